Background: an optimization exercise with open tools, aiming at small area. Do not read the settings as production practice. The RTL was checked by simulation tests, not by an equivalence proof against the original design. Runs are listed by start time; runs that overlapped did not see each other's results, and the first one shown may already differ from the original design. Not every run is shown, and edits may drop behaviour that the tests do not exercise. The flow treats the clock pin as an ideal source, which a real chip does not have. Power figures rest on the tool's default switching activity, not on a simulated workload.

### flow/design.v
`timescale 1ns / 1ps
module APB_master #(parameter
    size = 32,
    addr = 8
) (
    input                 clk_APB,
    input                 rst,
    input                 MIW,
    input                 MISEL,
    input  [size-1 : 0]   MIDATA,
    input  [addr-1 : 0] MIADDR,                
    input                 PREADY,
    input  [size-1 : 0]   PRDATA,
    output                PSEL,
    output                PEN,
    output                PW,
    output [size-1 : 0]   PWDATA,
    output [addr-1 : 0] PADDR,
    output [size-1 : 0]   MODATA,
    output  reg [1:0] state, nxt_state);
wire setup;
wire access;
reg pw_r;
reg [size-1:0] pwdat;
reg [addr-1:0] padd;
reg flg, flg_r;
assign setup = (state == 2'd1) ? 1'b1 : 1'b0;
assign access = (state == 2'd2) ? 1'b1 : 1'b0;
assign PSEL = setup | access;
assign PEN = access;
assign MODATA = ((!MIW) & PREADY & access) ? PRDATA : 'd0;
assign PWDATA = pwdat;
assign PADDR = padd;
assign PW = pw_r;
always @(posedge clk_APB,negedge rst) begin
    if(!rst) begin
        pwdat <= 'd0;
        padd <= 'd0;
        pw_r <= 'd0;
    end
    else if((access) && (!flg)) begin
        pwdat <= MIDATA;  
        padd <= MIADDR;
        pw_r <= MIW;
    end
    else begin
        pwdat <= pwdat;
        padd <= padd;
        pw_r <= pw_r;
    end
end
always @(posedge clk_APB, negedge rst) begin
    if(!rst) begin
        flg <= 'd0;
    end
    else begin
        flg <= access;
    end
end
always @(posedge clk_APB, negedge rst) begin
    if(!rst) begin
        state <= 2'd0;
    end
    else begin
        state <= nxt_state;
    end
end
always @(*) begin
    case (state)
        2'd0: begin
            nxt_state = MISEL ? 2'd1 : 2'd0;
        end
        2'd1: begin
            nxt_state = 2'd2;
        end
        2'd2: begin
            if (PREADY) begin
                nxt_state = MISEL ? 2'd1 : 2'd0;
            end
            else begin
                nxt_state = 2'd2;
            end
        end
        2'd3: nxt_state = 2'd0;
    endcase
end
endmodule 
`timescale 1ns / 1ps
module APB_slave #(parameter 
    size = 32,
    addr = 8 
)(
    input                clk_APB,
    input                rst, 
    output               PREADY, 
    output [size-1 : 0]  PRDATA,  
    input                PSEL, 
    input                PEN, 
    input                PW, 
    input  [size-1 : 0]  PWDATA, 
    input  [addr-1:0]    PADDR,
    output [size-1:0]    PRESCALAR);
    reg [size-1:0] device_regs [addr-1:0];
    assign PRESCALAR = device_regs[0];
    always @ (posedge clk_APB,negedge rst) begin
        if(!rst) begin
            device_regs[0][size-1:0] <= 'd0;
            device_regs[1][size-1:0] <= 'd0;
            device_regs[2][size-1:0] <= 'd0;
            device_regs[3][size-1:0] <= 'd0;
            device_regs[4][size-1:0] <= 'hbababab4;
            device_regs[5][size-1:0] <= 'hcacacac5;
            device_regs[6][size-1:0] <= 'd0;
            device_regs[7][size-1:0] <= 'd0;
        end
        else if (PADDR == 'd0 || PADDR == 'd1 || PADDR == 'd2 || PADDR == 'd3) begin
            device_regs[PADDR] <= (PW && PREADY) ? PWDATA : device_regs[PADDR];
        end
        else begin
            device_regs[PADDR] <= device_regs[PADDR];
        end
    end
    assign PRDATA = (!PW && PREADY && (PADDR < 8)) ? device_regs[PADDR[2:0]] : 'd0;
    assign PREADY = PSEL & PEN;  
endmodule
`timescale 1ns / 1ps
module APB_top #(parameter
    size = 32,
    addr = 8
) (
    input                 clk_APB,
    input                 rst,
    input                 MIW,
    input                 MISEL,
    input  [size-1 : 0]   MIDATA,
    input  [addr-1 : 0]   MIADDR,
    output [size-1 : 0]   MODATA,
    output [size-1 : 0]   PRESCALAR
);
    wire              PSEL, PEN, PW, PREADY;
    wire [size-1 : 0] PWDATA, PRDATA;
    wire [addr-1 : 0] PADDR;
    wire [1:0]        state, nxt_state;
    APB_master #(.size(size), .addr(addr)) u_master (
        .clk_APB(clk_APB), .rst(rst), .MIW(MIW), .MISEL(MISEL),
        .MIDATA(MIDATA), .MIADDR(MIADDR), .PREADY(PREADY), .PRDATA(PRDATA),
        .PSEL(PSEL), .PEN(PEN), .PW(PW), .PWDATA(PWDATA), .PADDR(PADDR),
        .MODATA(MODATA), .state(state), .nxt_state(nxt_state));
    APB_slave #(.size(size), .addr(addr)) u_slave (
        .clk_APB(clk_APB), .rst(rst), .PREADY(PREADY), .PRDATA(PRDATA),
        .PSEL(PSEL), .PEN(PEN), .PW(PW), .PWDATA(PWDATA), .PADDR(PADDR),
        .PRESCALAR(PRESCALAR));
endmodule
### flow/run.sh
#!/bin/bash
# synth_recipe.tcl (not shown) runs the flow's synth.tcl, then flattens the netlist and writes it again
# the make line also repeats each setting of config.mk as NAME=value (left out here)
make -C /OpenROAD-flow-scripts/flow DESIGN_CONFIG=/design/flow/config.mk WORK_HOME=/design/flow/orfs CLKGATE_MAP_FILE= SYNTH_SCRIPT=/design/flow/synth_recipe.tcl finish
### flow/config.mk
export PLATFORM = sky130hd
export DESIGN_NAME = APB_top
export DESIGN_NICKNAME = APB_top
export VERILOG_FILES = /design/flow/design.v
export SDC_FILE = /design/flow/constraint.sdc
export NUM_CORES = 4
export LEC_CHECK = 0
export CAP_MARGIN = 20
export CORE_MARGIN = 2
export CORE_UTILIZATION = 40
export PLACE_DENSITY = 0.6
export SLEW_MARGIN = 20
### flow/constraint.sdc
create_clock -name core_clock -period 6.0 [get_ports {clk_APB}]
set_input_delay 1.2000 -clock core_clock [delete_from_list [all_inputs] [get_ports {clk_APB}]]
set_output_delay 1.2000 -clock core_clock [all_outputs]
set_load 0.01 [all_outputs]
==> flow_summary.json, run 1 <==
{
  "dpl_cell_area_mm2": 0.0142,
  "drive_gt1_share_pct": 15.7,
  "synthToLayoutAreaGrowth_pct": 13.0,
  "synthFlopType": "dfrtp_1",
  "fin_skew_ps": 11.5,
  "start_util_pct": 40.4,
  "synth_compound_area_share_pct": 12.1,
  "synth.distinct_cells": 36,
  "status": "finished clean",
  "synthAdderAreaFrac_pct": 0,
  "via_per_inst": 5.26,
  "cts.sinks": 300,
  "async_reset_ff_share_pct": 100,
  "postSynthCellCount": 1191,
  "worstMarginPinSlew_ps": 1080,
  "die_y_um": 187,
  "dpl.hpwl_um": 17100,
  "final_area_mm2": 0.0152,
  "crit_fanout": 52,
  "vias": 8438,
  "synth_top_family_by_area": "multiplexers",
  "die_width_um": 187,
  "overflow": 0,
  "report.final.slew_viol_count": 0,
  "rsz0062_at_grt": "false",
  "start_kind": "flop",
  "synth-seq-area-share_pct": 56.2,
  "antenna_cells": 0,
  "num_rows": 67,
  "portBuffers": 107,
  "holdCritPathClass": "flop to flop",
  "tns_ps": 0,
  "ctsHoldBuffers": 0,
  "grt_start_max_net_pins": 122,
  "die_area_mm2": 0.0351,
  "io_pins": 108,
  "max_freq_mhz": 208,
  "htreeDepth": 1,
  "wl_per_cell_um": 19.1,
  "antenna_found_initial": 0,
  "synth_area_mm2": 0.0134,
  "fin_util_pct": 45.6,
  "maxCapViolCount": 0,
  "gp_congestion": 0.724,
  "synth.net_count": 1235,
  "synth_xor_area_share_pct": 0,
  "final_antenna_net_count": 0,
  "fin_crit_sh_pct": 80.0,
  "cts_made_buffers": 31,
  "slew_headroom_pct": 27.7,
  "fin_crit_ps": 4800,
  "leakage_nw": 6.56,
  "grt_first_pass_wirelength_um": 49000,
  "cts_setup_buffers": 0,
  "cts_buffer_depth": 3,
  "fin_total_pwr_w": 0.00624,
  "ys_seq_elements": 300,
  "peakVddDrop_mv": 0.289,
  "layout_commonest_cell": "dfrtp_1",
  "clkTransAtPathRegs_ps": 60,
  "synth-simple-area-share_pct": 9.99,
  "track_usage_pct": 17.4,
  "syn_avg_cell_area_um2": 11.3,
  "yosysWarningCount": 3,
  "cp-end-kind": "primary output",
  "final_hold_viol_count": 0,
  "insertion_delay_ps": 550,
  "arrival_ps": 3600,
  "final_cell_mix": "dfrtp_1, clkdlybuf4s50_1, a31oi_1, mux2i_1, o21ai_0",
  "final_nets": 1177,
  "hold_slack_ps": 365,
  "core_mm2": 0.0333,
  "cp.required_ps": 4800,
  "drt-initial-drc-count": 610,
  "synth_edf_count": 0,
  "path_class": "flop to primary output",
  "drtPass1Iterations": 5,
  "setup_viol_count_final": 0,
  "muxShareOfSynthArea_pct": 13.9,
  "powerDensity_mw_per_mm2": 411,
  "routed_wl_um": 30700,
  "cts_root_buf": "clkbuf_16",
  "fillCellCount": 3045,
  "drc_errors": 0,
  "cts-resized-gates": 0,
  "grt_pass1_vias": 8640,
  "cts_tree": "yes"
}
==> layout make-up <==
type	instances	area (um2)	area share, %
multi-input combinational	675	4870	32.1
tap	448	561	3.69
timing repair buffer	123	1210	7.96
inverter	2	7.51	0.0495
clock buffer	52	905	5.96
clock inverter	4	72.6	0.478
sequential	300	7560	49.8
==> power by group <==
group | total (W) | switching, W | internal [W]
Combinational | 0.00163 | 0.000893 | 0.000736
Sequential | 0.00274 | 0.000321 | 0.00242
Clock | 0.00187 | 0.000767 | 0.00110
Total | 0.00624 | 0.00198 | 0.00426
==> cell usage after synthesis, types with 2 or more instances <==
library cell	number	area share [%]
nor3_1	32	1.2
and2_1	32	1.5
buf_6	15	1.3
inv_1	2	0.056
a21oi_1	57	2.1
dfrtp_1	265	49
a31oi_1	96	4.5
mux2_2	42	3.5
o22ai_1	32	1.5
buf_4	10	0.56
nor2b_1	69	3.2
nand2_1	6	0.17
buf_2	34	1.3
mux2_4	30	3.4
nor2_1	38	1.1
nor3b_2	2	0.19
o21ai_1	25	0.93
mux2i_1	94	7.0
dfstp_2	35	6.8
o21ai_0	72	2.7
buf_12	3	0.45
clkbuf_1	152	4.2
nand2b_1	2	0.093
a211oi_1	4	0.22
nor3b_1	31	1.7
==> routing by layer <==
metal / share of wire (%) / routed length, um / vias to the layer above / global-route usage [%]
met1: 47 / 14400 / 4179 / 24.9
met3: 5.9 / 1800 / 33 / 3.38
li1: - / - / 3993 / -
met5: 0 / 0 / - / 0
met4: 1.5 / 467 / 0 / 3.27
met2: 46 / 14000 / 233 / 28.0
==> worst paths after layout <==
kind	from	end	slack (ps)	cells after the start
max	u_master.padd[1]	MODATA[0]	1200	6
min	u_slave.device_regs[4][21]	u_slave.device_regs[4][21]	370	0
max reg2reg	u_master.padd[1]	u_slave.device_regs[0][31]	2690	5
min reg2reg	u_slave.device_regs[4][21]	u_slave.device_regs[4][21]	370	0
max in group asynchronous	rst	u_master.padd[2]	4020	2
min in group asynchronous	rst	u_master.pwdat[1]	720	1
==> per-stage QoR <==
step | instances | setup WS (ps)
floorplan | 1191 | 2850
global placement | 1548 | 1380
detailed placement | 1548 | 1360
CTS | 1604 | 1070
global route | 1604 | 920
finish | 1604 | 1200
==> worst max-delay path, cell delays in order, from the launching register on <==
cell and delay (ps):
dfrtp_2 610, buf_4 590, nor2_1 150, nand2_2 780
nor2_1 70, nor3_1 230, clkdlybuf4s50_1 590
==> state kept, by name, summed over array words and instances (netlist names) <==
register / flops
u_master.pwdat: 32
u_master.padd: 8
u_master.pw_r: 1
u_master.flg: 1
u_master.state: 2
u_slave.device_regs: 256
==> cell families (layout without fill, tap and decap cells) <==
logic type | Yosys count | in the layout
compound gates | 288 | 288
buf+inv | 216 | 181
simple gates | 221 | 221
flops | 300 | 300
mux | 166 | 166
==> run 2, diff against run 1 <==
==> flow/design.v (replaced) <==
`timescale 1ns / 1ps
module APB_top #(parameter
    size = 32,
    addr = 8
) (
    input                 clk_APB,
    input                 rst,
    input                 MIW,
    input                 MISEL,
    input  [size-1 : 0]   MIDATA,
    input  [addr-1 : 0]   MIADDR,
    output [size-1 : 0]   MODATA,
    output [size-1 : 0]   PRESCALAR
);
    reg ph_s, ph_a;
    reg [2:0] op;
    reg v1, v2, v3;
    reg [size-1:0] r0, r1, r2, r3, pwdat;
    wire hi = (MIADDR[addr-1:3] == 0);
    wire a0 = hi & (MIADDR[2:0] == 3'd0);
    wire we1 = ph_a & MIW & hi & (MIADDR[2:0] == 3'd1);
    wire we2 = ph_a & MIW & hi & (MIADDR[2:0] == 3'd2);
    wire we3 = ph_a & MIW & hi & (MIADDR[2:0] == 3'd3);
    wire rd_ok = !MIW & hi & (MIADDR[2:1] != 2'b11);
    wire [2:0] op_nxt = (rd_ok ? MIADDR[2:0] : {2'b11, MIW & a0}) ^ 3'b110;
    wire we0 = ph_a & (op == (3'd7 ^ 3'b110));
    always @(posedge clk_APB, negedge rst) begin
        if (!rst) begin
            ph_s <= 1'b0;
            ph_a <= 1'b0;
        end else begin
            ph_s <= MISEL & !ph_s;
            ph_a <= ph_s;
        end
    end
    always @(posedge clk_APB, negedge rst) begin
        if (!rst)
            op <= 3'd0;
        else if (ph_a)
            op <= op_nxt;
    end
    always @(posedge clk_APB, negedge rst) begin
        if (!rst) begin
            v1 <= 1'b0;
            v2 <= 1'b0;
            v3 <= 1'b0;
        end else begin
            v1 <= v1 | we1;
            v2 <= v2 | we2;
            v3 <= v3 | we3;
        end
    end
    always @(posedge clk_APB, negedge rst) begin
        if (!rst)
            r0 <= 'd0;
        else if (we0)
            r0 <= pwdat;
    end
    always @(posedge clk_APB) begin
        if (ph_a)
            pwdat <= MIDATA;
        if (we1)
            r1 <= MIDATA;
        if (we2)
            r2 <= MIDATA;
        if (we3)
            r3 <= MIDATA;
    end
    wire rd = ph_a & !MIW;
    wire s0 = rd & (op == (3'd0 ^ 3'b110));
    wire s1 = rd & (op == (3'd1 ^ 3'b110)) & v1;
    wire s2 = rd & (op == (3'd2 ^ 3'b110)) & v2;
    wire s3 = rd & (op == (3'd3 ^ 3'b110)) & v3;
    wire s4 = rd & (op == (3'd4 ^ 3'b110));
    wire s5 = rd & (op == (3'd5 ^ 3'b110));
    assign MODATA = ({size{s0}} & r0) | ({size{s1}} & r1) |
                    ({size{s2}} & r2) | ({size{s3}} & r3) |
                    ({size{s4}} & 32'hbababab4) | ({size{s5}} & 32'hcacacac5);
    assign PRESCALAR = r0;
endmodule
==> run 2 against run 1 <==
Against the previous run:
- still clean
- maximum frequency down 0.56%
- clock skew shrank 4.9 ps
- utilization grew 6.1 points
- combinational power decreased by 89%
- cell area fell by 44%
- critical path depth unchanged
- register-to-register slack improved by 580 ps
- sequential power is 51% lower
- synthesized cell count is 64% lower
- clock power fell by about 40%
- hold slack gained 20 ps
- critical endpoint is now MODATA[10]
==> flow_summary.json, run 2 <==
{
  "portBuffers": 107,
  "path_class": "primary input to primary output",
  "final_cell_mix": "edfxtp_1, clkdlybuf4s50_1, nand3_1, dfrtp_1, mux2_1",
  "die_area_mm2": 0.0176,
  "cts-resized-gates": 0,
  "antenna_cells": 0,
  "final-instance-count-excl-fill": 761,
  "slew_headroom_pct": 36.0,
  "drtPass1Iterations": 4,
  "synth_area_mm2": 0.00662,
  "hold_end": "ph_a",
  "postSynthCellCount": 428,
  "die_y_um": 133,
  "use_met2_pct": 30.3,
  "holdCritPathClass": "flop to flop",
  "hold_start": "ph_s",
  "leakage_nw": 3.07,
  "worstMarginPinSlew_ps": 960,
  "cts.sinks": 168,
  "yosysWarningCount": 1,
  "synth.net_count": 472,
  "top_usage_layer": "met2",
  "max_freq_mhz": 207,
  "cpPeakStageDelay_ps": 810,
  "peakVddDrop_mv": 0.218,
  "num_rows": 47,
  "ys_seq_elements": 168,
  "cpLargestDelayFamily": "buffers and inverters",
  "synth-seq-area-share_pct": 73.2,
  "track_usage_pct": 18.5,
  "reg2reg_slack_ps": 3270,
  "crit_chain": "clkdlybuf4s50_1, and4bb_1, buf_4, nand3_1, nand4_1, clkdlybuf4s50_1",
  "final_hold_viol_count": 0,
  "ff2ff_path_depth": 3,
  "synth_top_cell_area_share_pct": 58.1,
  "cts_buffer_depth": 2,
  "layout_commonest_cell": "edfxtp_1",
  "status": "finished clean",
  "grt_start_max_net_pins": 41,
  "use_met1_pct": 23.8,
  "clkTransAtPathRegs_ps": 60,
  "async_reset_ff_share_pct": 23.8,
  "htreeDepth": 4,
  "dpl.hpwl_um": 9640,
  "via_per_inst": 5.27,
  "cp.required_ps": 4800,
  "grt_pass1_vias": 4273,
  "overflow": 0,
  "holdPathStages": 0,
  "critical_path_buf_inv_count": 3,
  "fillCellCount": 1409,
  "cpMaxStageDelayCell": "and4bb_1",
  "fin_crit_sh_pct": 80.4,
  "netlist.top_cell.by_area": "edfxtp_1",
  "cp-end-kind": "primary output",
  "drc_errors": 0,
  "crit_fanout": 15,
  "syn_avg_cell_area_um2": 15.5,
  "cts_made_buffers": 17,
  "fin_skew_ps": 6.68,
  "vias": 4009,
  "setup_viol_count_final": 0,
  "insertion_delay_ps": 430,
  "report.final.slew_viol_count": 0,
  "cts_root_buf": "clkbuf_16",
  "drive_gt1_share_pct": 9.24,
  "tns_ps": 0,
  "final_nets": 572,
  "path_common_cell": "clkdlybuf4s50_1",
  "arrival_ps": 3630,
  "grtUsageMet3_pct": 5.10,
  "synth.distinct_cells": 37,
  "powerDensity_mw_per_mm2": 314,
  "dp.cells": 729,
  "synth.most_common_cell": "edfxtp_1",
  "die_width_um": 133,
  "synth_edf_count": 128,
  "drt-initial-drc-count": 341,
  "wl_per_cell_um": 20.4,
  "start_kind": "primary input",
  "ctsHoldBuffers": 0,
  "core_mm2": 0.0163,
  "cts_tree": "yes",
  "final_antenna_net_count": 0,
  "r2r-end": "r3[27]",
  "cts_setup_buffers": 0,
  "rsz0062_at_grt": "false",
  "fin_crit_ps": 4830,
  "synth_common_cells": "edfxtp_1, nand3_1, dfrtp_1",
  "antenna_found_initial": 0,
  "io_pins": 108,
  "gp_congestion": 0.749,
  "maxCapViolCount": 0,
  "crit-reg2reg-launch": "ph_a",
  "synthTopCellsByArea": "edfxtp_1, dfrtp_1, nand3_1, mux2_1, nand4_1",
  "routed_wl_um": 15500,
  "grt_first_pass_wirelength_um": 24300,
  "synthFlopType": "edfxtp_1",
  "start_util_pct": 40.5,
  "synthToLayoutAreaGrowth_pct": 27.7
}
run 2: power breakdown:
group          total (W)  switching [W]  internal [W]  leakage (nW)
clock network    0.00113       0.000433      0.000694         0.298
logic           0.000183      0.0000728      0.000110          1.07
registers        0.00134      0.0000382       0.00130          1.70
run 2: worst max path at each step:
stage,slack (ps),to,depth (start not counted),from
2_1_floorplan,2560,MODATA[12],6,MIW
5_1_grt,1020,MODATA[5],6,MIW
3_5_place_dp,1170,MODATA[10],6,MIW
4_1_cts,1170,MODATA[10],6,MIW
3_3_place_gp,1200,MODATA[10],6,MIW
6_report,1170,MODATA[10],6,MIW
run 2: worst register-to-register path: stages (launching register included):
cell and delay (ps):
dfrtp_2 710, buf_4 430, and4b_1 370, and3_2 820
run 2: stage by stage:
step | util [%] | hold WS (ps) | setup slack, ps | instance area, um2 | total power, W
after global routing | 51.7 | 411 | 1020 | 8450 | 0.00274
after detailed placement | 47.9 | 373 | 1170 | 7840 | 0.00155
after floorplan | - | 354 | 2560 | 6620 | 0.00141
after CTS | 51.7 | 387 | 1170 | 8450 | 0.00267
final | 51.7 | 385 | 1170 | 8450 | 0.00265
after global placement | 47.8 | 370 | 1200 | 7820 | 0.00155
run 2: area by class of cell:
cell class | instances | area [um2] | share of cell area, %
Sequential cell | 168 | 4850 | 57.4
Multi-Input combinational cell | 221 | 1560 | 18.5
Timing Repair Buffer | 115 | 1140 | 13.4
Clock buffer | 19 | 433 | 5.12
Tap cell | 220 | 275 | 3.26
Clock inverter | 13 | 176 | 2.09
Inverter | 5 | 18.8 | 0.222
run 2: logic make-up (layout without fill, tap and decap cells):
family / after synthesis / count (layout) / synth area share (%)
muxes: 32 / 32 / 5.45
DFF: 168 / 168 / 73.2
AOI/OAI and AO/OA: 40 / 40 / 4.77
and+or+nand+nor: 149 / 149 / 13.2
buffers and inverters: 39 / 152 / 3.39
run 2: metal layers:
layer | wire length, um | up-vias
li1 | - | 1866
met1 | 6590 | 2007
met2 | 7960 | 126
met3 | 791 | 10
met4 | 158 | 0
met5 | 0 | -
==> run 3, diff against run 2 <==
==> flow/flow/run.sh (new file) <==
#!/bin/bash
# Standard layout (bash standard.sh), with two changes that only affect cell choice:
#  * port buffers are buf_1 instead of the buffer buffer_ports picks by default;
#  * CTS uses small clock buffers and inserts no dummy loads.
set -euo pipefail
export BUFFER_PORTS_ARGS="-buffer_cell sky130_fd_sc_hd__buf_1"
export CTS_ARGS="-sink_clustering_enable -repair_clock_nets -dont_use_dummy_load -buf_list {sky130_fd_sc_hd__clkbuf_4 sky130_fd_sc_hd__clkbuf_8}"
bash standard.sh > standard.log 2>&1
==> flow/standard.sh (new file) <==
#!/bin/bash
# synth_recipe.tcl (not shown) runs the flow's synth.tcl, then flattens the netlist and writes it again
# the make line also repeats each setting of config.mk as NAME=value (left out here)
make -C /OpenROAD-flow-scripts/flow DESIGN_CONFIG=/design/flow/config.mk WORK_HOME=/design/flow/orfs CLKGATE_MAP_FILE= SYNTH_SCRIPT=/design/flow/synth_recipe.tcl "${@:-finish}"
removed: flow/run.sh
==> run 3 against run 2 <==
Against the previous run:
- still clean on timing, DRC and antenna
- die area did not move
- combinational power fell by about 30%
- utilization decreased by 6.5 points
- sequential power about the same
==> flow_summary.json, run 3 <==
{
  "routed_wl_um": 16000,
  "wl_per_cell_um": 21.5,
  "netSwitchingFraction_pct": 22.0,
  "powerDensity_mw_per_mm2": 278,
  "clkTransAtPathRegs_ps": 70,
  "synth_compound_area_share_pct": 4.77,
  "synth_top_cell_area_share_pct": 58.1,
  "vias": 4120,
  "drt-initial-drc-count": 352,
  "fin_total_pwr_w": 0.00205,
  "arrival_ps": 2960,
  "synth_common_cells": "edfxtp_1, nand3_1, dfrtp_1",
  "cts_made_buffers": 17,
  "peakVddDrop_mv": 0.109,
  "ff2ff_path_depth": 2,
  "num_rows": 47,
  "layout_commonest_cell": "edfxtp_1",
  "drc_errors": 0,
  "grt_start_max_net_pins": 45,
  "cp-end-kind": "primary output",
  "synthToLayoutAreaGrowth_pct": 11.8,
  "postSynthCellCount": 428,
  "synth_area_mm2": 0.00662,
  "grt_pass1_vias": 4420,
  "rsz0062_at_grt": "false",
  "final_nets": 571,
  "cts_tree": "yes",
  "pre_cts_slack_ps": 1840,
  "die_width_um": 133,
  "leakage_nw": 2.62,
  "path_class": "primary input to primary output",
  "ys_seq_elements": 168,
  "cts.sinks": 168,
  "synth.distinct_cells": 37,
  "drive_gt1_share_pct": 7.62,
  "synth-simple-area-share_pct": 13.2,
  "dpl_cell_area_mm2": 0.00716,
  "async_reset_ff_share_pct": 23.8,
  "power_frac_clock_pct": 28.9,
  "final_antenna_net_count": 0,
  "crit_fanout": 21,
  "crit-reg2reg-launch": "op[0]",
  "start_kind": "primary input",
  "fin_crit_sh_pct": 69.4,
  "maxCapViolCount": 0,
  "gp_congestion": 0.731,
  "final_area_mm2": 0.00739,
  "synth.net_count": 472,
  "final_cell_mix": "edfxtp_1, buf_1, nand3_1, dfrtp_1, mux2_1",
  "fillCellCount": 1527,
  "fin_crit_ps": 4160,
  "drtPass1Iterations": 4,
  "cts_buffer_depth": 2,
  "fin_skew_ps": 20.1,
  "hold_start": "ph_s",
  "overflow": 0,
  "portBuffers": 107,
  "htreeDepth": 4,
  "worstMarginPinSlew_ps": 1030,
  "synthAdderAreaFrac_pct": 0,
  "synth.most_common_cell": "edfxtp_1",
  "synth_xor_area_share_pct": 0,
  "max_freq_mhz": 240,
  "io_pins": 108,
  "via_per_inst": 5.53,
  "synth_top_family_by_area": "simple AND/OR/NAND/NOR gates",
  "pwr-share-comb_pct": 6.2,
  "cp.required_ps": 4800,
  "ctsHoldBuffers": 0,
  "track_usage_pct": 18.7,
  "syn_avg_cell_area_um2": 15.5,
  "grt_first_pass_wirelength_um": 25100,
  "p_seq_share_pct": 64.9,
  "synth_edf_count": 128,
  "tns_ps": 0,
  "yosysWarningCount": 1,
  "critPathLaunch": "MIW",
  "worst_slack_ps": 1840,
  "r2r-end": "r0[0]",
  "insertion_delay_ps": 450,
  "die_area_mm2": 0.0176,
  "status": "finished clean",
  "die_y_um": 133,
  "cp-endpoint": "MODATA[10]",
  "synthFlopType": "edfxtp_1",
  "cts_root_buf": "clkbuf_8",
  "cts-resized-gates": 0,
  "cts_setup_buffers": 0,
  "power.internal_w": 0.00160,
  "netlist.top_cell.by_area": "edfxtp_1",
  "muxShareOfSynthArea_pct": 5.45,
  "synthTopCellsByArea": "edfxtp_1, dfrtp_1, nand3_1, mux2_1, nand4_1",
  "slew_headroom_pct": 31.3,
  "core_mm2": 0.0163,
  "report.final.slew_viol_count": 0,
  "final_hold_viol_count": 0,
  "p_sw_w": 0.000453,
  "antenna_found_initial": 0,
  "antenna_cells": 0,
  "reg2reg_slack_ps": 3390,
  "synth-seq-area-share_pct": 73.2,
  "dpl.hpwl_um": 9320,
  "holdCritPathClass": "flop to flop",
  "setup_viol_count_final": 0,
  "start_util_pct": 40.5
}
## run 3: power groups by stage
stage | logic (W) | clock network, W | registers (W)
2_1_floorplan | 0.0000430 | 0 | 0.00137
3_3_place_gp | 0.000126 | 0 | 0.00136
3_5_place_dp | 0.000132 | 0 | 0.00136
4_1_cts | 0.000132 | 0.000608 | 0.00133
5_1_grt | 0.000143 | 0.000648 | 0.00134
6_report | 0.000128 | 0.000593 | 0.00133
## run 3: how the worst min path moves through the flow
stage,slack [ps],to,cells after the start
floorplan,350,ph_a,0
global route,390,ph_a,0
global placement,370,ph_a,0
finish,370,ph_a,0
CTS,380,ph_a,0
detailed placement,360,ph_a,0
## run 3: through the flow
stage	hold slack [ps]	util, %	std cells
after CTS	376	45.2	745
final	374	45.2	745
after floorplan	354	-	428
after global routing	395	45.2	745
after detailed placement	365	43.8	728
after global placement	366	43.8	728
## run 3: cells by family after synthesis
| logic type | Yosys count |
|---|---|
| flops | 168 |
| simple gates | 149 |
| compound gates | 40 |
| buf+inv | 39 |
| mux | 32 |
## run 3: worst max-delay path, cell delays in order
cell and delay (ps):
buf_1 210, and4bb_1 1030, nand3_1 160, nand4_1 190, buf_1 170
## run 3: layer usage
metal	share of wire, %	track usage (%)	vias up
li1	-	-	1844
met1	42	23.5	2112
met2	50	31.0	140
met3	5.8	5.02	24
met4	2.2	7.53	0
met5	0	0	-
## run 3: final cells by class
cell class | instances | area (um2) | area share [%]
clock buffer | 17 | 234 | 3.16
tap | 220 | 275 | 3.72
multi-input combinational | 221 | 1570 | 21.2
inverter | 5 | 18.8 | 0.254
timing repair buffer | 114 | 455 | 6.16
sequential | 168 | 4850 | 65.5
==> run 4, diff against run 3 <==
==> flow/flow/run.sh (replaced) <==
#!/bin/bash
# The standard layout (standard.sh) with three changes that only affect cell choice:
#  * synthesis is the standard synthesis script, but ABC maps the combinational
#    logic with an area-oriented script (flow/area.abc) instead of abc_speed;
#    flip-flop mapping, flattening and renaming are unchanged;
#  * port buffers are buf_1 instead of the buffer buffer_ports picks by default;
#  * CTS uses small clock buffers and inserts no dummy loads.
set -euo pipefail
W=$PWD
sed "s#source \$::env(SCRIPTS_DIR)/synth.tcl#source $W/my_synth.tcl#" synth_recipe.tcl > my_synth_recipe.tcl
grep -q "source $W/my_synth.tcl" my_synth_recipe.tcl
sed "s#log_cmd abc {\*}\$abc_args#log_cmd abc -script $W/flow/area.abc {*}[lrange \$abc_args 2 end]#" \
    "$FLOW_HOME/scripts/synth.tcl" > my_synth.tcl
grep -q "flow/area.abc" my_synth.tcl
sed "s#SYNTH_SCRIPT=[^ ]*synth_recipe.tcl#SYNTH_SCRIPT=$W/my_synth_recipe.tcl#" standard.sh > my_standard.sh
grep -q "my_synth_recipe.tcl" my_standard.sh
export BUFFER_PORTS_ARGS="-buffer_cell sky130_fd_sc_hd__buf_1"
export CTS_ARGS="-sink_clustering_enable -repair_clock_nets -dont_use_dummy_load -buf_list {sky130_fd_sc_hd__clkbuf_4 sky130_fd_sc_hd__clkbuf_8}"
bash my_standard.sh > standard.log 2>&1
==> flow/flow/area.abc (new file) <==
&get -n
&st
&dch -f
&nf -R 1000
&st
&syn2
&dch -f
&nf -R 1000
&put
==> run 4 against run 3 <==
Against the previous run:
- first-iteration DRC count grew 41%
- clock-buffer cell count is the same
- critical path depth rose by 1
- area after synthesis shrank 9.4%
- register-to-register slack hardly changed
- sequential cell count is the same
- sequential power barely moved
- critical endpoint is now MODATA[0]
- highest routed layer unchanged
==> flow_summary.json, run 4 <==
{
  "slew_headroom_pct": 34.7,
  "ys_seq_elements": 168,
  "p_sw_w": 0.000427,
  "clkTransAtPathRegs_ps": 70,
  "synth_edf_count": 128,
  "final_nets": 506,
  "final_antenna_net_count": 0,
  "antenna_found_initial": 0,
  "vias": 3622,
  "fin_crit_ps": 4380,
  "max_freq_mhz": 228,
  "drc_errors": 0,
  "arrival_ps": 3180,
  "synth.distinct_cells": 21,
  "path_class": "flop to primary output",
  "synth.most_common_cell": "edfxtp_1",
  "hold_start": "ph_s",
  "cp.required_ps": 4800,
  "die_y_um": 126,
  "wl_per_cell_um": 20.7,
  "final_cell_mix": "edfxtp_1, buf_1, nand2_1, dfrtp_1",
  "crit_fanout": 40,
  "status": "finished clean",
  "htreeDepth": 4,
  "top_usage_layer": "met2",
  "yosysWarningCount": 1,
  "synthToLayoutAreaGrowth_pct": 16.2,
  "regArea_mm2": 0.00485,
  "grt_pass1_vias": 3607,
  "rsz0062_at_grt": "false",
  "report.final.slew_viol_count": 0,
  "fin_crit_sh_pct": 73.0,
  "syn_avg_cell_area_um2": 18.2,
  "cts_root_buf": "clkbuf_8",
  "cts-resized-gates": 0,
  "use_met1_pct": 23.1,
  "p_seq_share_pct": 66.5,
  "portBuffers": 107,
  "holdPathStages": 0,
  "leakage_nw": 2.54,
  "hold_end": "ph_a",
  "final-instance-count-excl-fill": 644,
  "worstMarginPinSlew_ps": 979,
  "core_mm2": 0.0146,
  "gp_congestion": 0.720,
  "fin_skew_ps": 17.1,
  "track_usage_pct": 17.2,
  "synth_area_mm2": 0.00599,
  "peakVddDrop_mv": 0.121,
  "grt_start_max_net_pins": 41,
  "setup_viol_count_final": 0,
  "postSynthCellCount": 329,
  "overflow": 0,
  "netSwitchingFraction_pct": 21.1,
  "power_frac_clock_pct": 28.6,
  "cts.sinks": 168,
  "synthTopCellsByArea": "edfxtp_1, dfrtp_1, mux2_1, a222oi_1, nand2_1",
  "antenna_cells": 0,
  "final_hold_viol_count": 0,
  "netlist.top_cell.by_area": "edfxtp_1",
  "cts_buffer_depth": 2,
  "io_pins": 108,
  "start_util_pct": 41.1,
  "layout_commonest_cell": "edfxtp_1",
  "synth-seq-area-share_pct": 80.8,
  "dp.cells": 626,
  "cp-end-kind": "primary output",
  "powerDensity_mw_per_mm2": 290,
  "via_per_inst": 5.62,
  "tns_ps": 0,
  "fillCellCount": 1261,
  "r2r-end": "r3[29]",
  "reg2reg_slack_ps": 3400,
  "ctsHoldBuffers": 0,
  "multi_input_area_mm2": 0.00117,
  "drt-initial-drc-count": 497,
  "insertion_delay_ps": 440,
  "async_reset_ff_share_pct": 23.8,
  "num_rows": 44,
  "maxCapViolCount": 0,
  "ff2ff_path_depth": 2,
  "synthFlopType": "edfxtp_1",
  "drive_gt1_share_pct": 7.61,
  "pwr-share-comb_pct": 4.8,
  "drtPass1Iterations": 6,
  "holdCritPathClass": "flop to flop",
  "power.internal_w": 0.00159,
  "cts_setup_buffers": 0,
  "routed_wl_um": 13300,
  "synth_top_cell_area_share_pct": 64.1,
  "cts_made_buffers": 17,
  "grtUsageMet3_pct": 4.93,
  "start_kind": "flop",
  "grt_first_pass_wirelength_um": 20500,
  "use_met2_pct": 27.1,
  "die_width_um": 126,
  "synth.net_count": 373,
  "cts_tree": "yes",
  "synth_common_cells": "edfxtp_1, nand2_1, dfrtp_1",
  "dpl.hpwl_um": 7790,
  "die_area_mm2": 0.0160,
  "crit-reg2reg-launch": "ph_a"
}
[run 4: layout make-up]
| class | instances | share of cell area (%) |
|---|---|---|
| Tap cell | 184 | 3.30 |
| Sequential cell | 168 | 69.6 |
| Timing Repair Buffer | 114 | 6.82 |
| Multi-Input combinational cell | 158 | 16.8 |
| Clock buffer | 17 | 3.36 |
| Inverter | 3 | 0.162 |
[run 4: critical path, stage by stage, from the launching register on]
cell and delay (ps):
dfrtp_2 1010, nand2_1 270, nor2_1 180, and4b_2 770, a222oi_1 200, nand2_1 160
buf_1 160
[run 4: worst max path at each step]
stage	startpoint	endpoint	slack, ps	cells after the start
4_1_cts	ph_a	MODATA[13]	1510	6
5_1_grt	ph_a	MODATA[21]	1270	6
6_report	ph_a	MODATA[0]	1620	6
3_3_place_gp	MIW	MODATA[26]	1970	6
2_1_floorplan	ph_a	MODATA[11]	830	4
3_5_place_dp	MIW	MODATA[26]	1930	6
[run 4: cells by family after synthesis]
group / after synthesis / share of synthesized area [%]
compound gates: 61 / 7.91
buf+inv: 3 / 0.188
flops: 168 / 80.8
mux: 32 / 6.01
simple gates: 65 / 5.07
[run 4: metal layers]
| layer | wire (um) | up-vias | share of wire [%] |
|---|---|---|---|
| met4 | 162 | 0 | 1.2 |
| li1 | - | 1601 | - |
| met3 | 925 | 16 | 6.9 |
| met2 | 6470 | 154 | 49 |
| met5 | 0 | - | 0 |
| met1 | 5780 | 1851 | 43 |
[run 4: metrics by stage]
| stage | setup slack (ps) | hold slack, ps | area (um2) | util (%) | power (W) |
|---|---|---|---|---|---|
| finish | 1620 | 372 | 6970 | 47.8 | 0.00202 |
| CTS | 1510 | 376 | 6940 | 47.6 | 0.00204 |
| detailed placement | 1930 | 372 | 6710 | 46.0 | 0.00147 |
| global route | 1270 | 375 | 6970 | 47.8 | 0.00211 |
| global placement | 1970 | 366 | 6710 | 46.0 | 0.00146 |
| floorplan | 828 | 354 | 5990 | - | 0.00140 |
[run 4: power groups by stage]
stage,Combinational [W],Sequential [W],Clock (W)
4_1_cts,0.000101,0.00134,0.000597
3_3_place_gp,0.0000969,0.00137,0
5_1_grt,0.000110,0.00135,0.000646
3_5_place_dp,0.000100,0.00137,0
6_report,0.0000978,0.00134,0.000578
2_1_floorplan,0.0000254,0.00137,0
==> run 5, diff against run 4 <==
--- a/flow/flow/run.sh
+++ b/flow/flow/run.sh
@@ -16,4 +16,4 @@
 grep -q "my_synth_recipe.tcl" my_standard.sh
 export BUFFER_PORTS_ARGS="-buffer_cell sky130_fd_sc_hd__buf_1"
-export CTS_ARGS="-sink_clustering_enable -repair_clock_nets -dont_use_dummy_load -buf_list {sky130_fd_sc_hd__clkbuf_4 sky130_fd_sc_hd__clkbuf_8}"
+export CTS_ARGS="-sink_clustering_enable -repair_clock_nets -dont_use_dummy_load -sink_clustering_size 10 -sink_clustering_max_diameter 60 -buf_list {sky130_fd_sc_hd__clkbuf_4 sky130_fd_sc_hd__clkbuf_8}"
 bash my_standard.sh > standard.log 2>&1
--- a/flow/config.mk
+++ b/flow/config.mk
@@ -6,7 +6,7 @@
 export NUM_CORES = 4
 export LEC_CHECK = 0
-export CAP_MARGIN = 20
+export CAP_MARGIN = 0
 export CORE_MARGIN = 2
-export CORE_UTILIZATION = 40
-export PLACE_DENSITY = 0.6
-export SLEW_MARGIN = 20
+export CORE_UTILIZATION = 60
+export PLACE_DENSITY = 0.75
+export SLEW_MARGIN = 0
==> run 5 against run 4 <==
Against the previous run:
- still clean
- sequential cell count stayed put
- worst setup slack lost 84 ps
- wire length decreased by 7.5%
- cell area is 1.1% lower
- via count is 1.5% lower
- critical path depth rose by 1
- clock-buffer cell count is the same
- area after synthesis unchanged
- critical path type unchanged
- highest routed layer unchanged
==> flow_summary.json, run 5 <==
{
  "synth.net_count": 373,
  "synthAdderAreaFrac_pct": 0,
  "crit-reg2reg-launch": "ph_a",
  "crit_fanout": 40,
  "hold_slack_ps": 390,
  "hold_end": "ph_a",
  "drtPass1Iterations": 5,
  "async_reset_ff_share_pct": 23.8,
  "report.final.slew_viol_count": 0,
  "synth_xor_area_share_pct": 0,
  "powerDensity_mw_per_mm2": 293,
  "reg2reg_slack_ps": 3290,
  "arrival_ps": 3270,
  "grt_pass1_vias": 3698,
  "drt-initial-drc-count": 374,
  "synth_edf_count": 128,
  "via_per_inst": 6.01,
  "antenna_found_initial": 0,
  "cts_setup_buffers": 0,
  "synth-simple-area-share_pct": 5.07,
  "muxShareOfSynthArea_pct": 6.01,
  "drive_gt1_share_pct": 7.38,
  "start_kind": "flop",
  "yosysWarningCount": 1,
  "wl_per_cell_um": 20.8,
  "grt_first_pass_wirelength_um": 19500,
  "cts_made_buffers": 17,
  "final_cell_mix": "edfxtp_1, buf_1, nand2_1, dfrtp_1",
  "final_antenna_net_count": 0,
  "htreeDepth": 4,
  "fin_crit_ps": 4470,
  "setup_viol_count_final": 0,
  "ys_seq_elements": 168,
  "final_area_mm2": 0.00689,
  "synthFlopType": "edfxtp_1",
  "synth.distinct_cells": 21,
  "ff2ff_path_depth": 3,
  "core_mm2": 0.00973,
  "portBuffers": 107,
  "die_width_um": 104,
  "num_rows": 36,
  "postSynthCellCount": 329,
  "dpl.hpwl_um": 7200,
  "maxCapViolCount": 0,
  "drc_errors": 0,
  "vias": 3568,
  "rsz0062_at_grt": "false",
  "netlist.top_cell.by_area": "edfxtp_1",
  "die_y_um": 104,
  "fin_crit_sh_pct": 74.4,
  "slew_headroom_pct": 28.5,
  "cts_root_buf": "clkbuf_8",
  "gp_congestion": 0.756,
  "cts_tree": "yes",
  "synth.most_common_cell": "edfxtp_1",
  "synthTopCellsByArea": "edfxtp_1, dfrtp_1, mux2_1, a222oi_1, nand2_1",
  "clkTransAtPathRegs_ps": 80,
  "antenna_cells": 0,
  "layout_commonest_cell": "edfxtp_1",
  "cts.sinks": 168,
  "synth_common_cells": "edfxtp_1, nand2_1, dfrtp_1",
  "holdCritPathClass": "flop to flop",
  "insertion_delay_ps": 440,
  "path_class": "flop to primary output",
  "overflow": 0,
  "synth_area_mm2": 0.00599,
  "cts-resized-gates": 0,
  "fin_util_pct": 70.8,
  "start_util_pct": 61.6,
  "final_nets": 507,
  "syn_avg_cell_area_um2": 18.2,
  "leakage_nw": 2.54,
  "hold_start": "ph_s",
  "synth_top_family_by_area": "compound AO/OA/AOI/OAI gates",
  "cp-end-kind": "primary output",
  "io_pins": 108,
  "dpl_cell_area_mm2": 0.00665,
  "synthToLayoutAreaGrowth_pct": 14.9,
  "synth_top_cell_area_share_pct": 64.1,
  "synth-seq-area-share_pct": 80.8,
  "cts_buffer_depth": 2,
  "cp.required_ps": 4800,
  "track_usage_pct": 24.0,
  "fin_skew_ps": 20.6,
  "status": "finished clean",
  "max_freq_mhz": 224,
  "die_area_mm2": 0.0108,
  "tns_ps": 0,
  "ctsHoldBuffers": 0,
  "routed_wl_um": 12300,
  "r2r-end": "r1[24]",
  "worstMarginPinSlew_ps": 1070,
  "holdPathStages": 0,
  "final_hold_viol_count": 0,
  "grt_start_max_net_pins": 41,
  "synth_compound_area_share_pct": 7.91,
  "peakVddDrop_mv": 0.151
}
[run 5: area by class of cell]
type | count | area [um2]
multi-input cells | 158 | 1170
clock buffers | 17 | 234
repair buffers | 115 | 463
fillers | 680 | 2840
well taps | 133 | 166
inverters | 3 | 11.3
flip-flops and latches | 168 | 4850
[run 5: worst max-delay path by stage]
stage,startpoint,endpoint,slack [ps],cells after the start
3_5_place_dp,MIW,MODATA[3],1900,7
3_3_place_gp,MIW,MODATA[3],1960,7
2_1_floorplan,ph_a,MODATA[11],830,4
4_1_cts,ph_a,MODATA[11],1500,7
5_1_grt,ph_a,MODATA[11],1260,7
6_report,ph_a,MODATA[26],1530,7
[run 5: per-layer routing]
layer | global-route usage, % | up-vias | routed length (um)
met3 | 5.95 | 16 | 930
met2 | 39.1 | 168 | 6150
met5 | 0 | - | 0
met1 | 32.3 | 1780 | 5120
met4 | 8.01 | 0 | 145
li1 | - | 1604 | -
[run 5: kinds of logic (layout without fill, tap and decap cells)]
kind of cell	Yosys count	in the layout
compound gates	61	61
buf+inv	3	135
flops	168	168
mux	32	32
simple gates	65	65
[run 5: power by group]
part | internal [W] | switching [W]
Sequential | 0.00130 | 0.0000393
Combinational | 0.0000388 | 0.0000605
Clock | 0.000250 | 0.000325
[run 5: worst max-delay path: stages (launching register included)]
cell      delay, ps
dfrtp_2        1020
nand2_1         260
nor2_1          200
and3_1          570
buf_4           370
a222oi_1        150
nand2_1         100
buf_1           150
[run 5: metrics by stage]
step	std cells	setup slack, ps	power (W)
final	594	1530	0.00202
after global routing	594	1260	0.00208
after CTS	594	1500	0.00203
after detailed placement	577	1900	0.00147
after global placement	577	1960	0.00146
after floorplan	329	828	0.00140
==> run 6, diff against run 5 <==
--- a/flow/flow/run.sh
+++ b/flow/flow/run.sh
@@ -5,5 +5,6 @@
 #    flip-flop mapping, flattening and renaming are unchanged;
 #  * port buffers are buf_1 instead of the buffer buffer_ports picks by default;
-#  * CTS uses small clock buffers and inserts no dummy loads.
+#  * CTS uses clkbuf_4 and inserts no dummy loads; flow/post_cts.tcl then
+#    upsizes the leaf buffers with the most flip-flops to clkbuf_8.
 set -euo pipefail
 W=$PWD
@@ -16,4 +17,6 @@
 grep -q "my_synth_recipe.tcl" my_standard.sh
 export BUFFER_PORTS_ARGS="-buffer_cell sky130_fd_sc_hd__buf_1"
-export CTS_ARGS="-sink_clustering_enable -repair_clock_nets -dont_use_dummy_load -sink_clustering_size 10 -sink_clustering_max_diameter 60 -buf_list {sky130_fd_sc_hd__clkbuf_4 sky130_fd_sc_hd__clkbuf_8}"
+export CTS_ARGS="-sink_clustering_enable -repair_clock_nets -dont_use_dummy_load -buf_list {sky130_fd_sc_hd__clkbuf_4}"
+export POST_CTS_TCL=$W/flow/post_cts.tcl
+export CLK_LEAF_UPSIZE_FANOUT=11
 bash my_standard.sh > standard.log 2>&1
==> flow/flow/post_cts.tcl (new file) <==
# After CTS: a leaf clock buffer (clkbuf_4) that drives many flip-flops is
# upsized to clkbuf_8, so that the flip-flop clock pins keep a sharp slew;
# the rest of the tree stays clkbuf_4. Then placement is legalised again.
set thr $::env(CLK_LEAF_UPSIZE_FANOUT)
set block [ord::get_db_block]
set n 0
foreach inst [$block getInsts] {
  if { [[$inst getMaster] getName] ne "sky130_fd_sc_hd__clkbuf_4" } { continue }
  set net [[$inst findITerm X] getNet]
  if { $net eq "NULL" } { continue }
  set loads [expr { [llength [$net getITerms]] - 1 }]
  if { $loads >= $thr } {
    replace_cell [$inst getName] sky130_fd_sc_hd__clkbuf_8
    incr n
  }
}
puts "post_cts: upsized $n clock buffers to clkbuf_8"
detailed_placement
check_placement -verbose
--- a/flow/config.mk
+++ b/flow/config.mk
@@ -6,7 +6,7 @@
 export NUM_CORES = 4
 export LEC_CHECK = 0
-export CAP_MARGIN = 0
+export CAP_MARGIN = 20
 export CORE_MARGIN = 2
-export CORE_UTILIZATION = 60
-export PLACE_DENSITY = 0.75
-export SLEW_MARGIN = 0
+export CORE_UTILIZATION = 40
+export PLACE_DENSITY = 0.6
+export SLEW_MARGIN = 20
==> run 6 against run 5 <==
Against the previous run:
- non-clock buffer count fell by 1
- cell area rose by 0.51%
- clock-buffer cell count did not move
- worst setup slack improved by 78 ps
- final cell count rose by 8.4%
==> flow_summary.json, run 6 <==
{
  "drt-initial-drc-count": 487,
  "vias": 3599,
  "dpl.hpwl_um": 7790,
  "clkTransAtPathRegs_ps": 90,
  "report.final.slew_viol_count": 0,
  "syn_avg_cell_area_um2": 18.2,
  "status": "finished clean",
  "synth_top_cell_area_share_pct": 64.1,
  "gp_congestion": 0.720,
  "cpLargestDelayFamily": "simple AND/OR/NAND/NOR gates",
  "tns_ps": 0,
  "synth-seq-area-share_pct": 80.8,
  "track_usage_pct": 17.2,
  "synthToLayoutAreaGrowth_pct": 15.5,
  "synthFlopType": "edfxtp_1",
  "p_seq_share_pct": 68.4,
  "grt_start_max_net_pins": 41,
  "drtPass1Iterations": 7,
  "cp.required_ps": 4800,
  "setup_viol_count_final": 0,
  "final_nets": 506,
  "die_area_mm2": 0.0160,
  "drive_gt1_share_pct": 7.61,
  "peakVddDrop_mv": 0.114,
  "layout_commonest_cell": "edfxtp_1",
  "synth_edf_count": 128,
  "rsz0062_at_grt": "false",
  "final_cell_mix": "edfxtp_1, buf_1, nand2_1, dfrtp_1",
  "hold_slack_ps": 413,
  "core_mm2": 0.0146,
  "max_freq_mhz": 228,
  "wl_per_cell_um": 20.6,
  "drc_errors": 0,
  "leakage_nw": 2.53,
  "final_hold_viol_count": 0,
  "start_kind": "flop",
  "antenna_found_initial": 0,
  "io_pins": 108,
  "fin_skew_ps": 32.1,
  "insertion_delay_ps": 440,
  "synth.most_common_cell": "edfxtp_1",
  "cp-end-kind": "primary output",
  "cpPeakStageDelay_ps": 1020,
  "crit_fanout": 40,
  "cts_tree": "yes",
  "synth.net_count": 373,
  "fin_crit_ps": 4390,
  "netlist.top_cell.by_area": "edfxtp_1",
  "portBuffers": 107,
  "overflow": 0,
  "slew_headroom_pct": 33.4,
  "start_util_pct": 41.1,
  "critical_path_buf_inv_count": 1,
  "antenna_cells": 0,
  "worst_slack_ps": 1610,
  "worstMarginPinSlew_ps": 999,
  "maxCapViolCount": 0,
  "cts.sinks": 168,
  "p_sw_w": 0.000418,
  "postSynthCellCount": 329,
  "fillCellCount": 1269,
  "pwr-share-comb_pct": 5.0,
  "path_class": "flop to primary output",
  "num_rows": 44,
  "pre_cts_slack_ps": 1930,
  "grt_first_pass_wirelength_um": 20500,
  "via_per_inst": 5.59,
  "power.internal_w": 0.00154,
  "netSwitchingFraction_pct": 21.3,
  "grt_pass1_vias": 3593,
  "synth_common_cells": "edfxtp_1, nand2_1, dfrtp_1",
  "die_y_um": 126,
  "fin_crit_sh_pct": 73.1,
  "powerDensity_mw_per_mm2": 283,
  "synthTopCellsByArea": "edfxtp_1, dfrtp_1, mux2_1, a222oi_1, nand2_1",
  "async_reset_ff_share_pct": 23.8,
  "die_width_um": 126,
  "synth.distinct_cells": 21,
  "crit_chain": "nand2_1, nor2_1, and4b_2, a222oi_1, nand2_1, buf_1",
  "power_frac_clock_pct": 26.6,
  "synth_area_mm2": 0.00599,
  "final_antenna_net_count": 0,
  "arrival_ps": 3190,
  "ys_seq_elements": 168,
  "holdCritPathClass": "flop to flop",
  "yosysWarningCount": 1,
  "path_common_cell": "nand2_1",
  "cpMaxStageDelayCell": "dfrtp_2",
  "routed_wl_um": 13200
}
==> run 6: layout make-up <==
type                    count  area (um2)  area share [%]
clock buffers              17         190            2.75
inverters                   3        11.3           0.163
repair buffers            114         475            6.87
well taps                 184         230            3.33
flip-flops and latches    168        4850            70.0
multi-input cells         158        1170            16.9
==> run 6: layer usage <==
metal	up-vias	GRT usage [%]	part of all wire [%]
met5	-	0	0
met4	0	6.33	1.2
met3	12	4.93	7.4
met2	148	27.0	49
met1	1836	23.0	43
li1	1603	-	-
==> run 6: final timing paths <==
check	from	endpoint	slack [ps]	depth (start not counted)
min in group asynchronous	rst	r0[11]	850	2
min reg2reg	ph_s	ph_a	410	0
min	ph_s	ph_a	410	0
max in group asynchronous	rst	ph_a	4670	2
max	ph_a	MODATA[21]	1610	6
max reg2reg	ph_a	r3[12]	3400	2
==> run 6: per-stage QoR <==
step	utilization (%)	cells	total power (W)	area, um2
floorplan	-	329	0.00140	5990
global placement	46.0	626	0.00146	6710
detailed placement	46.0	626	0.00147	6710
global route	47.5	644	0.00205	6920
finish	47.5	644	0.00196	6920
==> run 6: logic make-up after synthesis <==
logic type      count (synthesis)  share of synthesized area (%)
flops                         168                           80.8
mux                            32                           6.01
buf+inv                         3                          0.188
simple gates                   65                           5.07
compound gates                 61                           7.91
==> run 6: power by group through the flow <==
stage          logic (W)  clock network [W]  registers, W
2_1_floorplan  0.0000254                  0       0.00137
3_3_place_gp   0.0000969                  0       0.00137
3_5_place_dp    0.000100                  0       0.00137
5_1_grt         0.000110           0.000589       0.00135
6_report       0.0000979           0.000521       0.00134
==> run 6: worst register-to-register path: stages (launching register included) <==
cell and delay [ps]:
dfrtp_2 1020, and4b_1 370, and3_2 830
==> run 7, diff against run 6 <==
--- a/flow/config.mk
+++ b/flow/config.mk
@@ -8,5 +8,5 @@
 export CAP_MARGIN = 20
 export CORE_MARGIN = 2
-export CORE_UTILIZATION = 40
-export PLACE_DENSITY = 0.6
+export CORE_UTILIZATION = 60
+export PLACE_DENSITY = 0.75
 export SLEW_MARGIN = 20
==> run 7 against run 6 <==
Against the previous run:
- still clean on timing, DRC and antenna
- hold slack got worse by 21 ps
- maximum frequency decreased by 2.1%
- critical path depth increased by 1
- cell area decreased by 1.3%
- utilization increased by 23 points
- final cell count decreased by 7.8%
- first-iteration DRC count decreased by 31%
- clock-buffer cell count unchanged
- register-to-register slack got worse by 90 ps
- synthesized cell count unchanged
- clock skew decreased by 1.4 ps
- critical endpoint is now MODATA[26]
- largest power group unchanged
==> flow_summary.json, run 7 <==
{
  "fin_skew_ps": 30.7,
  "track_usage_pct": 23.9,
  "ff2ff_path_depth": 3,
  "wl_per_cell_um": 20.9,
  "postSynthCellCount": 329,
  "peakVddDrop_mv": 0.151,
  "final_antenna_net_count": 0,
  "async_reset_ff_share_pct": 23.8,
  "final_cell_mix": "edfxtp_1, buf_1, nand2_1, dfrtp_1",
  "dpl.hpwl_um": 7200,
  "report.final.slew_viol_count": 0,
  "synthFlopType": "edfxtp_1",
  "num_rows": 36,
  "crit_fanout": 40,
  "insertion_delay_ps": 440,
  "cts_tree": "yes",
  "synth-seq-area-share_pct": 80.8,
  "fin_crit_ps": 4480,
  "netlist.top_cell.by_area": "edfxtp_1",
  "powerDensity_mw_per_mm2": 285,
  "yosysWarningCount": 1,
  "hold_end": "ph_a",
  "drc_errors": 0,
  "layout_commonest_cell": "edfxtp_1",
  "hold_start": "ph_s",
  "syn_avg_cell_area_um2": 18.2,
  "synthTopCellsByArea": "edfxtp_1, dfrtp_1, mux2_1, a222oi_1, nand2_1",
  "r2r-end": "r1[15]",
  "final_nets": 507,
  "worstMarginPinSlew_ps": 1060,
  "cp-end-kind": "primary output",
  "dp.cells": 577,
  "ys_seq_elements": 168,
  "crit-reg2reg-launch": "ph_a",
  "antenna_found_initial": 0,
  "fin_crit_sh_pct": 74.7,
  "max_freq_mhz": 223,
  "arrival_ps": 3280,
  "cts.sinks": 168,
  "leakage_nw": 2.52,
  "slew_headroom_pct": 29.4,
  "core_mm2": 0.00973,
  "tns_ps": 0,
  "path_class": "flop to primary output",
  "rsz0062_at_grt": "false",
  "maxCapViolCount": 0,
  "grt_first_pass_wirelength_um": 19400,
  "grt_pass1_vias": 3735,
  "routed_wl_um": 12400,
  "cp.required_ps": 4800,
  "io_pins": 108,
  "synth_top_cell_area_share_pct": 64.1,
  "synth.net_count": 373,
  "start_util_pct": 61.6,
  "portBuffers": 107,
  "antenna_cells": 0,
  "reg2reg_slack_ps": 3310,
  "synth.most_common_cell": "edfxtp_1",
  "die_y_um": 104,
  "synth.distinct_cells": 21,
  "gp_congestion": 0.756,
  "die_width_um": 104,
  "synth_area_mm2": 0.00599,
  "synth_edf_count": 128,
  "via_per_inst": 5.99,
  "clkTransAtPathRegs_ps": 80,
  "synth_common_cells": "edfxtp_1, nand2_1, dfrtp_1",
  "start_kind": "flop",
  "grt_start_max_net_pins": 41,
  "vias": 3556,
  "final-instance-count-excl-fill": 594,
  "overflow": 0,
  "final_hold_viol_count": 0,
  "synthToLayoutAreaGrowth_pct": 14.0,
  "drive_gt1_share_pct": 7.38,
  "holdPathStages": 0,
  "die_area_mm2": 0.0108,
  "setup_viol_count_final": 0,
  "holdCritPathClass": "flop to flop",
  "drtPass1Iterations": 6,
  "drt-initial-drc-count": 335,
  "status": "finished clean"
}
==> run 7: cell counts after synthesis <==
Identical to the previous run, type by type.
==> run 7: worst max path at each step <==
| stage | start | end | slack (ps) | cells after the start |
|---|---|---|---|---|
| floorplan | ph_a | MODATA[11] | 830 | 4 |
| global placement | MIW | MODATA[3] | 1960 | 7 |
| detailed placement | MIW | MODATA[3] | 1900 | 7 |
| global route | ph_a | MODATA[11] | 1290 | 7 |
| finish | ph_a | MODATA[26] | 1520 | 7 |
==> run 7: kinds of logic (layout without fill, tap and decap cells) <==
logic type	Yosys count	count (layout)	share of synthesized area, %
DFF	168	168	80.8
and+or+nand+nor	65	65	5.07
AOI/OAI and AO/OA	61	61	7.91
muxes	32	32	6.01
buffers and inverters	3	135	0.188
==> run 7: cell type report <==
cell class	instances	area, um2
timing repair buffer	115	463
multi-input combinational	158	1170
sequential	168	4850
fill	698	2900
tap	133	166
inverter	3	11.3
clock buffer	17	178
==> run 7: where the power goes <==
group / total [W] / switching [W] / internal [W]
clock network: 0.000506 / 0.000318 / 0.000188
logic: 0.0000994 / 0.0000606 / 0.0000388
registers: 0.00134 / 0.0000392 / 0.00130
==> run 7: critical path, cell delays in order (launching register included) <==
cell,delay [ps]
dfrtp_2,1030
nand2_1,250
nor2_1,200
and3_1,590
buf_4,380
a222oi_1,150
nand2_1,90
buf_1,150
==> run 7: per-layer routing <==
metal | part of all wire, % | routed length [um] | GRT usage, % | vias up
li1 | - | - | - | 1606
met1 | 41 | 5120 | 31.3 | 1767
met2 | 50 | 6260 | 39.1 | 162
met3 | 6.9 | 855 | 5.95 | 21
met4 | 1.6 | 205 | 9.46 | 0
met5 | 0 | 0 | 0 | -
==> run 7: metrics by stage <==
stage	util (%)	power, W	worst slack, ps	hold slack (ps)	cell area [um2]
global route	70.2	0.00201	1290	406	6830
global placement	68.4	0.00146	1960	363	6650
finish	70.2	0.00195	1520	392	6830
detailed placement	68.4	0.00147	1900	372	6650
floorplan	-	0.00140	828	354	5990
==> run 8, diff against run 7 <==
--- a/flow/flow/run.sh
+++ b/flow/flow/run.sh
@@ -6,5 +6,5 @@
 #  * port buffers are buf_1 instead of the buffer buffer_ports picks by default;
 #  * CTS uses clkbuf_4 and inserts no dummy loads; flow/post_cts.tcl then
-#    upsizes the leaf buffers with the most flip-flops to clkbuf_8.
+#    sizes each leaf buffer for the slew at its flip-flops.
 set -euo pipefail
 W=$PWD
@@ -19,4 +19,3 @@
 export CTS_ARGS="-sink_clustering_enable -repair_clock_nets -dont_use_dummy_load -buf_list {sky130_fd_sc_hd__clkbuf_4}"
 export POST_CTS_TCL=$W/flow/post_cts.tcl
-export CLK_LEAF_UPSIZE_FANOUT=11
 bash my_standard.sh > standard.log 2>&1
==> flow/flow/post_cts.tcl (replaced) <==
set target 0.110
if { [info exists ::env(CLK_SLEW_TARGET)] } { set target $::env(CLK_SLEW_TARGET) }
set sizes {sky130_fd_sc_hd__clkbuf_2 sky130_fd_sc_hd__clkbuf_4 sky130_fd_sc_hd__clkbuf_8 sky130_fd_sc_hd__clkbuf_16}

proc leaf_max_slew { inst } {
  set net [[$inst findITerm X] getNet]
  set m 0
  foreach it [$net getITerms] {
    if { [$it isOutputSignal] } { continue }
    set p [get_pins [[$it getInst] getName]/[[$it getMTerm] getName]]
    set s [get_property $p slew_max]
    if { $s > $m } { set m $s }
  }
  return $m
}

set block [ord::get_db_block]
set leaves {}
foreach inst [$block getInsts] {
  if { ![string match sky130_fd_sc_hd__clkbuf_* [[$inst getMaster] getName]] } { continue }
  set net [[$inst findITerm X] getNet]
  if { $net eq "NULL" } { continue }
  if { [$net getSigType] ne "CLOCK" } { continue }
  set leaf 1
  foreach it [$net getITerms] {
    if { [$it isOutputSignal] } { continue }
    if { [string match *clkbuf* [[[$it getInst] getMaster] getName]] } { set leaf 0 }
  }
  if { $leaf } { lappend leaves $inst }
}
estimate_parasitics -placement
foreach inst $leaves {
  foreach sz $sizes {
    replace_cell [$inst getName] $sz
    estimate_parasitics -placement
    if { [leaf_max_slew $inst] <= $target } { break }
  }
  puts "post_cts: [$inst getName] -> $sz, estimated slew [leaf_max_slew $inst]"
}
detailed_placement
check_placement -verbose
estimate_parasitics -placement
--- a/flow/config.mk
+++ b/flow/config.mk
@@ -6,7 +6,7 @@
 export NUM_CORES = 4
 export LEC_CHECK = 0
-export CAP_MARGIN = 20
+export CAP_MARGIN = 0
 export CORE_MARGIN = 2
 export CORE_UTILIZATION = 60
 export PLACE_DENSITY = 0.75
-export SLEW_MARGIN = 20
+export SLEW_MARGIN = 0
==> run 8 against run 7 <==
Against the previous run:
- still clean on timing, DRC and antenna
- global-route usage down 0.083 points
- combinational power about the same
- maximum frequency down 2.2%
- register-to-register slack lost 20 ps
- via count up 0.51%
- first-iteration DRC count down 3.9%
- utilization is 0.064 points lower
- non-clock buffer count stayed put
- cell area hardly changed
- synthesized cell count unchanged
- largest cell class unchanged
- largest power group unchanged
==> flow_summary.json, run 8 <==
{
  "status": "finished clean",
  "cp.required_ps": 4800,
  "overflow": 0,
  "grt_first_pass_wirelength_um": 19300,
  "routed_wl_um": 12400,
  "start_util_pct": 61.6,
  "topRoutingLayerUsed": "met4",
  "insertion_delay_ps": 550,
  "pwr-share-comb_pct": 5.1,
  "wl_per_cell_um": 20.8,
  "holdCritPathClass": "flop to flop",
  "setup_viol_count_final": 0,
  "power.internal_w": 0.00152,
  "yosysWarningCount": 1,
  "maxCapViolCount": 0,
  "power_frac_clock_pct": 25.4,
  "rsz0062_at_grt": "false",
  "critical_path_buf_inv_count": 2,
  "dp.cells": 577,
  "drtPass1Iterations": 6,
  "p_seq_share_pct": 69.5,
  "final_hold_viol_count": 0,
  "path_common_cell": "nand2_1",
  "synth_top_cell_area_share_pct": 64.1,
  "synthToLayoutAreaGrowth_pct": 13.9,
  "path_class": "flop to primary output",
  "drc_errors": 0,
  "synth_edf_count": 128,
  "crit_chain": "nand2_1, nor2_1, and3_1, buf_4, a222oi_1, nand2_1, buf_1",
  "report.final.slew_viol_count": 0,
  "p_sw_w": 0.000412,
  "fin_skew_ps": 29.4,
  "synth-seq-area-share_pct": 80.8,
  "final_antenna_net_count": 0,
  "synthTopCellsByArea": "edfxtp_1, dfrtp_1, mux2_1, a222oi_1, nand2_1",
  "drive_gt1_share_pct": 7.38,
  "wl_met2_um": 6290,
  "cp-end-kind": "primary output",
  "via_per_inst": 6.02,
  "peakVddDrop_mv": 0.151,
  "route.met3.wl_um": 846,
  "drt-initial-drc-count": 322,
  "portBuffers": 107,
  "ys_seq_elements": 168,
  "die_width_um": 104,
  "slew_headroom_pct": 28.0,
  "die_area_mm2": 0.0108,
  "crit_fanout": 40,
  "max_freq_mhz": 218,
  "dpl.hpwl_um": 7200,
  "num_rows": 36,
  "io_pins": 108,
  "synth.distinct_cells": 21,
  "layout_commonest_cell": "edfxtp_1",
  "arrival_ps": 3390,
  "hold_slack_ps": 385,
  "die_y_um": 104,
  "fillCellCount": 702,
  "final-instance-count-excl-fill": 594,
  "synthFlopType": "edfxtp_1",
  "synth_area_mm2": 0.00599,
  "synth.most_common_cell": "edfxtp_1",
  "grt_start_max_net_pins": 41,
  "netSwitchingFraction_pct": 21.3,
  "worst_slack_ps": 1410,
  "gp_congestion": 0.756,
  "leakage_nw": 2.52,
  "async_reset_ff_share_pct": 23.8,
  "cts.sinks": 168,
  "antenna_found_initial": 0,
  "syn_avg_cell_area_um2": 18.2,
  "start_kind": "flop",
  "cpMaxStageDelayCell": "dfrtp_2",
  "powerDensity_mw_per_mm2": 283,
  "core_mm2": 0.00973,
  "track_usage_pct": 23.8,
  "antenna_cells": 0,
  "synth.net_count": 373,
  "fin_crit_ps": 4590,
  "postSynthCellCount": 329,
  "cpLargestDelayFamily": "simple AND/OR/NAND/NOR gates",
  "cts_tree": "yes",
  "final_nets": 507,
  "met1_length_um": 5090,
  "final_cell_mix": "edfxtp_1, buf_1, nand2_1, dfrtp_1",
  "cpPeakStageDelay_ps": 1030,
  "grt_pass1_vias": 3733,
  "fin_util_pct": 70.2,
  "vias": 3574,
  "fin_crit_sh_pct": 76.4,
  "clkTransAtPathRegs_ps": 80,
  "tns_ps": 0,
  "pre_cts_slack_ps": 1900,
  "worstMarginPinSlew_ps": 1080,
  "synth_common_cells": "edfxtp_1, nand2_1, dfrtp_1",
  "netlist.top_cell.by_area": "edfxtp_1"
}
[run 8: cell counts after synthesis]
No cell type changed its count.
[run 8: worst register-to-register path, stage by stage (launching register included)]
cell and delay [ps]:
dfrtp_2 1030, and4b_1 370, nand2_1 100, nor2_4 820
[run 8: power groups by stage]
stage	sequential, W	combinational, W	clock [W]
6_report	0.00134	0.0000993	0.000490
5_1_grt	0.00135	0.000109	0.000542
3_5_place_dp	0.00137	0.000101	0
3_3_place_gp	0.00136	0.0000964	0
2_1_floorplan	0.00137	0.0000254	0
[run 8: final timing paths]
path | from | to | slack (ps) | cells past startpoint
worst max-delay path | ph_a | MODATA[26] | 1410 | 7
max in group asynchronous | rst | ph_a | 4800 | 2
worst min-delay path | ph_s | ph_a | 390 | 0
worst max register to register | ph_a | r1[19] | 3290 | 3
min in group asynchronous | rst | r0[12] | 740 | 2
worst min register to register | ph_s | ph_a | 390 | 0
[run 8: metal layers]
metal / vias up / global-route usage [%]
li1: 1604 / -
met1: 1783 / 31.2
met2: 170 / 39.0
met3: 17 / 5.76
met4: 0 / 9.46
met5: - / 0
[run 8: cells by family (layout without fill, tap and decap cells)]
| family | count (synthesis) | after routing | synth area share [%] |
|---|---|---|---|
| flip-flops | 168 | 168 | 80.8 |
| AND/OR/NAND/NOR | 65 | 65 | 5.07 |
| AO/OA/AOI/OAI | 61 | 61 | 7.91 |
| multiplexers | 32 | 32 | 6.01 |
| buffers and inverters | 3 | 135 | 0.188 |
[run 8: per-stage QoR]
| step | power (W) | area [um2] |
|---|---|---|
| after floorplan | 0.00140 | 5990 |
| after global placement | 0.00146 | 6650 |
| after detailed placement | 0.00147 | 6650 |
| after global routing | 0.00200 | 6830 |
| final | 0.00193 | 6830 |
[run 8: final cells by class]
type                    count  area [um2]  share of cell area [%]
clock buffers              17         171                    2.51
well taps                 133         166                    2.44
inverters                   3        11.3                   0.165
flip-flops and latches    168        4850                    71.0
multi-input cells         158        1170                    17.1
repair buffers            115         463                    6.78
==> run 9, diff against run 8 <==
--- a/flow/config.mk
+++ b/flow/config.mk
@@ -6,7 +6,7 @@
 export NUM_CORES = 4
 export LEC_CHECK = 0
-export CAP_MARGIN = 0
+export CAP_MARGIN = 20
 export CORE_MARGIN = 2
-export CORE_UTILIZATION = 60
-export PLACE_DENSITY = 0.75
-export SLEW_MARGIN = 0
+export CORE_UTILIZATION = 70
+export PLACE_DENSITY = 0.8
+export SLEW_MARGIN = 20
==> run 9 against run 8 <==
Against the previous run:
- critical endpoint is now MODATA[6]
- non-clock buffer count up 1
- synthesized cell count unchanged
- largest power group unchanged
- combinational power shrank 0.4%
- clock skew increased by 2.1 ps
- first-iteration DRC count up 39%
- wire length down 0.76%
- utilization up 12 points
- largest cell class unchanged
==> flow_summary.json, run 9 <==
{
  "status": "finished clean",
  "grt_first_pass_wirelength_um": 18500,
  "drt-initial-drc-count": 448,
  "start_util_pct": 72.6,
  "final_nets": 508,
  "cts.sinks": 168,
  "synth_top_cell_area_share_pct": 64.1,
  "synth.distinct_cells": 21,
  "path_class": "flop to primary output",
  "synthToLayoutAreaGrowth_pct": 13.7,
  "core_mm2": 0.00826,
  "cpMaxStageDelayCell": "dfrtp_2",
  "drive_gt1_share_pct": 7.58,
  "dp.cells": 549,
  "via_per_inst": 6.46,
  "leakage_nw": 2.53,
  "netlist.top_cell.by_area": "edfxtp_1",
  "track_usage_pct": 28.3,
  "power.internal_w": 0.00150,
  "drtPass1Iterations": 6,
  "vias": 3671,
  "powerDensity_mw_per_mm2": 280,
  "postSynthCellCount": 329,
  "pwr-share-comb_pct": 5.2,
  "peakVddDrop_mv": 0.187,
  "power_frac_clock_pct": 24.5,
  "fin_crit_sh_pct": 77.3,
  "p_sw_w": 0.000409,
  "fin_crit_ps": 4640,
  "die_y_um": 96.5,
  "p_seq_share_pct": 70.3,
  "crit_chain": "nand2_1, nor2_1, and4b_1, buf_4, a222oi_1, nand2_1, buf_1",
  "cp.required_ps": 4800,
  "final_antenna_net_count": 0,
  "final-instance-count-excl-fill": 568,
  "antenna_found_initial": 1,
  "fillCellCount": 436,
  "io_pins": 108,
  "synthTopCellsByArea": "edfxtp_1, dfrtp_1, mux2_1, a222oi_1, nand2_1",
  "cpLargestDelayFamily": "simple AND/OR/NAND/NOR gates",
  "grt_start_max_net_pins": 41,
  "synth_area_mm2": 0.00599,
  "final_cell_mix": "edfxtp_1, buf_1, nand2_1, dfrtp_1",
  "insertion_delay_ps": 530,
  "synth_common_cells": "edfxtp_1, nand2_1, dfrtp_1",
  "synth_edf_count": 128,
  "synth.net_count": 373,
  "fin_skew_ps": 31.4,
  "async_reset_ff_share_pct": 23.8,
  "yosysWarningCount": 1,
  "cpPeakStageDelay_ps": 1000,
  "synthFlopType": "edfxtp_1",
  "rsz0062_at_grt": "false",
  "worstMarginPinSlew_ps": 979,
  "die_width_um": 96.5,
  "arrival_ps": 3440,
  "drc_errors": 0,
  "dpl.hpwl_um": 7340,
  "start_kind": "flop",
  "die_area_mm2": 0.00932,
  "slew_headroom_pct": 34.8,
  "report.final.slew_viol_count": 0,
  "routed_wl_um": 12300,
  "syn_avg_cell_area_um2": 18.2,
  "max_freq_mhz": 216,
  "grt_pass1_vias": 3655,
  "crit_fanout": 40,
  "final_hold_viol_count": 0,
  "num_rows": 33,
  "clkTransAtPathRegs_ps": 80,
  "holdCritPathClass": "flop to flop",
  "wl_per_cell_um": 21.6,
  "maxCapViolCount": 0,
  "critical_path_buf_inv_count": 2,
  "synth.most_common_cell": "edfxtp_1",
  "tns_ps": 0,
  "ys_seq_elements": 168,
  "setup_viol_count_final": 0,
  "cts_tree": "yes",
  "fin_util_pct": 82.5,
  "portBuffers": 107,
  "overflow": 0,
  "netSwitchingFraction_pct": 21.4,
  "cp-end-kind": "primary output",
  "synth-seq-area-share_pct": 80.8,
  "gp_congestion": 0.769,
  "layout_commonest_cell": "edfxtp_1",
  "path_common_cell": "nand2_1"
}
[run 9: changes by cell type in the layout (fill, tap and decap cells not counted), sizes merged]
cell,before,now
diode,0,1
buf,114,115
[run 9: per-layer routing]
layer | share of wire, % | up-vias | track usage, %
li1 | - | 1605 | -
met1 | 38 | 1808 | 36.9
met2 | 51 | 234 | 45.9
met3 | 9.4 | 24 | 5.82
met4 | 2.2 | 0 | 14.8
met5 | 0 | - | 0
[run 9: cells by family (layout without fill, tap and decap cells)]
group                  Yosys count  in the layout  share of synthesized area, %
flip-flops                     168            168                          80.8
AND/OR/NAND/NOR                 65             65                          5.07
AO/OA/AOI/OAI                   61             61                          7.91
multiplexers                    32             32                          6.01
buffers and inverters            3            136                         0.188
other                            0              1                             0
[run 9: area by class of cell]
class                      count  area, um2  area share, %
inverter                       3       11.3          0.165
multi-input combinational    158       1170           17.1
timing repair buffer         116        503           7.38
sequential                   168       4850           71.1
clock buffer                  17        153           2.24
antenna                        1       2.50         0.0367
tap                          105        131           1.93
[run 9: worst paths after layout]
check	start	cells after the start	slack [ps]	endpoint
setup / recovery	ph_a	7	1360	MODATA[6]
max in group asynchronous	rst	2	4800	ph_a
hold reg to reg	ph_s	0	400	ph_a
min in group asynchronous	rst	2	730	r0[0]
setup reg to reg	ph_a	2	3440	r0[7]
hold / removal	ph_s	0	400	ph_a
[run 9: through the flow]
step	setup slack, ps	cell area [um2]	power (W)	hold slack, ps
after global placement	1880	6630	0.00146	375
after detailed placement	1810	6630	0.00147	378
after global routing	1110	6810	0.00198	408
final	1360	6810	0.00191	402
after floorplan	828	5990	0.00140	354
[run 9: power groups by stage]
stage | Sequential [W] | Clock (W) | Combinational [W]
after detailed placement | 0.00137 | 0 | 0.000100
after global placement | 0.00136 | 0 | 0.0000952
after global routing | 0.00135 | 0.000515 | 0.000111
final | 0.00134 | 0.000467 | 0.0000989
after floorplan | 0.00137 | 0 | 0.0000254
==> run 10, diff against run 9 <==
--- a/flow/config.mk
+++ b/flow/config.mk
@@ -8,5 +8,5 @@
 export CAP_MARGIN = 20
 export CORE_MARGIN = 2
-export CORE_UTILIZATION = 70
-export PLACE_DENSITY = 0.8
+export CORE_UTILIZATION = 60
+export PLACE_DENSITY = 0.75
 export SLEW_MARGIN = 20
==> run 10 against run 9 <==
Against the previous run:
- area after synthesis unchanged
- maximum frequency is 1.1% higher
- critical path type unchanged
- non-clock buffer count is 1 lower
- largest cell class unchanged
- still clean on timing, DRC and antenna
==> flow_summary.json, run 10 <==
{
  "synth-seq-area-share_pct": 80.8,
  "yosysWarningCount": 1,
  "rsz0062_at_grt": "false",
  "pwr-share-comb_pct": 5.1,
  "fin_util_pct": 70.2,
  "num_rows": 36,
  "synth_area_mm2": 0.00599,
  "cts_tree": "yes",
  "route.met3.wl_um": 846,
  "cpMaxStageDelayCell": "dfrtp_2",
  "vias": 3574,
  "power_frac_clock_pct": 25.4,
  "grt_first_pass_wirelength_um": 19300,
  "gp_congestion": 0.756,
  "die_area_mm2": 0.0108,
  "synth_edf_count": 128,
  "via_per_inst": 6.02,
  "final_nets": 507,
  "final_cell_mix": "edfxtp_1, buf_1, nand2_1, dfrtp_1",
  "status": "finished clean",
  "slew_headroom_pct": 28.0,
  "insertion_delay_ps": 550,
  "portBuffers": 107,
  "clkTransAtPathRegs_ps": 80,
  "ys_seq_elements": 168,
  "critical_path_buf_inv_count": 2,
  "postSynthCellCount": 329,
  "synth_common_cells": "edfxtp_1, nand2_1, dfrtp_1",
  "wl_per_cell_um": 20.8,
  "synthTopCellsByArea": "edfxtp_1, dfrtp_1, mux2_1, a222oi_1, nand2_1",
  "start_kind": "flop",
  "p_seq_share_pct": 69.5,
  "final_hold_viol_count": 0,
  "crit_fanout": 40,
  "maxCapViolCount": 0,
  "grt_start_max_net_pins": 41,
  "die_y_um": 104,
  "synth.net_count": 373,
  "drc_errors": 0,
  "holdPathStages": 0,
  "syn_avg_cell_area_um2": 18.2,
  "die_width_um": 104,
  "crit-reg2reg-launch": "ph_a",
  "final_area_mm2": 0.00683,
  "worstMarginPinSlew_ps": 1080,
  "max_freq_mhz": 218,
  "worst_slack_ps": 1410,
  "cp.required_ps": 4800,
  "fin_crit_sh_pct": 76.4,
  "cp-end-kind": "primary output",
  "arrival_ps": 3390,
  "synth_top_cell_area_share_pct": 64.1,
  "routed_wl_um": 12400,
  "ff2ff_path_depth": 3,
  "layout_commonest_cell": "edfxtp_1",
  "powerDensity_mw_per_mm2": 283,
  "track_usage_pct": 23.8,
  "synth.most_common_cell": "edfxtp_1",
  "fin_crit_ps": 4590,
  "report.final.slew_viol_count": 0,
  "leakage_nw": 2.52,
  "pre_cts_slack_ps": 1900,
  "final_antenna_net_count": 0,
  "grt_pass1_vias": 3733,
  "hold_end": "ph_a",
  "path_common_cell": "nand2_1",
  "async_reset_ff_share_pct": 23.8,
  "power.internal_w": 0.00152,
  "tns_ps": 0,
  "overflow": 0,
  "hold_slack_ps": 385,
  "reg2reg_slack_ps": 3290,
  "synth.distinct_cells": 21,
  "drt-initial-drc-count": 322,
  "netSwitchingFraction_pct": 21.3,
  "met1_length_um": 5090,
  "path_class": "flop to primary output",
  "wl_met2_um": 6290,
  "hold_start": "ph_s",
  "io_pins": 108,
  "cpPeakStageDelay_ps": 1030,
  "drive_gt1_share_pct": 7.38,
  "fin_skew_ps": 29.4,
  "start_util_pct": 61.6,
  "core_mm2": 0.00973,
  "holdCritPathClass": "flop to flop",
  "r2r-end": "r1[19]",
  "synthToLayoutAreaGrowth_pct": 13.9,
  "topRoutingLayerUsed": "met4",
  "p_sw_w": 0.000412,
  "cts.sinks": 168,
  "antenna_found_initial": 0,
  "dpl.hpwl_um": 7200,
  "drtPass1Iterations": 6,
  "dpl_cell_area_mm2": 0.00665,
  "antenna_cells": 0,
  "setup_viol_count_final": 0,
  "fillCellCount": 702,
  "crit_chain": "nand2_1, nor2_1, and3_1, buf_4, a222oi_1, nand2_1, buf_1",
  "synthFlopType": "edfxtp_1",
  "peakVddDrop_mv": 0.151,
  "cpLargestDelayFamily": "simple AND/OR/NAND/NOR gates",
  "netlist.top_cell.by_area": "edfxtp_1"
}
run 10: changes by cell type in the layout (fill, tap and decap cells not counted):
cell,delta
clkbuf_4,-3
buf_4,+1
buf_16,-1
clkbuf_8,+3
buf_12,-1
diode_2,-1
run 10: cell type report:
type                       count  area [um2]  share of cell area, %
clock buffer                  17         171                   2.51
inverter                       3        11.3                  0.165
multi-input combinational    158        1170                   17.1
sequential                   168        4850                   71.0
tap                          133         166                   2.44
timing repair buffer         115         463                   6.78
run 10: worst max path at each step:
| stage | from | to | slack [ps] | cells after the start |
|---|---|---|---|---|
| floorplan | ph_a | MODATA[11] | 830 | 4 |
| global placement | MIW | MODATA[3] | 1960 | 7 |
| detailed placement | MIW | MODATA[3] | 1900 | 7 |
| global route | ph_a | MODATA[11] | 1160 | 7 |
| finish | ph_a | MODATA[26] | 1410 | 7 |
run 10: logic make-up (layout without fill, tap and decap cells):
| logic type | count (synthesis) | in the layout | synth area share [%] |
|---|---|---|---|
| multiplexers | 32 | 32 | 6.01 |
| AND/OR/NAND/NOR | 65 | 65 | 5.07 |
| buffers and inverters | 3 | 135 | 0.188 |
| AO/OA/AOI/OAI | 61 | 61 | 7.91 |
| flip-flops | 168 | 168 | 80.8 |
run 10: layer usage:
layer  vias to the layer above  global-route usage [%]
li1                       1604                       -
met1                      1783                    31.2
met2                       170                    39.0
met4                         0                    9.46
met3                        17                    5.76
met5                         -                       0
run 10: through the flow:
| stage | total power [W] | cells |
|---|---|---|
| finish | 0.00193 | 594 |
| floorplan | 0.00140 | 329 |
| detailed placement | 0.00147 | 577 |
| global route | 0.00200 | 594 |
| global placement | 0.00146 | 577 |
run 10: power by group through the flow:
| stage | Clock (W) | Sequential, W | Combinational, W |
|---|---|---|---|
| after detailed placement | 0 | 0.00137 | 0.000101 |
| final | 0.000490 | 0.00134 | 0.0000993 |
| after global routing | 0.000542 | 0.00135 | 0.000109 |
| after floorplan | 0 | 0.00137 | 0.0000254 |
| after global placement | 0 | 0.00136 | 0.0000964 |

-- what the ideal ports hide --
Ports are ideal in the flow. The routed layouts listed here were re-timed in OpenROAD.
Step 1 assumes that a clkbuf_16 drives the clock port and a buf_2 every other input.
Step 2 also shifts input and output timing later by t, the mid clock arrival at the registers, as if the neighbouring blocks saw the same clock.
Slacks: ideal / step 1 / step 2; pairs: ideal / step 1.
run	t, ns	setup slack, ns	worst setup path after step 2
run 1	0.592	1.201 / 1.149 / 1.413	input to output
run 2	0.466	1.174 / 1.132 / 1.132	input to output
run 3	0.476	1.836 / 1.815 / 1.815	input to output
run 4	0.463	1.617 / 1.583 / 1.936	input to output
run 5	0.461	1.533 / 1.500 / 1.844	input to output
run 6	0.459	1.612 / 1.578 / 1.943	input to output
run 7	0.459	1.516 / 1.482 / 1.815	input to output
run 8	0.567	1.414 / 1.380 / 1.836	input to output
run 9	0.549	1.361 / 1.326 / 1.763	input to output
run 10	0.567	1.414 / 1.380 / 1.836	input to output
After both steps every run listed still meets setup and hold. The setup slack of run 2, which loses most, moves by -0.042 ns with the drivers and by -0.042 ns with both steps.
